Background: an optimization exercise with open tools, aiming at small area. Do not read the settings as production practice. The RTL was checked by simulation tests, not by an equivalence proof against the original design. The runs stand in the order in which they began. Some may have run side by side, so a run need not build on the results above it, and the first need not be the original design. Some runs may be left out. An edit can pass the tests and still lose a function that they never use. Power is estimated from default activity; no workload was simulated.

`design/flow/design.v`:
```
module ALU(
    input ALU_Src,
    input [2:0]ALU_op,
    input [31:0]rs_in,rt_in,imm_in,
    output overflow,zero,bltzal_sign,
    output reg [32:0]result
    );
    always@(*)
    begin
        result = 33'b0;
        case(ALU_Src)  
            1'b0:
            begin
                case(ALU_op)
                    3'b000: result = rs_in + rt_in;    
                    3'b001: result = rs_in - rt_in;
                    3'b010: result = rs_in | rt_in;
                    3'b011: begin
                                if(rs_in[31]==1 && rt_in[31]==0 )     result = 1;
                                else if(rs_in[31]==0 && rt_in[31]==1) result = 0;
                                else if(rs_in[31]==0 && rt_in[31]==0) result = (rs_in<rt_in)?1:0;
                                else if(rs_in[31]==1 && rt_in[31]==1) result = (rs_in[30:0]<rs_in[30:0])?1:0;
                            end
                    3'b110: begin
                                if(rs_in[31] == 1) result = 1;
                                else result = 0;
                            end          
                endcase
            end
            1'b1:
            begin
                case(ALU_op)
                    3'b000: result = rs_in + imm_in;
                    3'b001: result = rs_in - imm_in;
                    3'b010: result = rs_in | imm_in;
                    3'b100: result={rs_in[31],rs_in[31:0]}+imm_in;
                    3'b101: result = imm_in; 
                endcase
            end
        endcase
    end
    assign zero=(result==0)?1:0;
    assign overflow=(ALU_op==3'b100)?( (result[32]!=result[31])?1:0 ):0;
    assign bltzal_sign = (ALU_op==3'b110 && result==1)?1:0;
endmodule
module CP0(
    input clk,rst,
    input [31:0]din,
    input [31:0]PC,
    input [5:0]HWInt,
    input [4:0]sel,
    input EPC_wr,CP0_wr,
    input EXL_set,EXL_clr,
    output reg [31:0]EPC,
    output [31:0]dout,
    output IntReq
);
    reg [15:10]IM;
    reg EXL,IE;
    wire [31:0]SR;
    assign SR={16'b0,IM,8'b0,EXL,IE};
    reg [15:10]HWInt_pend;
    wire [31:0]Cause;
    assign Cause = {16'b0,HWInt_pend,10'b0};
    reg [31:0]PRID;
    wire [31:0]prid;
    assign prid = PRID;
    assign dout = (sel==12)?SR:(sel==13)?Cause:(sel==14)?EPC:(sel==15)?prid:32'b0;
    assign IntReq = (|HWInt[5:0] & IM[15:10]) & IE & !EXL; 
    always @(posedge clk,posedge rst)
    begin
        if(rst)
        begin
            IM<=0;EXL<=0;IE<=0;PRID<=0;EPC<=0;HWInt_pend<=0;
        end
        else
        begin
            if(EXL_set) EXL<=1;
            if(EXL_clr) begin EXL<=0; HWInt_pend<=0; end
            else HWInt_pend<=HWInt;
            if(CP0_wr)
            begin
                case(sel)
                    12:
                    begin
                        IM <=din[15:10];
                        EXL<=din[1];
                        IE <=din[0];
                    end
                    15: PRID<=din;
                endcase
            end
            if(EPC_wr) EPC<=PC;
        end
    end
endmodule
module Controller_Mul (
    input clk,reset,zero,overflow,IntReq,bltzal_sign,
    input [4:0]rs,rt,      
    input [5:0]OpCode,func,
    input [31:0]addr,
    output  ALU_Src,Reg_Write,Mem_Write,Pc_Write,IR_Write,cp0_wr,EPC_wr,EXL_set,EXL_clr,wecpu,lb_sign,sb_sign,
    output  [1:0]Ext_op,Reg_Dst,
    output  [2:0]ALU_op,nPC_op,Mem_to_Reg
);
    reg [3:0] state;
    reg [3:0] next_state;
    parameter   IF        = 4'b0000;
    parameter   ID        = 4'b0001;
    parameter   EXE_ls    = 4'b0010;
    parameter   MEM_sa    = 4'b0011;
    parameter   MEM_ld    = 4'b0100;
    parameter   WB_dm     = 4'b0101;
    parameter   EXE_com   = 4'b0110;
    parameter   EXE_cal   = 4'b0111;
    parameter   WB_cal    = 4'b1000;
    parameter   WB_jal    = 4'b1001;
    parameter   EXE_jr    = 4'b1010;
    parameter   BRANCH    = 4'b1011;
    parameter   INT       = 4'b1100;
    always@(posedge clk,posedge reset)
    begin
        if(reset) state<=IF;
        else state<=next_state;
    end
    always@(*)
    begin
            next_state = IF;
            case(state)
            IF:
            begin
                next_state = ID;
            end
            ID:
            begin
                casex({OpCode,func})
                    12'b000010_xxxxxx  :next_state=BRANCH;
                    12'b000011_xxxxxx:next_state=WB_jal;
                    12'b000000_001000 :next_state=EXE_jr;
                    12'b101011_xxxxxx:next_state=EXE_ls;
                    12'b100011_xxxxxx:next_state=EXE_ls;
                    12'b101000_xxxxxx:next_state=EXE_ls;
                    12'b100000_xxxxxx:next_state=EXE_ls;
                    12'b000100_xxxxxx:next_state=EXE_com;
                    default:
                    begin
                        if(OpCode == 6'b010000)
                        begin
                            case(rs)
                                6'b00100:next_state=MEM_sa;
                                6'b00000:next_state=MEM_ld;
                                6'b10000:next_state=BRANCH;
                                default:next_state=EXE_cal;
                            endcase
                        end
                        if(OpCode==6'b000001)
                        begin
                            case(rt)
                                6'b10000:next_state=EXE_com;
                                default:next_state=ID;
                            endcase
                        end
                        else if(OpCode!=6'b010000) next_state=EXE_cal;
                    end
                endcase
            end
            EXE_ls:
            begin
                casex ({OpCode,func})
                    12'b100011_xxxxxx:next_state=MEM_ld;
                    12'b100000_xxxxxx:next_state=MEM_ld;
                    12'b101011_xxxxxx:next_state=MEM_sa;
                    12'b101000_xxxxxx:next_state=MEM_sa;
                    default:
                    begin
                        case(rs)
                            6'b00000:next_state=MEM_ld;
                            6'b00100:next_state=MEM_sa;
                            default:next_state=IF;
                        endcase
                    end 
                endcase
            end
            MEM_ld:
            begin
                next_state=WB_dm;
            end
            MEM_sa:
            begin
                next_state=IF;
            end
            WB_dm:
            begin
                if(IntReq) next_state=INT;
                else next_state=IF;
            end
            EXE_com:
            begin
                if(OpCode==6'b000001 && rt==6'b10000) next_state=WB_jal; 
                else next_state=BRANCH;
            end
            EXE_cal:
            begin
                next_state=WB_cal;
            end
            WB_cal:
            begin
                if(IntReq) next_state=INT;
                else next_state=IF;
            end
            WB_jal:
            begin
                next_state=BRANCH;
            end
            EXE_jr:
            begin
                next_state=BRANCH;
            end
            BRANCH:
            begin
                if(IntReq) next_state=INT;
                else next_state=IF;
            end
            INT:
            begin
                next_state=IF;
            end
            default: next_state=IF;
            endcase
    end
    assign ALU_Src       = (OpCode==6'b100000 || OpCode==6'b101000 || OpCode==6'b001101 || OpCode==6'b100011 || OpCode==6'b101011 || OpCode==6'b101000 || OpCode==6'b001111 || OpCode==6'b001000 || OpCode==6'b001001);
    assign Mem_to_Reg[2] = ((OpCode==6'b010000 && rs==6'b00000) || (state==WB_dm && addr>32'h7EFF));
    assign Mem_to_Reg[1] = (OpCode==6'b000011  || overflow || (state==WB_dm && addr>32'h7EFF) || (OpCode==6'b000001 && rt==6'b10000));
    assign Mem_to_Reg[0] = ((OpCode==6'b100011 && addr<32'h0000_3000) || (OpCode==6'b100000 && addr<32'h0000_3000) || overflow || (OpCode==6'b010000 && rs==6'b00000));
    assign Reg_Dst[1]    = (OpCode==6'b000011 || overflow || (OpCode==6'b000001 && rt==6'b10000));
    assign Reg_Dst[0]    = (OpCode==6'b0 && (func==6'b100001 || func==6'b100011 || func==6'b101010) || overflow);
    assign nPC_op[2]     = (state==INT || (OpCode==6'b010000 && rs==6'b10000));
    assign nPC_op[1]     = (state!=INT && state==BRANCH && (OpCode==6'b000010 || OpCode==6'b000011 || (OpCode==6'b0 && func==6'b001000)));
    assign nPC_op[0]     = (state!=INT && ((state==BRANCH && ((OpCode==6'b000001 && rt==6'b10000) || (OpCode==6'b000100 && zero==1) || (OpCode==6'b0 && func===6'b001000))) || (OpCode==6'b010000 && rs==6'b10000)));
    assign Ext_op[1]     = (OpCode==6'b001111);
    assign Ext_op[0]     = (OpCode==6'b100011 || OpCode==6'b101011 || OpCode==6'b100000 || OpCode==6'b101000 || OpCode==6'b100011 || OpCode==6'b001000 || OpCode==6'b001001);
    assign ALU_op[2]     = (OpCode==6'b001000 || OpCode==6'b001111 || (OpCode==6'b000001 && rt==6'b10000));   
    assign ALU_op[1]     = (OpCode==6'b001101 || (OpCode==0 && func==6'b101010) || (OpCode==6'b000001 && rt==6'b10000));   
    assign ALU_op[0]     = ((OpCode==6'b0 && func==6'b100011) || (OpCode==6'b0 && func==6'b101010) || OpCode==6'b001111 || OpCode==6'b000100);
    assign lb_sign       = (OpCode==6'b100000);
    assign sb_sign       = (OpCode==6'b101000);
    assign EXL_clr       = (OpCode==6'b010000 && rs==6'b10000);
    assign Pc_Write      = (state==INT || state==IF || (state==BRANCH && OpCode!=6'b000100 && OpCode!=6'b000001) || (state==BRANCH && OpCode==6'b000100 && zero) || (state==BRANCH && OpCode==6'b000001 && rt==6'b10000 && bltzal_sign));
    assign IR_Write      = (state==IF); 
    assign Reg_Write     = (state==WB_jal || state==WB_cal || state==WB_dm);
    assign Mem_Write     = (state==MEM_sa && OpCode!=6'b010000 && addr < 32'h0000_3000);
    assign cp0_wr        = ((state==MEM_sa && OpCode==6'b010000) || state==INT);
    assign EPC_wr        = (state==INT);
    assign EXL_set       = (state==INT);
    assign wecpu         = (state==MEM_sa && addr > 32'h0000_7EFF);
endmodule
module Extender(
    input [15:0]Imm,
    input [1:0]Ext_op,
    output reg [31:0]Ext_result
    );
    always@(*)
    begin
        Ext_result = 32'b0;
        case(Ext_op)
            2'b00: Ext_result = { {16{1'b0}} , Imm };
            2'b01: Ext_result = { {16{Imm[15]}} , Imm};
            2'b10: Ext_result = { Imm , {16{1'b0}} };
        endcase
    end
endmodule
module IR(
    input clk,rst,IR_Write,
    input [31:0] ins,
    output reg[5:0]OpCode,func,
    output reg[4:0]shamt,rt,rd,rs,
    output reg[15:0]Imm,
    output reg[25:0]Imm_abs
);
    reg [31:0]ins_out;
    always@(posedge clk,posedge rst)
    begin
        if(rst)
        begin
            ins_out<=0; Imm<=0; Imm_abs<=0; func<=0; shamt<=0; rd<=0; rt<=0; rs<=0; OpCode<=0;
        end
        else if(IR_Write)
        begin
            ins_out<=ins;
            Imm<=ins[15:0];
            Imm_abs<=ins[25:0];
            func<=ins[5:0];
            shamt<=ins[10:6];
            rd<=ins[15:11];
            rt<=ins[20:16];
            rs<=ins[25:21];
            OpCode<=ins[31:26];
        end
    end
endmodule
module Pc(
    input clk,rst,Pc_Write,
    input [31:0]pc_next,
    output reg[31:0] pc
);
    always@(posedge clk,posedge rst)
    begin
        if(rst) pc<=32'h0000_3000;
        else
        begin
            if(Pc_Write) pc<=pc_next;
            else pc<=pc;
        end
    end
endmodule
module RegFile(
    input reset,clk,Reg_Write,
    input [1:0]Reg_Dst,
    input [2:0]Mem_to_Reg,
    input [31:0]data_dm,data_CP0,data_PrRD,
    input [31:0]t0,  
    input [31:0]data_alu,
    input [4:0]rs,rt,rd,
    output [31:0]rs_out,rt_out
);
    reg[31:0] regfile[31:0];
    integer i;
    always@(posedge clk,posedge reset)
    begin
        if(reset)
            for(i=0;i<32;i=i+1) regfile[i]<=32'h0000_0000;
        else
        begin   
            if(regfile[30]==1) regfile[30]<=0;
            if(Reg_Write)       
            begin
                case(Reg_Dst)
                    2'b00: 
                    begin
                        if(rt!=5'b0)
                        begin
                            case(Mem_to_Reg)
                                3'b000: regfile[rt]<=data_alu;
                                3'b001: regfile[rt]<=data_dm;
                                3'b101: regfile[rt]<=data_CP0;
                                3'b110: regfile[rt]<=data_PrRD;
                            endcase
                        end
                    end   
                    2'b01:
                    begin
                        if(rd!=5'b0)
                        begin
                            case(Mem_to_Reg)
                                3'b000: regfile[rd]<=data_alu;
                                3'b001: regfile[rd]<=data_dm;
                            endcase
                        end
                    end    
                    2'b10: regfile[31]<=t0;
                endcase
                if(Reg_Dst==2'b11)
                begin
                    case(Mem_to_Reg)
                        3'b011: regfile[30]<=1;
                    endcase
                end
            end
        end
    end
    assign rs_out = regfile[rs];   
    assign rt_out = regfile[rt];
endmodule
module Temp_Reg_A(
    input clk,
    input [31:0]data_in,
    output reg [31:0]data_out
);
    always@(posedge clk)
    begin
        data_out<=data_in;
    end
endmodule
module Temp_Reg_ALU(
    input clk,
    input [31:0]data_in,
    output reg [31:0]data_out
);
    always@(posedge clk)
    begin
        data_out<=data_in;
    end
endmodule
module Temp_Reg_B(
    input clk,
    input [31:0]data_in,
    output reg [31:0]data_out
);
    always@(posedge clk)
    begin
        data_out<=data_in;
    end
endmodule
module Temp_Reg_DM(
    input clk,
    input lb_sign,
    input [31:0]data_in,
    output reg [31:0]data_out
);
    reg lb_pos;
    always@(posedge clk)
    begin
        if(!lb_sign) data_out<=data_in;
        else data_out<={ {24{data_in[7]}}  , data_in[7:0] };
    end
endmodule
module bridge (
    input [31:0]PrAddr,
    input [31:0]PrWD,
    input [31:0]dev0_rd,dev1_rd,dev2_rd,
    input IRQ,
    input wecpu,
    output we_dev0,we_dev2,
    output [5:0]HWInt,
    output [31:0]PrRD,
    output [31:0]DEV_WD,
    output [1:0]DEV_addr
);
    assign we_dev0 = wecpu && (PrAddr[31:4] == 'h0000_7F0);
    assign we_dev2 = wecpu && (PrAddr[31:4] == 'h0000_7F2);
    assign DEV_WD = PrWD;
    wire Hit_dev0,Hit_dev1,Hit_dev2;  
    assign Hit_dev0 = (PrAddr[31:4] == 'h0000_7F0);
    assign Hit_dev1 = (PrAddr[31:4] == 'h0000_7F1);
    assign Hit_dev2 = (PrAddr[31:4] == 'h0000_7F2);
    assign PrRD = (Hit_dev0)?dev0_rd:(Hit_dev1)?dev1_rd:(Hit_dev2)?dev2_rd:32'hffff_ffff;
    assign DEV_addr = PrAddr[3:2];
    assign HWInt = {5'b0,IRQ};
endmodule
module timer (
    input clk_i,rst_i,we_i,clk,
    input [3:2]addr_i,
    input [31:0]data_in,
    output [31:0]data_out,
    output reg IRQ
);
    reg [31:0]CTRL,PRESET,COUNT;
    assign data_out = 32'b0;
    always @(posedge clk,posedge rst_i) 
    begin
        if(rst_i) begin CTRL<=0;PRESET<=0;IRQ<=0; COUNT<=0;end
        else
        begin
            if(CTRL[2:1]==2'b00)
            begin
                if(COUNT!=0 && CTRL[0]==1) COUNT<=COUNT-1;
                if(COUNT==0)
                begin
                    CTRL[0]<=0;
                    if(CTRL[3]==1)
                    begin
                        IRQ<=1;
                        CTRL[3]<=0;
                    end
                end
            end
            if(CTRL[2:1]==2'b01)
            begin
                if(COUNT!=0 && CTRL[0]==1) COUNT<=COUNT-1;
                if(COUNT==0)
                begin
                    COUNT<=PRESET;
                    if(CTRL[3]==1)  IRQ<=1;
                end
            end
            if(IRQ==1) IRQ<=0;
            if(we_i)
            begin
                case(addr_i)  
                    2'b00: CTRL<=data_in;
                    2'b01: begin PRESET<=data_in;COUNT<=data_in; end
                endcase
            end
        end
    end
endmodule
module nPc(
    input rst,
    input [2:0]nPC_op,
    input [31:0]pc_now,
    input [15:0]imm_com,
    input [25:0]imm_abs,
    input [31:0]pc_jr,
    input [31:0]EPC,
    output reg [31:0] pc_next
);
    reg [31:0]t0;
    always@(*)
    begin
        t0 = pc_now+4;
        pc_next = t0;
        if(rst) pc_next = 32'h0000_3004;
        else
        begin
            t0 = pc_now+4;
            case(nPC_op)
                3'b000 : pc_next = t0;
                3'b001 : pc_next = pc_now + { {14{imm_com[15]}} , imm_com , 2'b00 };
                3'b010 : pc_next = { pc_now[31:28] , imm_abs , 2'b00 };
                3'b011 : pc_next = pc_jr;
                3'b100 : pc_next = 32'h0000_4180;
                3'b101 : pc_next = EPC;
            endcase 
        end
    end
endmodule
module sb (
    input sb_sign,
    input [31:0]data_in,
    input [23:0]pre_dm,
    output reg[31:0]data_out
);
    always@(*)
    begin
        if(!sb_sign) data_out = data_in;
        else data_out = {pre_dm,data_in[7:0] };
    end
endmodule
module output_equip(
    input clk,rst,WR_en,
    input addr,
    input [31:0]din,
    output [31:0]dout,
    output [31:0]out0,out1
);
    reg [31:0]regfile[1:0];
    assign out0 = regfile[0];
    assign out1 = regfile[1];
    assign dout = (addr == 1'b1)?regfile[1]:32'h0;
    always@(posedge clk,posedge rst)
    begin
        if(rst) begin regfile[0]<=0;regfile[1]<=0; end
        else begin
            if(WR_en)
            begin
                case(addr)
                    1'b0: regfile[0]<=din;
                    1'b1: regfile[1]<=din;
                endcase
            end
        end
    end
endmodule
module input_equip(
    input [31:0] din,
    output [31:0] dout
);
    reg [31:0] data_in;
    always@(*)
    begin
        data_in = din;
    end
    assign dout = data_in;
endmodule
module mips(clk,rst,PrAddr,PrRD,PrWD,wecpu,HWInt,imem_addr,imem_rdata,dmem_addr,dmem_wdata,dmem_we,dmem_rdata);
    input clk;
    input rst;
    input [5:0] HWInt;
    input [31:0] PrRD;
    output wecpu;
    output [31:0]PrAddr,PrWD;
    output [12:0] imem_addr;
    input  [31:0] imem_rdata;
    output [13:0] dmem_addr;
    output [31:0] dmem_wdata;
    output dmem_we;
    input  [31:0] dmem_rdata;
wire        EXL_clr,zero,overflow,ALU_Src,Reg_Write,Mem_Write,Pc_Write,IR_Write,condition,lb_sign,sb_sign,IntReq,CP0_wr,EPC_wr,EXL_set,bltzal_sign;
wire [1:0]  Reg_Dst,Ext_op;
wire [2:0]  ALU_op,Mem_to_Reg,nPC_op;
wire [4:0]  shamt,rs,rt,rd;
wire [5:0]  OpCode,func;
wire [15:0] Imm;
wire [23:0] pre_dm;
wire [25:0] Imm_abs;
wire [31:0] t0,pc_now,pc_next,rs_out,rt_out,Ext_out,dout_ins,dout_dm,data_dm,data_alu,rs_into_A,rt_into_B,rt_out_pro,data_CP0,EPC;
wire [32:0] result_alu;
assign PrWD = rt_out;
assign PrAddr = data_alu; 
Controller_Mul #(
    .IF      ( 4'b0000 ),
    .ID      ( 4'b0001 ),
    .EXE_ls  ( 4'b0010 ),
    .MEM_sa  ( 4'b0011 ),
    .MEM_ld  ( 4'b0100 ),
    .WB_dm   ( 4'b0101 ),
    .EXE_com ( 4'b0110 ),
    .EXE_cal ( 4'b0111 ),
    .WB_cal  ( 4'b1000 ),
    .WB_jal  ( 4'b1001 ),
    .EXE_jr  ( 4'b1010 ),
    .BRANCH  ( 4'b1011 ),
    .INT     ( 4'b1100 ))
 u_Controller_Mul (
    .clk                     ( clk                ),
    .reset                   ( rst                ),
    .zero                    ( zero               ),
    .overflow                ( overflow           ),
    .OpCode                  ( OpCode             ),
    .func                    ( func               ),
    .rs                      ( rs                 ),
    .rt                      ( rt                 ),
    .IntReq                  ( IntReq             ),
    .addr                    ( data_alu           ),
    .bltzal_sign             ( bltzal_sign        ),
    .ALU_Src                 ( ALU_Src      ),
    .Reg_Write               ( Reg_Write    ),
    .Mem_Write               ( Mem_Write    ),
    .Pc_Write                ( Pc_Write     ),
    .IR_Write                ( IR_Write     ),
    .Ext_op                  ( Ext_op       ),
    .Reg_Dst                 ( Reg_Dst      ),
    .nPC_op                  ( nPC_op       ),
    .Mem_to_Reg              ( Mem_to_Reg   ),
    .ALU_op                  ( ALU_op       ),
    .lb_sign                 ( lb_sign      ),
    .sb_sign                 ( sb_sign      ),
    .wecpu                   ( wecpu        ), 
    .cp0_wr                  ( CP0_wr       ),
    .EPC_wr                  ( EPC_wr       ),
    .EXL_set                 ( EXL_set      ),
    .EXL_clr                 ( EXL_clr      )
);
CP0  u_CP0 (
    .clk                     ( clk       ),
    .rst                     ( rst       ),
    .din                     ( rt_out    ),
    .PC                      ( pc_now    ),
    .HWInt                   ( HWInt     ),
    .sel                     ( rd        ),
    .EPC_wr                  ( EPC_wr    ),
    .CP0_wr                  ( CP0_wr    ),
    .EXL_set                 ( EXL_set   ),
    .EXL_clr                 ( EXL_clr   ),
    .EPC                     ( EPC       ),
    .dout                    ( data_CP0  ),
    .IntReq                  ( IntReq    )
);
nPc  u_nPc (
    .rst                     ( rst       ),
    .nPC_op                  ( nPC_op    ),
    .pc_now                  ( pc_now    ),
    .pc_jr                   ( rs_out    ),
    .imm_com                 ( Imm       ),
    .imm_abs                 ( Imm_abs   ),
    .EPC                     ( EPC       ),
    .pc_next                 ( pc_next   )
);
Pc  u_Pc (
    .clk                     ( clk           ),
    .rst                     ( rst           ),
    .Pc_Write                ( Pc_Write      ),
    .pc_next                 ( pc_next       ),
    .pc                      ( pc_now        )
);
assign imem_addr = pc_now[12:0];
assign dout_ins  = imem_rdata;
IR  u_IR (
    .clk                     ( clk              ),
    .rst                     ( rst              ),
    .IR_Write                ( IR_Write         ),
    .ins                     ( dout_ins         ),
    .OpCode                  ( OpCode           ),
    .func                    ( func             ),
    .shamt                   ( shamt            ),
    .rt                      ( rt               ),
    .rd                      ( rd               ),
    .rs                      ( rs               ),
    .Imm                     ( Imm              ),
    .Imm_abs                 ( Imm_abs          )
);
RegFile  u_RegFile (
    .reset                   ( rst            ),
    .clk                     ( clk            ),
    .Reg_Write               ( Reg_Write      ),
    .Mem_to_Reg              ( Mem_to_Reg     ),
    .Reg_Dst                 ( Reg_Dst        ),
    .data_dm                 ( data_dm        ),
    .t0                      ( pc_now         ),
    .data_alu                ( data_alu       ),
    .rs                      ( rs             ),
    .rt                      ( rt             ),
    .rd                      ( rd             ),
    .data_CP0                ( data_CP0       ),
    .data_PrRD               ( PrRD           ),
    .rs_out                  ( rs_into_A      ),
    .rt_out                  ( rt_into_B      )
);
Temp_Reg_A  u_Temp_Reg_A (
    .clk                     ( clk          ),
    .data_in                 ( rs_into_A    ),
    .data_out                ( rs_out       ) 
);
Temp_Reg_B  u_Temp_Reg_B (
    .clk                     ( clk          ),
    .data_in                 ( rt_into_B    ),
    .data_out                ( rt_out       ) 
);
Extender  u_Extender (
    .Imm                     ( Imm          ),
    .Ext_op                  ( Ext_op       ),
    .Ext_result              ( Ext_out      )
);
ALU  u_ALU (
    .ALU_Src                 ( ALU_Src      ),
    .ALU_op                  ( ALU_op       ),
    .rs_in                   ( rs_out       ),
    .rt_in                   ( rt_out       ),
    .imm_in                  ( Ext_out      ),
    .overflow                ( overflow     ),
    .zero                    ( zero         ),
    .result                  ( result_alu   ),
    .bltzal_sign             ( bltzal_sign  )
);
Temp_Reg_ALU  u_Temp_Reg_ALU (
    .clk                     ( clk                ),
    .data_in                 ( result_alu[31:0]   ),
    .data_out                ( data_alu           )
);
sb  u_sb (
    .sb_sign                 ( sb_sign             ),
    .data_in                 ( rt_out              ),
    .pre_dm                  ( dout_dm[31:8]       ),
    .data_out                ( rt_out_pro          )
);
assign dmem_addr  = data_alu[13:0];
assign dmem_wdata = rt_out_pro;
assign dmem_we    = Mem_Write;
assign dout_dm    = dmem_rdata;
Temp_Reg_DM  u_Temp_Reg_DM (  
    .clk                     ( clk             ),
    .data_in                 ( dout_dm         ),
    .lb_sign                 ( lb_sign         ),
    .data_out                ( data_dm         )
);
endmodule
module mach(
    input clk,rst,
    input [31:0] in,
    output [12:0] imem_addr,
    input  [31:0] imem_rdata,
    output [13:0] dmem_addr,
    output [31:0] dmem_wdata,
    output dmem_we,
    input  [31:0] dmem_rdata,
    output [31:0] out0,
    output [31:0] out1
);
wire wecpu,we_output_equip,we_timer;
wire [1:0]DEV_addr;
wire [5:0]HWInt;
wire [31:0] PrRD,PrAddr,PrWD,data_timer,data_input_equip,data_output_equip,DEV_WD;
wire IRQ;
mips  u_mips (
    .clk                     ( clk      ),
    .rst                     ( rst      ),
    .HWInt                   ( HWInt    ),
    .PrRD                    ( PrRD     ),
    .wecpu                   ( wecpu    ),
    .PrAddr                  ( PrAddr   ),
    .PrWD                    ( PrWD     ),
    .imem_addr               ( imem_addr  ),
    .imem_rdata              ( imem_rdata ),
    .dmem_addr               ( dmem_addr  ),
    .dmem_wdata              ( dmem_wdata ),
    .dmem_we                 ( dmem_we    ),
    .dmem_rdata              ( dmem_rdata )
);
bridge  u_bridge (
    .PrAddr                  ( PrAddr               ),
    .PrWD                    ( PrWD                 ),
    .dev0_rd                 ( data_timer           ),
    .dev1_rd                 ( data_input_equip     ),
    .dev2_rd                 ( data_output_equip    ),
    .IRQ                     ( IRQ                  ),
    .wecpu                   ( wecpu                ),
    .we_dev0                 ( we_timer           ),
    .we_dev2                 ( we_output_equip    ),
    .HWInt                   ( HWInt              ),
    .PrRD                    ( PrRD               ),
    .DEV_WD                  ( DEV_WD             ),
    .DEV_addr                ( DEV_addr           )
);
timer  u_timer (
    .clk                     ( clk             ),
    .clk_i                   ( 1'b0            ),
    .rst_i                   ( rst             ),
    .we_i                    ( we_timer        ),
    .addr_i                  ( DEV_addr        ),
    .data_in                 ( DEV_WD          ),
    .data_out                ( data_timer      ),
    .IRQ                     ( IRQ             )
);
input_equip  u_input_equip (
    .din                     ( in                    ),
    .dout                    ( data_input_equip      )
);
output_equip  u_output_equip (
    .clk                     ( clk                 ),
    .rst                     ( rst                 ),
    .WR_en                   ( we_output_equip     ),
    .addr                    ( DEV_addr[0]         ),
    .din                     ( DEV_WD              ),
    .dout                    ( data_output_equip   ),
    .out0                    ( out0                ),
    .out1                    ( out1                )
);
endmodule
```
`design/flow/run.sh`:
```
#!/bin/bash
# synth_recipe.tcl (not shown) runs the flow's synth.tcl, then flattens the netlist and writes it again
# the make line also repeats each setting of config.mk as NAME=value (left out here)
make -C /OpenROAD-flow-scripts/flow DESIGN_CONFIG=/design/flow/config.mk WORK_HOME=/design/flow/orfs CLKGATE_MAP_FILE= SYNTH_SCRIPT=/design/flow/synth_recipe.tcl finish
```
`design/flow/config.mk`:
```
export PLATFORM = sky130hd
export DESIGN_NAME = mach
export DESIGN_NICKNAME = mach
export VERILOG_FILES = /design/flow/design.v
export SDC_FILE = /design/flow/constraint.sdc
export NUM_CORES = 4
export LEC_CHECK = 0
export CAP_MARGIN = 20
export CORE_MARGIN = 2
export CORE_UTILIZATION = 40
export SLEW_MARGIN = 20
```
`design/flow/constraint.sdc`:
```
create_clock -name core_clock -period 12.0 [get_ports {clk}]
set_input_delay 2.4000 -clock core_clock [delete_from_list [all_inputs] [get_ports {clk}]]
set_output_delay 2.4000 -clock core_clock [all_outputs]
set_load 0.01 [all_outputs]
```
==> results.ini, run 1 <==
[run_status]
outcome = finished clean

[timing]
fin_skew_ns = 0.06198
finalHoldViolations = 0
fmax_mhz = 95.07
drv_slew = 0
tightest_slew_ns = 1.338
rsz0062_at_grt = no
setup_viol_count_final = 0
relSlewSlack_pct = 10.05
fin_crit_ns = 10.52
tns_ns = 0
whs_ns = 0.4596
fin_crit_sh_pct = 87.66

[floorplan]
core_mm2 = 0.2023
pin_count = 222
rows = 165
die_w_um = 455.2
start_util_pct = 40.25
die_area_mm2 = 0.2072
fp.dieH_um = 455.2

[final_layout]
top_regs = u_mips.u_RegFile.regfile (1024), u_output_equip.regfile (64)
largest_reg_flops = 1024
fillers = 18920
syn_to_final_growth_pct = 14.54
nets = 8162
final-seq-area_mm2 = 0.03505
drive_gt1_share_pct = 15.89
multi_input_area_mm2 = 0.04378
regMostFlops = u_mips.u_RegFile.regfile

[global_route]
grt_use_total_pct = 41.44
antenna_found_initial = 47
grt_max_degree = 187
grt_pass1_wl_um = 601900
grt-ovfl-total = 0
grt_pass1_vias = 74090

[placed_design]
port_buffers = 221
dp_hpwl_um = 281400
routabilityCongestion = 1.039

[synth]
syn_inst = 7894
synth.distinct_cells = 96
synth_top_cell_by_area = dfrtp_1
synth_top_flop_cell = dfrtp_1
ys_seq_area_share_pct = 43.03
yosys-top-cells-area = dfrtp_1 (40%), mux2_1 (8.9%), mux2_2 (7.1%)
syn_area_mm2 = 0.08144
synth_enable_flop_cells = 0
async_reset_ff_share_pct = 91.02
synth_warnings = 18
ys_ff_latch = 1426
yosys-top-cells-count = dfrtp_1 (1296), mux2_1 (647), clkbuf_1 (555)
syn_nets = 8219
avgSynthCellArea_um2 = 10.32
synth_top_area_share_pct = 39.82
yosysMostFrequentCell = dfrtp_1

[min_path]
hold_class = flip-flop to flip-flop

[power_and_ir_drop]
power.density_mw_per_mm2 = 317.3
peakVddDrop_mv = 0.2266
p_leak_nw = 36.84

[route]
ant_nets = 0
top_layer = met5
drt-pass1-iter-count = 8
vias = 78340
wl_met3_um = 61690
via_per_inst = 7.325
met1_length_um = 154900
dr_wl_met2_um = 179300
wl_per_cell_um = 41.35
drt-initial-drc-count = 14060
drc = 0
drt-total-wl_um = 442200

[critical_path]
worst_path_most_repeated_cell = nand3_1
timing.rr.end = u_mips.u_Pc.pc[28]
r2r_setup_slack_ns = 1.48
arrival_ns = 11.24
required_ns = 12.72
cp_slowest_cell = a2111oi_1
endpoint_kind = flip-flop
critPathCapture = u_mips.u_Pc.pc[28]
critPathMaxStageDelay_ns = 1.04
rr_worst_depth = 37
crit_fanout = 29
path_class = flip-flop to flip-flop
cp-startpoint = u_mips.u_IR.OpCode[0]
reg2reg_from = u_mips.u_IR.OpCode[0]
start_kind = flip-flop

[clock_tree]
clk_latency_ns = 0.88
cts_setup_buffers = 0
cts_resized = 0
htreeDepth = 4
path_clk_slew_ns = 0.06
cts-root-buf = clkbuf_16
cts_tree = yes
cts.sinks = 1426
clock_path_buffers = 3
cts_inserted_buffers = 163
post_cts_hold_buffer_count = 0

[job]
maxCapViolations = 0

-- routing by layer --
layer / vias to the layer above / global-route usage, %
li1: 30100 / -
met1: 38790 / 48.72
met2: 7098 / 58.75
met3: 2325 / 17.44
met4: 34 / 33.62
met5: - / 1.585
-- cells by family (layout without fill, tap and decap cells) --
kind of cell / count (synthesis) / in the layout / synth area share (%)
adders and majority gates: 227 / 227 / 3.533
AOI/OAI and AO/OA: 2501 / 2501 / 22.53
and+or+nand+nor: 1588 / 1588 / 9.384
DFF: 1426 / 1426 / 43.03
buffers and inverters: 904 / 990 / 4.489
muxes: 1183 / 1183 / 16.33
xor gates and xnor gates: 65 / 65 / 0.6990
other: 0 / 44 / 0
-- worst min-delay path by stage --
stage,cells after the start,slack (ns),to,from
after global placement,2,0.44,u_timer.PRESET[6],u_timer.PRESET[6]
after global routing,2,0.49,u_timer.PRESET[6],u_timer.PRESET[6]
after detailed placement,2,0.45,u_timer.PRESET[6],u_timer.PRESET[6]
final,2,0.46,u_timer.PRESET[6],u_timer.PRESET[6]
after floorplan,1,0.42,u_timer.IRQ,u_timer.IRQ
after CTS,2,0.46,u_timer.PRESET[6],u_timer.PRESET[6]
-- cell type report --
type / instances / area share, %
antenna: 44 / 0.1180
clock buffer: 229 / 5.014
clock inverter: 79 / 1.198
inverter: 180 / 0.7283
multi-input combinational: 5564 / 46.93
sequential: 1426 / 37.57
tap: 2672 / 3.584
timing repair buffer: 502 / 4.862
-- where the power goes --
| part | leakage, nW | switching [W] | internal, W | total [W] |
|---|---|---|---|---|
| combinational | 18.0 | 0.0100 | 0.00505 | 0.0150 |
| sequential | 16.0 | 0.00246 | 0.00666 | 0.00911 |
| clock | 2.84 | 0.00229 | 0.00314 | 0.00544 |
-- cell usage in the layout (no fill, tap or decap), types with 85 or more instances in the layout --
cell / instances
a21oi_1: 365
a221oi_1: 359
a22o_1: 336
a22oi_1: 345
a31oi_1: 86
buf_4: 265
clkbuf_16: 163
clkdlybuf4s50_1: 221
dfrtp_1: 1296
dfxtp_1: 128
ha_1: 221
inv_1: 177
mux2_1: 647
mux2_2: 511
nand2_1: 439
nand3_1: 161
nand4_1: 153
nor2_1: 339
nor3_1: 85
o21ai_0: 418
-- critical path: cells and delay by family (launching register included) --
family / cells / cell delay [ns]
buf+inv: 3 / 0.54
simple gates: 15 / 3.38
xor+xnor: 1 / 0.19
mux: 1 / 0.32
fa+ha+maj: 3 / 0.84
compound gates: 14 / 4.54
flops: 1 / 0.53
-- per-stage QoR --
stage	setup slack [ns]	std cells	cell area [um^2]	total power (W)	utilization, %
3_5_place_dp	1.659	10340	87280	0.02310	43.14
6_report	1.481	10700	93290	0.02960	46.11
4_1_cts	1.598	10650	93070	0.02857	46.00
5_1_grt	0.8904	10660	93200	0.03020	46.06
3_3_place_gp	1.291	10340	87260	0.02302	43.13
2_1_floorplan	-11.11	7894	81450	0.01640	-
==> run 2: changes to the inputs <==
==> design/flow/design.v (replaced) <==
module mach(
    input clk,rst,
    input [31:0] in,
    output [12:0] imem_addr,
    input  [31:0] imem_rdata,
    output [13:0] dmem_addr,
    output [31:0] dmem_wdata,
    output dmem_we,
    input  [31:0] dmem_rdata,
    output [31:0] out0,
    output [31:0] out1
);
localparam IF      = 4'd0;
localparam ID      = 4'd1;
localparam EXE_ls  = 4'd2;
localparam MEM_sa  = 4'd3;
localparam MEM_ld  = 4'd4;
localparam WB_dm   = 4'd5;
localparam EXE_com = 4'd6;
localparam EXE_cal = 4'd7;
localparam WB_cal  = 4'd8;
localparam WB_jal  = 4'd9;
localparam EXE_jr  = 4'd10;
localparam BRANCH  = 4'd11;
localparam INT     = 4'd12;
reg [3:0]  state;
reg [31:0] IR, PC, A;
reg [4:0]  Prt;           
reg [3:0]  dq;            
reg        f30;           
reg [15:10] IM;
reg EXL, IE, pend;
reg [31:0] PRID, EPC;
reg [3:0]  CTRL;
reg [31:0] PRESET, COUNT;
reg IRQ;
reg [31:0] o0, o1;
assign out0 = o0;
assign out1 = o1;
wire [5:0]  op = IR[31:26];
wire [4:0]  rs = IR[25:21];
wire [4:0]  rt = IR[20:16];
wire [4:0]  rd = IR[15:11];
wire [5:0]  fn = IR[5:0];
wire [15:0] imm = IR[15:0];
wire d_rtype  = (op == 6'h00);
wire d_jr     = d_rtype & (fn == 6'h08);
wire d_subu   = d_rtype & (fn == 6'h23);
wire d_slt    = d_rtype & (fn == 6'h2a);
wire d_r3     = d_rtype & ((fn == 6'h21) | (fn == 6'h23) | (fn == 6'h2a));
wire d_bltzal = (op == 6'h01) & (rt == 5'd16);
wire d_op1    = (op == 6'h01);
wire d_j      = (op == 6'h02);
wire d_jal    = (op == 6'h03);
wire d_beq    = (op == 6'h04);
wire d_addi   = (op == 6'h08);
wire d_addiu  = (op == 6'h09);
wire d_ori    = (op == 6'h0d);
wire d_lui    = (op == 6'h0f);
wire d_cp0    = (op == 6'h10);
wire d_mtc0   = d_cp0 & (rs == 5'd4);
wire d_eret   = d_cp0 & (rs == 5'd16);
wire d_mfc0   = d_cp0 & (rs == 5'd0);
wire d_lw     = (op == 6'h23);
wire d_sw     = (op == 6'h2b);
wire d_lb     = (op == 6'h20);
wire d_sb     = (op == 6'h28);
wire d_mem    = d_lw | d_sw | d_lb | d_sb;
wire d_store  = op[3];           
wire nxt_mtc0 = (imem_rdata[31:26] == 6'h10) & (imem_rdata[25:21] == 5'd4);
reg [31:0] R [1:31];
reg [31:1] V;
wire [4:0] ridx = (state == IF) ? (nxt_mtc0 ? rs : imem_rdata[25:21]) :
                  (state == ID) ? Prt : rt;
reg [31:0] rport;
integer i;
always @(*) begin
    rport = 32'b0;
    for (i = 1; i < 32; i = i + 1)
        rport = rport | ({32{(ridx == i) & V[i]}} & R[i]);
end
wire c30 = V[30] & (R[30] == 32'd1);
wire [31:0] Bv = {rport[31:1], rport[0] | ((state == ID) & (Prt == 5'd30) & f30)};
wire use_imm = d_addi | d_addiu | d_mem;
wire [31:0] sext = {{16{imm[15]}}, imm};
wire [31:0] opb  = use_imm ? sext : Bv;
wire        sub  = d_subu | d_slt | d_beq;
wire [31:0] sum;
wire        cout;
assign {cout, sum} = {1'b0, A} + {1'b0, sub ? ~opb : opb} + {32'b0, sub};
wire        slt_r = ~Bv[31] & (A[31] | sum[31]);
wire [31:0] alu  = d_lui ? {imm, 16'b0} :
                   d_ori ? (A | {16'b0, imm}) :
                   d_slt ? {31'b0, slt_r} : sum;
wire ovf  = d_addi & (A[31] ^ cout ^ sum[31]);
wire zero = (sum == 32'b0);
wire lt3000 = (alu[31:14] == 18'b0) & ~(alu[13] & alu[12]);
wire gt7eff = (alu[31:15] != 17'b0) | (alu[14:8] == 7'h7f);
wire hit0   = (alu[31:4] == 28'h00007f0);
wire hit1   = (alu[31:4] == 28'h00007f1);
wire hit2   = (alu[31:4] == 28'h00007f2);
wire IntReq = IRQ & IM[10] & IE & ~EXL;
wire sel12 = (rd == 5'd12);
wire sel15 = (rd == 5'd15);
wire [31:0] cp0_rd = sel12 ? {16'b0, IM, 8'b0, EXL, IE} :
                     (rd == 5'd13) ? {21'b0, pend, 10'b0} :
                     (rd == 5'd14) ? EPC :
                     sel15 ? PRID : 32'b0;
wire wb_state = (state == WB_cal) | (state == WB_dm) | (state == BRANCH);
wire cp0w = (wb_state & IntReq) | ((state == MEM_sa) & d_cp0);
always @(posedge clk, posedge rst) begin
    if (rst) begin
        IM <= 0; EXL <= 0; IE <= 0; pend <= 0; PRID <= 0; EPC <= 0;
    end else begin
        pend <= d_eret ? 1'b0 : IRQ;
        if (state == INT) begin
            if (!sel12) EXL <= ~d_eret;
            EPC <= PC;
        end else begin
            if (cp0w & sel12) EXL <= Bv[1];
            else if (d_eret) EXL <= 1'b0;
        end
        if (cp0w & sel12) begin IM <= Bv[15:10]; IE <= Bv[0]; end
        if (cp0w & sel15) PRID <= Bv;
    end
end
wire [31:0] PrRD = hit0 ? 32'b0 : hit1 ? in : hit2 ? (alu[2] ? o1 : 32'b0) : 32'hffffffff;
wire we_t = (state == MEM_sa) & dq[3];
wire we_o = (state == MEM_sa) & dq[2];
always @(posedge clk, posedge rst) begin
    if (rst) begin
        CTRL <= 0; PRESET <= 0; IRQ <= 0; COUNT <= 0;
    end else begin
        if (CTRL[2:1] == 2'b00) begin
            if (COUNT != 0 && CTRL[0]) COUNT <= COUNT - 1;
            if (COUNT == 0) begin
                CTRL[0] <= 1'b0;
                if (CTRL[3]) begin IRQ <= 1'b1; CTRL[3] <= 1'b0; end
            end
        end
        if (CTRL[2:1] == 2'b01) begin
            if (COUNT != 0 && CTRL[0]) COUNT <= COUNT - 1;
            if (COUNT == 0) begin
                COUNT <= PRESET;
                if (CTRL[3]) IRQ <= 1'b1;
            end
        end
        if (IRQ) IRQ <= 1'b0;
        if (we_t) begin
            case (dq[1:0])
                2'b00: CTRL <= Bv[3:0];
                2'b01: begin PRESET <= Bv; COUNT <= Bv; end
                default: ;
            endcase
        end
    end
end
always @(posedge clk, posedge rst) begin
    if (rst) begin o0 <= 0; o1 <= 0; end
    else if (we_o) begin
        if (dq[0]) o1 <= Bv; else o0 <= Bv;
    end
end
assign dmem_addr  = alu[13:0];
assign dmem_wdata = d_sb ? {dmem_rdata[31:8], Bv[7:0]} : Bv;
assign dmem_we    = (state == MEM_sa) & ~d_cp0 & lt3000;
wire [31:0] data_dm = d_lb ? {{24{dmem_rdata[7]}}, dmem_rdata[7:0]} : dmem_rdata;
reg        wen;
reg [4:0]  wdst;
reg [31:0] wdat;
always @(*) begin
    wen = 1'b0; wdst = rt; wdat = alu;
    case (state)
        WB_jal: begin wen = 1'b1; wdst = 5'd31; wdat = PC; end
        WB_cal: begin
            wen = 1'b1;
            if (d_r3) wdst = rd;
            else if (ovf) begin wdst = 5'd30; wdat = 32'd1; end
        end
        WB_dm: begin
            if (d_mfc0) begin wen = ~gt7eff; wdat = cp0_rd; end
            else begin
                wen = 1'b1;
                if (lt3000) wdat = data_dm;
                else if (gt7eff) wdat = PrRD;
            end
        end
        default: ;
    endcase
end
always @(posedge clk) begin
    for (i = 1; i < 32; i = i + 1)
        if (wen && wdst == i) R[i] <= wdat;
end
always @(posedge clk, posedge rst) begin
    if (rst) V <= 0;
    else begin
        if (c30) V[30] <= 1'b0;
        if (wen && wdst != 5'd0) V[wdst] <= 1'b1;
    end
end
reg [3:0] ns;
always @(*) begin
    ns = IF;
    case (state)
        IF: ns = ID;
        ID: begin
            if (d_j | d_eret) ns = BRANCH;
            else if (d_jal) ns = WB_jal;
            else if (d_jr) ns = EXE_jr;
            else if (d_mem) ns = EXE_ls;
            else if (d_beq | d_bltzal) ns = EXE_com;
            else if (d_mtc0) ns = MEM_sa;
            else if (d_mfc0) ns = MEM_ld;
            else if (d_op1) ns = ID;
            else ns = EXE_cal;
        end
        EXE_ls:  ns = d_store ? MEM_sa : MEM_ld;
        MEM_ld:  ns = WB_dm;
        MEM_sa:  ns = IF;
        EXE_com: ns = d_bltzal ? WB_jal : BRANCH;
        EXE_cal: ns = WB_cal;
        WB_jal:  ns = BRANCH;
        EXE_jr:  ns = BRANCH;
        WB_dm, WB_cal, BRANCH: ns = IntReq ? INT : IF;
        default: ns = IF;
    endcase
end
always @(posedge clk, posedge rst) begin
    if (rst) state <= IF;
    else state <= ns;
end
always @(posedge clk, posedge rst) begin
    if (rst) IR <= 32'b0;
    else if (state == IF) IR <= imem_rdata;
end
always @(posedge clk) begin
    if (state == IF) begin
        A   <= {rport[31:1], rport[0] & ~(~nxt_mtc0 & (imem_rdata[25:21] == 5'd30) & c30)};
        Prt <= rt;
    end
    dq  <= {hit0, hit2, alu[3], alu[2]};
    f30 <= c30;
end
wire [31:0] pc4  = PC + 32'd4;
wire [31:0] pcbr = PC + {{14{imm[15]}}, imm, 2'b00};
always @(posedge clk, posedge rst) begin
    if (rst) PC <= 32'h00003000;
    else begin
        case (state)
            IF:  PC <= d_eret ? EPC : pc4;
            INT: PC <= 32'h00004180;
            BRANCH: begin
                if (d_j | d_jal) PC <= {PC[31:28], IR[25:0], 2'b00};
                else if (d_jr) PC <= A;
                else if (d_eret) PC <= EPC;
                else if (d_beq ? zero : A[31]) PC <= pcbr;
            end
            default: ;
        endcase
    end
end
assign imem_addr = PC[12:0];
endmodule
--- a/design/flow/config.mk
+++ b/design/flow/config.mk
@@ -7,2 +7,3 @@
 export LEC_CHECK = 0
+export ABC_AREA = 1
 export CAP_MARGIN = 20
==> results.ini, run 2 <==
[synth]
avgSynthCellArea_um2 = 10.52  ; was 10.32 um^2
yosys-top-cells-area = edfxtp_1 (50%), dfrtp_1 (12%), nand2_1 (8.2%)  ; was dfrtp_1 (40%), mux2_1 (8.9%), mux2_2 (7.1%)
async_reset_ff_share_pct = 22.78  ; was 91.02%
synth_warnings = 2  ; was 18
synth_enable_flop_cells = 1029  ; was 0
synth.distinct_cells = 71  ; was 96
ys_seq_area_share_pct = 62.22  ; was 43.03%
syn_nets = 6076  ; was 8219
yosys-top-cells-count = nand2_1 (1349), edfxtp_1 (1029), nor2_1 (469)  ; was dfrtp_1 (1296), mux2_1 (647), clkbuf_1 (555)
syn_inst = 5900  ; was 7894
ys_ff_latch = 1339  ; was 1426
synth_top_flop_cell = edfxtp_1  ; was dfrtp_1
synth_top_area_share_pct = 49.76  ; was 39.82%
synth_top_cell_by_area = edfxtp_1  ; was dfrtp_1
yosysMostFrequentCell = nand2_1  ; was dfrtp_1
syn_area_mm2 = 0.06209  ; was 0.08144 mm^2

[clock_tree]
post_cts_hold_buffer_count = 0  ; unchanged
cts.sinks = 1339  ; was 1426
clk_latency_ns = 0.82  ; was 0.88 ns
clock_path_buffers = 3  ; unchanged
htreeDepth = 4  ; unchanged
path_clk_slew_ns = 0.06  ; about the same
cts-root-buf = clkbuf_16  ; unchanged
cts_tree = yes  ; unchanged
cts_inserted_buffers = 149  ; was 163

[job]
maxCapViolations = 0  ; unchanged

[final_layout]
final_common_cell = nand2_1  ; was dfrtp_1
largest_reg_flops = 992  ; was 1024
final_cell_mix = nand2_1 (1342), edfxtp_1 (1029), buf_4 (564)  ; was dfrtp_1 (1296), mux2_1 (647), mux2_2 (511)
nets = 6846  ; was 8162
fillers = 13830  ; was 18920
syn_to_final_growth_pct = 25.74  ; was 14.54%
drive_gt1_share_pct = 18.19  ; was 15.89%
regMostFlops = R  ; was u_mips.u_RegFile.regfile
instances_no_fill = 8845  ; was 10700

[critical_path]
critPathMaxStageDelay_ns = 0.46  ; was 1.04 ns
reg2reg_from = state[1]  ; was u_mips.u_IR.OpCode[0]
crit_fanout = 14  ; was 29
cp_slowest_cell = clkdlybuf4s50_1  ; was a2111oi_1
rr_worst_depth = 70  ; was 37
arrival_ns = 9.23  ; was 11.24 ns
path_class = input pin to primary output  ; was flip-flop to flip-flop
endpoint_kind = primary output  ; was flip-flop
timing.rr.end = V[19]  ; was u_mips.u_Pc.pc[28]
r2r_setup_slack_ns = 2.09  ; was 1.48 ns
required_ns = 9.60  ; was 12.72 ns
worst_path_most_repeated_cell = nand2_1  ; was nand3_1
start_kind = input pin  ; was flip-flop

[route]
drt-initial-drc-count = 6536  ; was 14060
drt-total-wl_um = 267900  ; was 442200 um
drt-pass1-iter-count = 5  ; was 8
vias = 52080  ; was 78340
via_per_inst = 5.888  ; was 7.325
ant_nets = 0  ; unchanged
drc = 0  ; unchanged
wl_per_cell_um = 30.29  ; was 41.35 um

[min_path]
min_path_cells = 2  ; unchanged
hp-start = V[27]  ; was u_timer.PRESET[6]
hold_class = flip-flop to flip-flop  ; unchanged
min_to = V[27]  ; was u_timer.PRESET[6]

[placed_design]
routabilityCongestion = 1.006  ; was 1.039
dp.cells = 8556  ; was 10340
dp_hpwl_um = 191300  ; was 281400 um
port_buffers = 221  ; unchanged

[global_route]
grt_pass1_vias = 49110  ; was 74090
grt-ovfl-total = 0  ; unchanged
antenna_found_initial = 11  ; was 47
grt_max_degree = 143  ; was 187
grt_pass1_wl_um = 374300  ; was 601900 um
grt_use_total_pct = 33.36  ; was 41.44%

[timing]
fin_crit_ns = 11.63  ; was 10.52 ns
fin_crit_sh_pct = 96.88  ; was 87.66%
fin_skew_ns = 0.06183  ; was 0.06198 ns
fmax_mhz = 86.01  ; was 95.07 MHz
setup_viol_count_final = 0  ; unchanged
tightest_slew_ns = 1.014  ; was 1.338 ns
relSlewSlack_pct = 31.97  ; was 10.05%
rsz0062_at_grt = yes  ; was no
finalHoldViolations = 0  ; unchanged
drv_slew = 0  ; unchanged

[run_status]
outcome = finished clean  ; unchanged

[floorplan]
rows = 144  ; was 165
fp.dieH_um = 398  ; was 455.2 um
core_mm2 = 0.1540  ; was 0.2023 mm^2
die_w_um = 398  ; was 455.2 um
start_util_pct = 40.31  ; was 40.25%
die_area_mm2 = 0.1584  ; was 0.2072 mm^2
pin_count = 222  ; unchanged

run 2: cell count changes after synthesis, sizes merged, moves of 183 or more:
cell,before,now
dfrtp,1296,303
mux2,1158,45
a221oi,359,176
inv,179,448
a22o,336,125
nand2,444,1386
clkbuf,556,208
edfxtp,0,1029
a22oi,345,10
run 2: cell families after synthesis:
family / count (synthesis) / share of synthesized area, %
muxes: 45 / 0.8161
buffers and inverters: 734 / 4.703
adders and majority gates: 78 / 1.596
DFF: 1339 / 62.22
xor gates and xnor gates: 99 / 1.396
AOI/OAI and AO/OA: 1115 / 11.86
and+or+nand+nor: 2490 / 17.41
run 2: cell type report:
class	count	area [um^2]	share of cell area, %
Timing Repair Buffer	893	8562	10.97
Clock inverter	82	996.0	1.276
Clock buffer	189	3970	5.085
Sequential cell	1339	38630	49.48
Tap cell	2044	2557	3.276
Inverter	460	1748	2.239
Multi-Input combinational cell	3827	21580	27.64
Antenna cell	11	27.53	0.03526
run 2: how the worst max path moves through the flow:
stage                   start           end  slack (ns)  cells after the start
2_1_floorplan  imem_rdata[22]       dmem_we        0.98                     46
3_5_place_dp   imem_rdata[30]       dmem_we       -0.72                     44
4_1_cts        imem_rdata[30]  dmem_addr[0]        0.04                     42
5_1_grt        imem_rdata[30]       dmem_we       -0.14                     51
3_3_place_gp   imem_rdata[30]       dmem_we       -0.75                     44
6_report       imem_rdata[30]       dmem_we        0.37                     47
run 2: through the flow:
stage / TNS [ns] / hold slack [ns] / instance area (um^2) / utilization, % / worst slack (ns)
after floorplan: 0 / 0.4214 / 62090 / - / 0.9797
after global placement: -10.82 / 0.4453 / 72460 / 47.04 / -0.7513
after detailed placement: -11.52 / 0.4519 / 72470 / 47.04 / -0.7153
after CTS: 0 / 0.4662 / 77840 / 50.53 / 0.04241
after global routing: -0.1368 / 0.4891 / 78050 / 50.67 / -0.1368
final: 0 / 0.4667 / 78080 / 50.68 / 0.3739
run 2: metal layers:
metal / wire length [um] / GRT usage, % / up-vias
met1: 107500 / 45.69 / 26000
met5: 0 / 0 / -
met4: 15000 / 16.99 / 0
met3: 26920 / 7.012 / 522
met2: 118500 / 50.07 / 3007
li1: - / - / 22550
run 2: timing repair:
item,in CTS,in global routing
endpoints found under the hold margin,0,0
buffers inserted,5,2
endpoints found under the setup margin,2,34
pin swaps,18,20
resized for setup,92,46
run 2: critical path, delay by kind of cell:
family          cells  cell delay (ns)
buf+inv            16             2.47
fa+ha+maj           1             0.42
xor+xnor            1             0.14
compound gates      5             1.17
simple gates       24             2.58
Power of run 2 is left out: the tool's default activity adds up to more than one toggle a clock period on the data nets, which glitch-free logic cannot reach.
==> run 3: changes to the inputs <==
--- a/design/flow/design.v
+++ b/design/flow/design.v
@@ -28,3 +28,4 @@
 reg [4:0]  Prt;           
-reg [3:0]  dq;            
+reg [13:0] aq;            
+reg        ltq, gtq, h0q, h1q, h2q;   
 reg        f30;           
@@ -33,2 +34,5 @@
 reg [31:0] PRID, EPC;
+reg PRIDv, EPCv, PRESETv;
+wire [31:0] PRIDe = PRIDv ? PRID : 32'b0;
+wire [31:0] EPCe  = EPCv ? EPC : 32'b0;
 reg [3:0]  CTRL;
@@ -69,7 +73,6 @@
 wire d_store  = op[3];           
-wire nxt_mtc0 = (imem_rdata[31:26] == 6'h10) & (imem_rdata[25:21] == 5'd4);
 reg [31:0] R [1:31];
 reg [31:1] V;
-wire [4:0] ridx = (state == IF) ? (nxt_mtc0 ? rs : imem_rdata[25:21]) :
-                  (state == ID) ? Prt : rt;
+wire ld_A = (state == IF) | ((state == ID) & ~d_mtc0);
+wire [4:0] ridx = ld_A ? rs : (state == ID) ? Prt : rt;
 reg [31:0] rport;
@@ -106,4 +109,4 @@
                      (rd == 5'd13) ? {21'b0, pend, 10'b0} :
-                     (rd == 5'd14) ? EPC :
-                     sel15 ? PRID : 32'b0;
+                     (rd == 5'd14) ? EPCe :
+                     sel15 ? PRIDe : 32'b0;
 wire wb_state = (state == WB_cal) | (state == WB_dm) | (state == BRANCH);
@@ -112,3 +115,3 @@
     if (rst) begin
-        IM <= 0; EXL <= 0; IE <= 0; pend <= 0; PRID <= 0; EPC <= 0;
+        IM <= 0; EXL <= 0; IE <= 0; pend <= 0; PRIDv <= 0; EPCv <= 0;
     end else begin
@@ -117,3 +120,3 @@
             if (!sel12) EXL <= ~d_eret;
-            EPC <= PC;
+            EPCv <= 1'b1;
         end else begin
@@ -123,11 +126,16 @@
         if (cp0w & sel12) begin IM <= Bv[15:10]; IE <= Bv[0]; end
-        if (cp0w & sel15) PRID <= Bv;
-    end
-end
-wire [31:0] PrRD = hit0 ? 32'b0 : hit1 ? in : hit2 ? (alu[2] ? o1 : 32'b0) : 32'hffffffff;
-wire we_t = (state == MEM_sa) & dq[3];
-wire we_o = (state == MEM_sa) & dq[2];
+        if (cp0w & sel15) PRIDv <= 1'b1;
+    end
+end
+always @(posedge clk) begin
+    if (state == INT) EPC <= PC;
+    if (cp0w & sel15) PRID <= Bv;
+end
+wire [31:0] PrRD = h0q ? 32'b0 : h1q ? in : h2q ? (aq[2] ? o1 : 32'b0) : 32'hffffffff;
+wire [1:0] dsel = aq[3:2];
+wire we_t = (state == MEM_sa) & h0q;
+wire we_o = (state == MEM_sa) & h2q;
 always @(posedge clk, posedge rst) begin
     if (rst) begin
-        CTRL <= 0; PRESET <= 0; IRQ <= 0; COUNT <= 0;
+        CTRL <= 0; PRESETv <= 0; IRQ <= 0; COUNT <= 0;
     end else begin
@@ -143,3 +151,3 @@
             if (COUNT == 0) begin
-                COUNT <= PRESET;
+                COUNT <= PRESETv ? PRESET : 32'b0;
                 if (CTRL[3]) IRQ <= 1'b1;
@@ -149,5 +157,5 @@
         if (we_t) begin
-            case (dq[1:0])
+            case (dsel)
                 2'b00: CTRL <= Bv[3:0];
-                2'b01: begin PRESET <= Bv; COUNT <= Bv; end
+                2'b01: begin PRESETv <= 1'b1; COUNT <= Bv; end
                 default: ;
@@ -157,2 +165,5 @@
 end
+always @(posedge clk) begin
+    if (we_t && dsel == 2'b01) PRESET <= Bv;
+end
 always @(posedge clk, posedge rst) begin
@@ -160,8 +171,8 @@
     else if (we_o) begin
-        if (dq[0]) o1 <= Bv; else o0 <= Bv;
-    end
-end
-assign dmem_addr  = alu[13:0];
+        if (dsel[0]) o1 <= Bv; else o0 <= Bv;
+    end
+end
+assign dmem_addr  = aq;
 assign dmem_wdata = d_sb ? {dmem_rdata[31:8], Bv[7:0]} : Bv;
-assign dmem_we    = (state == MEM_sa) & ~d_cp0 & lt3000;
+assign dmem_we    = (state == MEM_sa) & ~d_cp0 & ltq;
 wire [31:0] data_dm = d_lb ? {{24{dmem_rdata[7]}}, dmem_rdata[7:0]} : dmem_rdata;
@@ -180,7 +191,7 @@
         WB_dm: begin
-            if (d_mfc0) begin wen = ~gt7eff; wdat = cp0_rd; end
+            if (d_mfc0) begin wen = ~gtq; wdat = cp0_rd; end
             else begin
                 wen = 1'b1;
-                if (lt3000) wdat = data_dm;
-                else if (gt7eff) wdat = PrRD;
+                if (ltq) wdat = data_dm;
+                else if (gtq) wdat = PrRD;
             end
@@ -238,6 +249,11 @@
     if (state == IF) begin
-        A   <= {rport[31:1], rport[0] & ~(~nxt_mtc0 & (imem_rdata[25:21] == 5'd30) & c30)};
         Prt <= rt;
     end
-    dq  <= {hit0, hit2, alu[3], alu[2]};
+    if (ld_A) A <= rport;
+    aq  <= alu[13:0];
+    ltq <= lt3000;
+    gtq <= gt7eff;
+    h0q <= hit0;
+    h1q <= hit1;
+    h2q <= hit2;
     f30 <= c30;
@@ -250,3 +266,3 @@
         case (state)
-            IF:  PC <= d_eret ? EPC : pc4;
+            IF:  PC <= d_eret ? EPCe : pc4;
             INT: PC <= 32'h00004180;
@@ -255,3 +271,3 @@
                 else if (d_jr) PC <= A;
-                else if (d_eret) PC <= EPC;
+                else if (d_eret) PC <= EPCe;
                 else if (d_beq ? zero : A[31]) PC <= pcbr;
--- a/design/flow/config.mk
+++ b/design/flow/config.mk
@@ -7,6 +7,9 @@
 export LEC_CHECK = 0
-export ABC_AREA = 1
+export ABC_AREA = 0
 export CAP_MARGIN = 20
 export CORE_MARGIN = 2
-export CORE_UTILIZATION = 40
+export CORE_UTILIZATION = 55
+export CTS_BUF_LIST = sky130_fd_sc_hd__clkbuf_8 sky130_fd_sc_hd__clkbuf_16
+export CTS_CLUSTER_DIAMETER = 60
+export CTS_CLUSTER_SIZE = 30
 export SLEW_MARGIN = 20
==> results.ini, run 3 <==
[clock_tree]
cts_setup_buffers = 0  ; was 5
cts-root-buf = clkbuf_16  ; unchanged
cts_tree = yes  ; unchanged
clock_path_buffers = 3  ; unchanged
post_cts_hold_buffer_count = 0  ; unchanged
clk_latency_ns = 0.78  ; was 0.82 ns
cts_resized = 0  ; was 92
htreeDepth = 3  ; was 4
cts_inserted_buffers = 108  ; was 149
path_clk_slew_ns = 0.08  ; was 0.06 ns
cts.sinks = 1357  ; was 1339

[power_and_ir_drop]
peakVddDrop_mv = 0.3368
p_leak_nw = 24.56
power.density_mw_per_mm2 = 293.5
total_power_w = 0.02032

[critical_path]
crit_family = simple AND/OR/NAND/NOR gates  ; unchanged
crit_fanout = 30  ; was 14
path_depth = 42  ; was 47
path_class = flip-flop to flip-flop  ; was input pin to primary output
cp_num_buf_inv = 3  ; was 16
critPathMaxStageDelay_ns = 0.67  ; was 0.46 ns
cp_slowest_cell = nor3_1  ; was clkdlybuf4s50_1
required_ns = 12.70  ; was 9.60 ns
rr_worst_depth = 42  ; was 70
arrival_ns = 11.90  ; was 9.23 ns
endpoint_kind = flip-flop  ; was primary output
start_kind = flip-flop  ; was input pin

[synth]
syn_area_mm2 = 0.06003  ; was 0.06209 mm^2
ys_ff_latch = 1357  ; was 1339
yosysMostFrequentCell = edfxtp_1  ; was nand2_1
synth_enable_flop_cells = 1125  ; was 1029
async_reset_ff_share_pct = 15.62  ; was 22.78%
synth_top_area_share_pct = 56.27  ; was 49.76%
yosys-top-cells-count = edfxtp_1 (1125), a22oi_1 (298), nor2_1 (270)  ; was nand2_1 (1349), edfxtp_1 (1029), nor2_1 (469)
synth_warnings = 2  ; unchanged
syn_inst = 4547  ; was 5900
synth_top_flop_cell = edfxtp_1  ; unchanged
synth_top_cell_by_area = edfxtp_1  ; unchanged
syn_nets = 4722  ; was 6076
yosys-top-cells-area = edfxtp_1 (56%), dfrtp_1 (8.8%), a22oi_1 (3.7%)  ; was edfxtp_1 (50%), dfrtp_1 (12%), nand2_1 (8.2%)
avgSynthCellArea_um2 = 13.20  ; was 10.52 um^2
synth.distinct_cells = 101  ; was 71
ys_seq_area_share_pct = 65.78  ; was 62.22%

[route]
drt-pass1-iter-count = 8  ; was 5
vias = 44540  ; was 52080
drt-total-wl_um = 228900  ; was 267900 um
wl_per_cell_um = 36.23  ; was 30.29 um
drc = 0  ; unchanged
dr_wl_met2_um = 104400  ; was 118500 um
drt-initial-drc-count = 6742  ; was 6536
via_per_inst = 7.049  ; was 5.888
wl_met3_um = 25290  ; was 26920 um
top_layer = met5  ; was met4
met1_length_um = 84630  ; was 107500 um
ant_nets = 0  ; unchanged

[final_layout]
final_common_cell = edfxtp_1  ; was nand2_1
post-route-util_pct = 63.78  ; was 50.68%
final_cell_mix = edfxtp_1 (1125), a22oi_1 (298), a21oi_1 (236)  ; was nand2_1 (1342), edfxtp_1 (1029), buf_4 (564)
largest_reg_flops = 992  ; unchanged
drive_gt1_share_pct = 14.18  ; was 18.19%
syn_to_final_growth_pct = 15.33  ; was 25.74%
fillers = 8113  ; was 13830
nets = 4982  ; was 6846
regMostFlops = R  ; unchanged

[floorplan]
die_w_um = 334.4  ; was 398 um
start_util_pct = 55.31  ; was 40.31%
pin_count = 222  ; unchanged
rows = 121  ; was 144
die_area_mm2 = 0.1118  ; was 0.1584 mm^2
fp.dieH_um = 334.4  ; was 398 um
core_mm2 = 0.1086  ; was 0.1540 mm^2

[timing]
finalHoldViolations = 0  ; unchanged
setup_viol_count_final = 0  ; unchanged
relSlewSlack_pct = 12.46  ; was 31.97%
fin_skew_ns = 0.09186  ; was 0.06183 ns
drv_slew = 0  ; unchanged
fmax_mhz = 89.29  ; was 86.01 MHz
rsz0062_at_grt = no  ; was yes
fin_crit_ns = 11.20  ; was 11.63 ns
tns_ns = 0  ; unchanged
fin_crit_sh_pct = 93.33  ; was 96.88%
tightest_slew_ns = 1.301  ; was 1.014 ns

[placed_design]
port_buffers = 221  ; unchanged
routabilityCongestion = 1.032  ; was 1.006
dp_hpwl_um = 152400  ; was 191300 um

[min_path]
hold_class = flip-flop to flip-flop  ; unchanged
min_path_cells = 2  ; unchanged

[job]
maxCapViolations = 0  ; unchanged

[run_status]
outcome = finished clean  ; unchanged

[global_route]
grt_pass1_wl_um = 318800  ; was 374300 um
antenna_found_initial = 5  ; was 11
grt-ovfl-total = 0  ; unchanged
grt_pass1_vias = 41710  ; was 49110
grt_use_total_pct = 40.43  ; was 33.36%
grt_max_degree = 97  ; was 143

-- run 3: final cells by class --
class                      instances  area [um^2]  share of cell area, %
sequential                      1357        39490                  57.04
multi-input combinational       2841        19700                  28.45
timing repair buffer             440         4035                  5.828
clock buffer                     109         2728                  3.940
tap                             1414         1769                  2.555
clock inverter                    94         1276                  1.843
inverter                          59        229.0                 0.3307
antenna                            4        10.01                0.01446
-- run 3: routing by layer --
metal | GRT usage (%) | up-vias
li1 | - | 18510
met1 | 53.74 | 22240
met2 | 63.21 | 3154
met3 | 8.211 | 624
met4 | 21.29 | 4
met5 | 0 | -
-- run 3: power by group --
group / leakage, nW / internal (W) / total [W] / switching [W]
clock: 1.93 / 0.00195 / 0.00395 / 0.00200
combinational: 9.36 / 0.00224 / 0.00819 / 0.00594
sequential: 13.3 / 0.00761 / 0.00818 / 0.000574
-- run 3: final timing paths --
kind	slack, ns	startpoint	to
max	0.80	IR[27]	V[11]
min	0.49	o0[0]	o0[0]
max reg2reg	0.80	IR[27]	V[11]
min reg2reg	0.49	o0[0]	o0[0]
max in group asynchronous	7.50	rst	o0[26]
min in group asynchronous	2.18	rst	IR[8]
-- run 3: kinds of logic after synthesis --
kind of cell / count (synthesis) / share of synthesized area, %
compound gates: 1335 / 15.74
xor+xnor: 114 / 1.686
fa+ha+maj: 77 / 1.630
mux: 184 / 3.383
flops: 1357 / 65.78
buf+inv: 349 / 2.393
simple gates: 1131 / 9.393
-- run 3: worst min-delay path, delay by kind of cell (launching register included) --
kind | cells | cell delay, ns
DFF | 1 | 0.35
AOI/OAI and AO/OA | 1 | 0.06
and+or+nand+nor | 1 | 0.05
-- run 3: stage by stage --
step / cell area [um^2] / hold slack [ns] / instances / setup WS [ns]
after detailed placement: 65190 / 0.4761 / 6111 / 0.7191
after CTS: 69200 / 0.4937 / 6314 / 0.7476
after global routing: 69230 / 0.5129 / 6315 / 0.06540
after global placement: 65190 / 0.4619 / 6111 / 0.8737
after floorplan: 60030 / 0.4151 / 4547 / 2.353
final: 69240 / 0.4929 / 6318 / 0.8006
==> run 4: changes to the inputs <==
--- a/design/flow/design.v
+++ b/design/flow/design.v
@@ -86,9 +86,12 @@
 wire [31:0] Bv = {rport[31:1], rport[0] | ((state == ID) & (Prt == 5'd30) & f30)};
+wire pc_mode = (state == IF) | (state == BRANCH);
 wire use_imm = d_addi | d_addiu | d_mem;
 wire [31:0] sext = {{16{imm[15]}}, imm};
-wire [31:0] opb  = use_imm ? sext : Bv;
-wire        sub  = d_subu | d_slt | d_beq;
+wire [31:0] opb  = pc_mode ? ((state == IF) ? 32'd4 : {sext[29:0], 2'b00}) :
+                   use_imm ? sext : Bv;
+wire [31:0] opa  = pc_mode ? PC : A;
+wire        sub  = ~pc_mode & (d_subu | d_slt | d_beq);
 wire [31:0] sum;
 wire        cout;
-assign {cout, sum} = {1'b0, A} + {1'b0, sub ? ~opb : opb} + {32'b0, sub};
+assign {cout, sum} = {1'b0, opa} + {1'b0, sub ? ~opb : opb} + {32'b0, sub};
 wire        slt_r = ~Bv[31] & (A[31] | sum[31]);
@@ -99,2 +102,3 @@
 wire zero = (sum == 32'b0);
+reg  zq, ovfq;
 wire lt3000 = (alu[31:14] == 18'b0) & ~(alu[13] & alu[12]);
@@ -188,3 +192,3 @@
             if (d_r3) wdst = rd;
-            else if (ovf) begin wdst = 5'd30; wdat = 32'd1; end
+            else if (ovfq) begin wdst = 5'd30; wdat = 32'd1; end
         end
@@ -253,2 +257,4 @@
     aq  <= alu[13:0];
+    zq  <= zero;
+    ovfq <= ovf;
     ltq <= lt3000;
@@ -260,4 +266,2 @@
 end
-wire [31:0] pc4  = PC + 32'd4;
-wire [31:0] pcbr = PC + {{14{imm[15]}}, imm, 2'b00};
 always @(posedge clk, posedge rst) begin
@@ -266,3 +270,3 @@
         case (state)
-            IF:  PC <= d_eret ? EPCe : pc4;
+            IF:  PC <= d_eret ? EPCe : sum;
             INT: PC <= 32'h00004180;
@@ -272,3 +276,3 @@
                 else if (d_eret) PC <= EPCe;
-                else if (d_beq ? zero : A[31]) PC <= pcbr;
+                else if (d_beq ? zq : A[31]) PC <= sum;
             end
==> results.ini, run 4 <==
[run_status]
outcome = finished clean  ; unchanged

[final_layout]
post-route-util_pct = 63.76  ; was 63.78%
final_common_cell = edfxtp_1  ; unchanged
nets = 4855  ; was 4982
largest_reg_flops = 992  ; unchanged
syn_to_final_growth_pct = 14.70  ; was 15.33%
final_cell_mix = edfxtp_1 (1125), nand2_1 (446), nor2_1 (265)  ; was edfxtp_1 (1125), a22oi_1 (298), a21oi_1 (236)
insertedDiodeCount = 0  ; was 4
regMostFlops = R  ; unchanged
fin_area_mm2 = 0.06731  ; was 0.06924 mm^2
drive_gt1_share_pct = 12.66  ; was 14.18%

[synth]
synthAdderAreaFrac_pct = 1.015  ; was 1.630%
synth_xor_area_share_pct = 1.207  ; was 1.686%
syn_inst = 4503  ; was 4547
syn_area_mm2 = 0.05868  ; was 0.06003 mm^2
yosysMostFrequentCell = edfxtp_1  ; unchanged
synth.distinct_cells = 107  ; was 101
async_reset_ff_share_pct = 15.60  ; was 15.62%
yosys-top-cells-area = edfxtp_1 (58%), dfrtp_1 (9.0%), nand2_1 (2.9%)  ; was edfxtp_1 (56%), dfrtp_1 (8.8%), a22oi_1 (3.7%)
synth_top_family_by_area = compound AO/OA/AOI/OAI gates  ; unchanged
synth_top_flop_cell = edfxtp_1  ; unchanged
synth-compound-area-share_pct = 15.46  ; was 15.74%
syn_nets = 4648  ; was 4722
ys_seq_area_share_pct = 67.36  ; was 65.78%
synth_top_area_share_pct = 57.57  ; was 56.27%
synth_enable_flop_cells = 1125  ; unchanged
synth_mux_area_share_pct = 2.345  ; was 3.383%
synth_top_cell_by_area = edfxtp_1  ; unchanged
avgSynthCellArea_um2 = 13.03  ; was 13.20 um^2
yosys-top-cells-count = edfxtp_1 (1125), nand2_1 (447), nor2_1 (307)  ; was edfxtp_1 (1125), a22oi_1 (298), nor2_1 (270)
yosys.area_share.simple_pct = 10.10  ; was 9.393%
ys_ff_latch = 1359  ; was 1357
synth_warnings = 2  ; unchanged

[critical_path]
start_kind = flip-flop  ; unchanged
critPathMaxStageDelay_ns = 0.95  ; was 0.67 ns
endpoint_kind = flip-flop  ; unchanged
cp_slowest_cell = a221o_1  ; was nor3_1
reg2reg_from = IR[26]  ; was IR[27]
cp-startpoint = IR[26]  ; was IR[27]
path_class = flip-flop to flip-flop  ; unchanged
crit_fanout = 31  ; was 30
required_ns = 12.34  ; was 12.70 ns
arrival_ns = 10.90  ; was 11.90 ns

[global_route]
grt_pass1_vias = 40810  ; was 41710
grt-ovfl-total = 0  ; unchanged
grt_pass1_wl_um = 313100  ; was 318800 um
grt_use_total_pct = 41.03  ; was 40.43%
grt_max_degree = 112  ; was 97
antenna_found_initial = 4  ; was 5

[route]
via_per_inst = 7.042  ; was 7.049
ant_nets = 0  ; unchanged
vias = 43610  ; was 44540
drt-initial-drc-count = 6752  ; was 6742
wl_per_cell_um = 36.39  ; was 36.23 um
drt-total-wl_um = 225300  ; was 228900 um
drc = 0  ; unchanged
drt-pass1-iter-count = 7  ; was 8

[timing]
fmax_mhz = 94.75  ; was 89.29 MHz
rsz0062_at_grt = no  ; unchanged
drv_slew = 0  ; unchanged
fin_crit_sh_pct = 87.95  ; was 93.33%
fin_skew_ns = 0.06875  ; was 0.09186 ns
tightest_slew_ns = 1.266  ; was 1.301 ns
setup_viol_count_final = 0  ; unchanged
finalHoldViolations = 0  ; unchanged
relSlewSlack_pct = 14.84  ; was 12.46%
setup_ws_ns = 1.446  ; was 0.8006 ns
fin_crit_ns = 10.55  ; was 11.20 ns
tns_ns = 0  ; unchanged

[clock_tree]
cts_resized = 0  ; unchanged
cts_tree = yes  ; unchanged
post_cts_hold_buffer_count = 0  ; unchanged
clk_latency_ns = 0.76  ; was 0.78 ns
cts_inserted_buffers = 105  ; was 108
htreeDepth = 3  ; unchanged
cts-root-buf = clkbuf_16  ; unchanged
cts.sinks = 1359  ; was 1357
path_clk_slew_ns = 0.08  ; about the same
cts_setup_buffers = 0  ; unchanged
clock_path_buffers = 3  ; unchanged

[placed_design]
dpl_cell_area_mm2 = 0.06333  ; was 0.06519 mm^2
dp_hpwl_um = 144400  ; was 152400 um
preCtsSetupSlack_ns = 1.843  ; was 0.7191 ns
port_buffers = 221  ; unchanged
routabilityCongestion = 1.024  ; was 1.032

[min_path]
hp-start = V[11]  ; was o0[0]
hold_class = flip-flop to flip-flop  ; unchanged

[floorplan]
pin_count = 222  ; unchanged
start_util_pct = 55.59  ; was 55.31%
die_area_mm2 = 0.1093  ; was 0.1118 mm^2
core_mm2 = 0.1056  ; was 0.1086 mm^2
die_w_um = 330.6  ; was 334.4 um
rows = 119  ; was 121
fp.dieH_um = 330.6  ; was 334.4 um

[job]
maxCapViolations = 0  ; unchanged

## run 4: routing by layer
metal	track usage [%]	routed length, um	vias up
li1	-	-	18090
met1	54.99	81770	21710
met2	62.34	101000	3164
met3	8.474	26000	647
met4	24.32	16580	2
met5	0	13	-
## run 4: final timing paths
kind | end | slack, ns | depth (start not counted)
hold reg to reg | V[11] | 0.49 | 1
min in group asynchronous | o0[2] | 2.23 | 2
max in group asynchronous | state[0] | 7.60 | 4
setup / recovery | R[18][0] | 1.45 | 29
setup reg to reg | R[18][0] | 1.45 | 29
hold / removal | V[11] | 0.49 | 1
## run 4: worst max-delay path, delay by kind of cell (launching register included)
kind	cells	cell delay [ns]
compound gates	15	4.44
xor+xnor	2	0.35
fa+ha+maj	1	0.45
buf+inv	2	0.40
flops	1	0.50
mux	1	0.32
simple gates	8	3.65
## run 4: cells by family after synthesis
group,after synthesis
muxes,127
DFF,1359
xor gates and xnor gates,80
and+or+nand+nor,1251
buffers and inverters,364
adders and majority gates,47
AOI/OAI and AO/OA,1275
## run 4: final cells by class
cell class | instances | area, um^2
clock buffer | 109 | 2716
fill | 7988 | 38260
tap | 1391 | 1740
clock inverter | 90 | 1204
inverter | 52 | 202.7
timing repair buffer | 412 | 3691
sequential | 1359 | 39530
multi-input combinational | 2780 | 18220
## run 4: metrics by stage
stage | std cells | hold slack (ns)
2_1_floorplan | 4503 | 0.4193
3_3_place_gp | 5991 | 0.4719
3_5_place_dp | 5992 | 0.4787
4_1_cts | 6191 | 0.4935
5_1_grt | 6193 | 0.5055
6_report | 6193 | 0.4901
Power of run 4 is not shown: the default activity estimate is doubtful for this run.
==> run 5: changes to the inputs <==
--- a/design/flow/design.v
+++ b/design/flow/design.v
@@ -35,4 +35,2 @@
 reg PRIDv, EPCv, PRESETv;
-wire [31:0] PRIDe = PRIDv ? PRID : 32'b0;
-wire [31:0] EPCe  = EPCv ? EPC : 32'b0;
 reg [3:0]  CTRL;
@@ -97,5 +95,2 @@
 wire        slt_r = ~Bv[31] & (A[31] | sum[31]);
-wire [31:0] alu  = d_lui ? {imm, 16'b0} :
-                   d_ori ? (A | {16'b0, imm}) :
-                   d_slt ? {31'b0, slt_r} : sum;
 wire ovf  = d_addi & (A[31] ^ cout ^ sum[31]);
@@ -103,7 +98,7 @@
 reg  zq, ovfq;
-wire lt3000 = (alu[31:14] == 18'b0) & ~(alu[13] & alu[12]);
-wire gt7eff = (alu[31:15] != 17'b0) | (alu[14:8] == 7'h7f);
-wire hit0   = (alu[31:4] == 28'h00007f0);
-wire hit1   = (alu[31:4] == 28'h00007f1);
-wire hit2   = (alu[31:4] == 28'h00007f2);
+wire lt3000 = (sum[31:14] == 18'b0) & ~(sum[13] & sum[12]);
+wire gt7eff = (sum[31:15] != 17'b0) | (sum[14:8] == 7'h7f);
+wire hit0   = (sum[31:4] == 28'h00007f0);
+wire hit1   = (sum[31:4] == 28'h00007f1);
+wire hit2   = (sum[31:4] == 28'h00007f2);
 wire IntReq = IRQ & IM[10] & IE & ~EXL;
@@ -111,6 +106,2 @@
 wire sel15 = (rd == 5'd15);
-wire [31:0] cp0_rd = sel12 ? {16'b0, IM, 8'b0, EXL, IE} :
-                     (rd == 5'd13) ? {21'b0, pend, 10'b0} :
-                     (rd == 5'd14) ? EPCe :
-                     sel15 ? PRIDe : 32'b0;
 wire wb_state = (state == WB_cal) | (state == WB_dm) | (state == BRANCH);
@@ -137,3 +128,2 @@
 end
-wire [31:0] PrRD = h0q ? 32'b0 : h1q ? in : h2q ? (aq[2] ? o1 : 32'b0) : 32'hffffffff;
 wire [1:0] dsel = aq[3:2];
@@ -181,26 +171,37 @@
 assign dmem_we    = (state == MEM_sa) & ~d_cp0 & ltq;
-wire [31:0] data_dm = d_lb ? {{24{dmem_rdata[7]}}, dmem_rdata[7:0]} : dmem_rdata;
-reg        wen;
-reg [4:0]  wdst;
-reg [31:0] wdat;
-always @(*) begin
-    wen = 1'b0; wdst = rt; wdat = alu;
-    case (state)
-        WB_jal: begin wen = 1'b1; wdst = 5'd31; wdat = PC; end
-        WB_cal: begin
-            wen = 1'b1;
-            if (d_r3) wdst = rd;
-            else if (ovfq) begin wdst = 5'd30; wdat = 32'd1; end
-        end
-        WB_dm: begin
-            if (d_mfc0) begin wen = ~gtq; wdat = cp0_rd; end
-            else begin
-                wen = 1'b1;
-                if (ltq) wdat = data_dm;
-                else if (gtq) wdat = PrRD;
-            end
-        end
-        default: ;
-    endcase
-end
+wire wb_ld  = (state == WB_dm) & ~d_mfc0;      
+wire wb_mf  = (state == WB_dm) & d_mfc0;
+wire wb_cal = (state == WB_cal);
+wire s_sum  = (wb_cal & ~ovfq & ~d_ori & ~d_lui & ~d_slt) | (wb_ld & ~ltq & ~gtq);
+wire s_ori  = wb_cal & ~ovfq & d_ori;
+wire s_lui  = wb_cal & ~ovfq & d_lui;
+wire s_slt  = wb_cal & ~ovfq & d_slt;
+wire s_one  = wb_cal & ovfq;
+wire s_dmw  = wb_ld & ltq & ~d_lb;
+wire s_dmb  = wb_ld & ltq & d_lb;
+wire s_in   = wb_ld & gtq & h1q;
+wire s_o1   = wb_ld & gtq & h2q & aq[2];
+wire s_ff   = wb_ld & gtq & ~h0q & ~h1q & ~h2q;
+wire s_sr   = wb_mf & sel12;
+wire s_ca   = wb_mf & (rd == 5'd13);
+wire s_epc  = wb_mf & (rd == 5'd14) & EPCv;
+wire s_prid = wb_mf & sel15 & PRIDv;
+wire s_pc   = (state == WB_jal);
+wire [31:0] wdat =
+      ({32{s_sum}}  & sum)
+    | ({32{s_ori}}  & (A | {16'b0, imm}))
+    | ({32{s_lui}}  & {imm, 16'b0})
+    | {31'b0, (s_slt & slt_r) | s_one}
+    | ({32{s_dmw}}  & dmem_rdata)
+    | ({32{s_dmb}}  & {{24{dmem_rdata[7]}}, dmem_rdata[7:0]})
+    | ({32{s_in}}   & in)
+    | ({32{s_o1}}   & o1)
+    | {32{s_ff}}
+    | ({32{s_sr}}   & {16'b0, IM, 8'b0, EXL, IE})
+    | {21'b0, s_ca & pend, 10'b0}
+    | ({32{s_epc}}  & EPC)
+    | ({32{s_prid}} & PRID)
+    | ({32{s_pc}}   & PC);
+wire wen = s_pc | wb_cal | wb_ld | (wb_mf & ~gtq);
+wire [4:0] wdst = s_pc ? 5'd31 : (wb_cal & ovfq) ? 5'd30 : (wb_cal & d_r3) ? rd : rt;
 always @(posedge clk) begin
@@ -256,3 +257,3 @@
     if (ld_A) A <= rport;
-    aq  <= alu[13:0];
+    aq  <= sum[13:0];
     zq  <= zero;
@@ -266,17 +267,21 @@
 end
+wire st_br  = (state == BRANCH);
+wire p_sum  = ((state == IF) & ~d_eret) |
+              (st_br & ((d_beq & zq) | (d_bltzal & A[31])));
+wire p_epc  = ((state == IF) | st_br) & d_eret & EPCv;
+wire p_jt   = st_br & (d_j | d_jal);
+wire p_jr   = st_br & d_jr;
+wire p_vec  = (state == INT);
+wire p_hold = ~((state == IF) | st_br | p_vec) |
+              (st_br & ((d_beq & ~zq) | (d_bltzal & ~A[31])));
+wire [31:0] pc_next =
+      ({32{p_sum}}  & sum)
+    | ({32{p_epc}}  & EPC)
+    | ({32{p_jt}}   & {PC[31:28], IR[25:0], 2'b00})
+    | ({32{p_jr}}   & A)
+    | ({32{p_vec}}  & 32'h00004180)
+    | ({32{p_hold}} & PC);
 always @(posedge clk, posedge rst) begin
     if (rst) PC <= 32'h00003000;
-    else begin
-        case (state)
-            IF:  PC <= d_eret ? EPCe : sum;
-            INT: PC <= 32'h00004180;
-            BRANCH: begin
-                if (d_j | d_jal) PC <= {PC[31:28], IR[25:0], 2'b00};
-                else if (d_jr) PC <= A;
-                else if (d_eret) PC <= EPCe;
-                else if (d_beq ? zq : A[31]) PC <= sum;
-            end
-            default: ;
-        endcase
-    end
+    else PC <= pc_next;
 end
==> results.ini, run 5 <==
[run_status]
outcome = finished clean  ; unchanged

[global_route]
grt_pass1_wl_um = 299300  ; was 313100 um
grt_pass1_vias = 39420  ; was 40810
grt_max_degree = 88  ; was 112
antenna_found_initial = 13  ; was 4
grt_use_total_pct = 39.69  ; was 41.03%
grt-ovfl-total = 0  ; unchanged

[final_layout]
final_cell_mix = edfxtp_1 (1125), nand2_1 (262), clkdlybuf4s50_1 (221)  ; was edfxtp_1 (1125), nand2_1 (446), nor2_1 (265)
syn_to_final_growth_pct = 14.93  ; was 14.70%
regMostFlops = R  ; unchanged
final_common_cell = edfxtp_1  ; unchanged
fin_area_mm2 = 0.06612  ; was 0.06731 mm^2
nets = 4381  ; was 4855
drive_gt1_share_pct = 15.25  ; was 12.66%
largest_reg_flops = 992  ; unchanged
fillers = 7648  ; was 7988

[floorplan]
rows = 118  ; was 119
start_util_pct = 55.51  ; was 55.59%
die_w_um = 327.4  ; was 330.6 um
fp.dieH_um = 327.4  ; was 330.6 um
core_mm2 = 0.1036  ; was 0.1056 mm^2
pin_count = 222  ; unchanged
die_area_mm2 = 0.1072  ; was 0.1093 mm^2

[clock_tree]
clock_path_buffers = 3  ; unchanged
cts.sinks = 1359  ; unchanged
cts_tree = yes  ; unchanged
cts_resized = 0  ; unchanged
path_clk_slew_ns = 0.08  ; about the same
cts-root-buf = clkbuf_16  ; unchanged
post_cts_hold_buffer_count = 0  ; unchanged
clk_latency_ns = 0.78  ; was 0.76 ns
htreeDepth = 3  ; unchanged
cts_inserted_buffers = 106  ; was 105
cts_setup_buffers = 0  ; unchanged

[critical_path]
endpoint_kind = flip-flop  ; unchanged
critPathMaxStageDelay_ns = 0.68  ; was 0.95 ns
crit_family = simple AND/OR/NAND/NOR gates  ; was compound AO/OA/AOI/OAI gates
path_class = flip-flop to flip-flop  ; unchanged
arrival_ns = 10.44  ; was 10.90 ns
cp_num_buf_inv = 3  ; was 2
cp_slowest_cell = or4_4  ; was a221o_1
start_kind = flip-flop  ; unchanged
crit_fanout = 40  ; was 31
required_ns = 12.63  ; was 12.34 ns

[min_path]
hold_class = flip-flop to flip-flop  ; unchanged

[route]
drt-pass1-iter-count = 7  ; unchanged
via_per_inst = 7.243  ; was 7.042
wl_per_cell_um = 37.60  ; was 36.39 um
drt-total-wl_um = 214600  ; was 225300 um
drc = 0  ; unchanged
vias = 41350  ; was 43610
drt-initial-drc-count = 6778  ; was 6752
ant_nets = 0  ; unchanged

[placed_design]
preCtsSetupSlack_ns = 2.244  ; was 1.843 ns
routabilityCongestion = 0.9730  ; was 1.024
dp_hpwl_um = 129700  ; was 144400 um
port_buffers = 221  ; unchanged
dpl_cell_area_mm2 = 0.06218  ; was 0.06333 mm^2

[synth]
avgSynthCellArea_um2 = 14.22  ; was 13.03 um^2
synth_top_cell_by_area = edfxtp_1  ; unchanged
ys_seq_area_share_pct = 68.71  ; was 67.36%
syn_inst = 4046  ; was 4503
syn_area_mm2 = 0.05753  ; was 0.05868 mm^2
async_reset_ff_share_pct = 15.60  ; unchanged
synth_enable_flop_cells = 1125  ; unchanged
synth_top_area_share_pct = 58.72  ; was 57.57%
synth_top_flop_cell = edfxtp_1  ; unchanged
yosysMostFrequentCell = edfxtp_1  ; unchanged
synth.distinct_cells = 90  ; was 107
syn_nets = 4192  ; was 4648
yosys-top-cells-area = edfxtp_1 (59%), dfrtp_1 (9.1%), mux2_2 (3.2%)  ; was edfxtp_1 (58%), dfrtp_1 (9.0%), nand2_1 (2.9%)
yosys-top-cells-count = edfxtp_1 (1125), nand2_1 (262), clkbuf_1 (250)  ; was edfxtp_1 (1125), nand2_1 (447), nor2_1 (307)
synth_warnings = 2  ; unchanged
ys_ff_latch = 1359  ; unchanged

[timing]
setup_ws_ns = 2.191  ; was 1.446 ns
relSlewSlack_pct = 23.11  ; was 14.84%
tns_ns = 0  ; unchanged
fin_crit_sh_pct = 81.74  ; was 87.95%
drv_slew = 0  ; unchanged
rsz0062_at_grt = no  ; unchanged
fmax_mhz = 102.0  ; was 94.75 MHz
whs_ns = 0.4718  ; was 0.4901 ns
fin_crit_ns = 9.809  ; was 10.55 ns
finalHoldViolations = 0  ; unchanged
tightest_slew_ns = 1.153  ; was 1.266 ns
fin_skew_ns = 0.08666  ; was 0.06875 ns
setup_viol_count_final = 0  ; unchanged

[power_and_ir_drop]
sw_frac_of_total_pct = 38.72
p_leak_nw = 23.22
seqPwrFrac_pct = 41.5
peakVddDrop_mv = 0.1697
clockPowerShare_pct = 24.8
p_switching_w = 0.006025
power.density_mw_per_mm2 = 235.4
pwr-share-comb_pct = 33.7
internal_power_w = 0.009537

[job]
maxCapViolations = 0  ; unchanged

-- run 5: cell count changes after synthesis, sizes merged, moves of 90 or more --
cell    previous run  this run
nand2            447       263
a21oi            248       101
nor2             307       169
a22o              69       176
a221oi            86       178
a22oi            212       122
-- run 5: final cells by class --
cell class | count | area (um^2) | share of cell area, %
antenna | 2 | 5.005 | 0.007569
clock buffer | 106 | 2653 | 4.011
clock inverter | 94 | 1214 | 1.835
inverter | 47 | 183.9 | 0.2782
multi-input combinational | 2341 | 17400 | 26.31
sequential | 1359 | 39530 | 59.78
tap | 1380 | 1727 | 2.611
timing repair buffer | 380 | 3415 | 5.164
-- run 5: worst reg2reg max path, delay by kind of cell (launching register included) --
kind                       cells  cell delay (ns)
AOI/OAI and AO/OA              9             2.26
xor gates and xnor gates       2             0.60
adders and majority gates      1             0.32
buffers and inverters          3             1.07
DFF                            1             0.36
muxes                          2             0.89
and+or+nand+nor               13             4.24
-- run 5: path summary, 6_finish.rpt --
check | start | end | slack, ns | cells after the start
worst max-delay path | IR[27] | zq | 2.19 | 30
worst min-delay path | PRIDv | PRIDv | 0.47 | 2
worst max register to register | IR[27] | zq | 2.19 | 30
worst min register to register | PRIDv | PRIDv | 0.47 | 2
max in group asynchronous | rst | CTRL[2] | 8.27 | 3
min in group asynchronous | rst | IR[10] | 2.17 | 2
-- run 5: metal layers --
| metal | part of all wire (%) | vias to the layer above | track usage (%) |
|---|---|---|---|
| met5 | 0 | - | 0 |
| met4 | 6.3 | 0 | 20.74 |
| met3 | 12 | 684 | 7.805 |
| met2 | 46 | 3264 | 62.65 |
| met1 | 35 | 20760 | 52.52 |
| li1 | - | 16640 | - |
-- run 5: logic make-up after synthesis --
| group | count (synthesis) | share of synthesized area, % |
|---|---|---|
| buffers and inverters | 346 | 2.429 |
| adders and majority gates | 48 | 1.057 |
| DFF | 1359 | 68.71 |
| muxes | 226 | 4.291 |
| AOI/OAI and AO/OA | 1063 | 14.17 |
| xor gates and xnor gates | 74 | 1.153 |
| and+or+nand+nor | 930 | 8.197 |
-- run 5: through the flow --
stage / power [W] / std cells / utilization (%)
finish: 0.01556 / 5709 / 63.80
global route: 0.01602 / 5707 / 63.79
CTS: 0.01540 / 5705 / 63.73
detailed placement: 0.01160 / 5505 / 60.00
global placement: 0.01151 / 5504 / 59.99
floorplan: 0.009296 / 4046 / -
-- run 5: power groups by stage --
stage          Combinational, W  Sequential, W  Clock, W
6_report                0.00525        0.00646   0.00386
5_1_grt                 0.00549        0.00649   0.00404
4_1_cts                 0.00508        0.00645   0.00387
3_5_place_dp            0.00505        0.00655         0
3_3_place_gp            0.00498        0.00653         0
2_1_floorplan           0.00300        0.00630         0
==> run 6: changes to the inputs <==
==> design/flow/flow/run.sh (new file) <==
#!/bin/bash
# The standard layout (standard.sh, unchanged synthesis, floorplan,
# power grid, placement, routing), with two changes passed to ORFS through
# its own variables:
#  - the port buffers are buf_1 cells instead of the default clkdlybuf4s50_1;
#  - clock tree synthesis inserts no dummy loads (the clustering settings are
#    the same as config.mk's CTS_* settings).
# Each tool's output stays in ORFS's own log files (orfs/logs/...); the
# output of standard.sh itself goes to standard.log.
set -o pipefail
export BUFFER_PORTS_ARGS="-buffer_cell sky130_fd_sc_hd__buf_1"
export CTS_ARGS="-sink_clustering_enable -repair_clock_nets -sink_clustering_size 30 -sink_clustering_max_diameter 60 -buf_list {sky130_fd_sc_hd__clkbuf_8 sky130_fd_sc_hd__clkbuf_16} -dont_use_dummy_load"
cp standard.sh standard_sh.log 2>/dev/null
bash standard.sh > standard.log 2>&1
==> design/flow/standard.sh (new file) <==
#!/bin/bash
# synth_recipe.tcl (not shown) runs the flow's synth.tcl, then flattens the netlist and writes it again
# the make line also repeats each setting of config.mk as NAME=value (left out here)
make -C /OpenROAD-flow-scripts/flow DESIGN_CONFIG=/design/flow/config.mk WORK_HOME=/design/flow/orfs CLKGATE_MAP_FILE= SYNTH_SCRIPT=/design/flow/synth_recipe.tcl "${@:-finish}"
removed: design/flow/run.sh
==> results.ini, run 6 <==
[run_status]
outcome = finished clean  ; unchanged

[final_layout]
final_cell_mix = edfxtp_1 (1125), nand2_1 (262), buf_1 (221)  ; was edfxtp_1 (1125), nand2_1 (262), clkdlybuf4s50_1 (221)
nets = 4382  ; was 4381
final-seq-area_mm2 = 0.03953  ; about the same
largest_reg_flops = 992  ; unchanged
drive_gt1_share_pct = 13.39  ; was 15.25%
fin_area_mm2 = 0.06336  ; was 0.06612 mm^2
syn_to_final_growth_pct = 10.12  ; was 14.93%
multi_input_area_mm2 = 0.01738  ; was 0.01740 mm^2
fillers = 8063  ; was 7648
regMostFlops = R  ; unchanged
final_common_cell = edfxtp_1  ; unchanged

[route]
drt-pass1-iter-count = 8  ; was 7
drt-initial-drc-count = 5886  ; was 6778
via_per_inst = 7.238  ; was 7.243
ant_nets = 0  ; unchanged
wl_per_cell_um = 37.89  ; was 37.60 um
drt-total-wl_um = 212800  ; was 214600 um
drc = 0  ; unchanged
vias = 40660  ; was 41350

[floorplan]
core_mm2 = 0.1036  ; unchanged
rows = 118  ; unchanged
fp.dieH_um = 327.4  ; unchanged
pin_count = 222  ; unchanged
start_util_pct = 55.51  ; unchanged
die_w_um = 327.4  ; unchanged
die_area_mm2 = 0.1072  ; unchanged

[placed_design]
port_buffers = 221  ; unchanged
dpl_cell_area_mm2 = 0.06092  ; was 0.06218 mm^2
dp_hpwl_um = 129800  ; was 129700 um
routabilityCongestion = 0.9651  ; was 0.9730

[job]
maxCapViolations = 0  ; unchanged

[critical_path]
cp_num_buf_inv = 2  ; was 3
arrival_ns = 9.97  ; was 10.44 ns
start_kind = flip-flop  ; unchanged
critPathMaxStageDelay_ns = 0.79  ; was 0.68 ns
crit_family = simple AND/OR/NAND/NOR gates  ; unchanged
path_class = flip-flop to flip-flop  ; unchanged
reg2reg_from = IR[27]  ; unchanged
cp_slowest_cell = o311a_4  ; was or4_4
rr_worst_depth = 29  ; was 30
required_ns = 12.53  ; was 12.63 ns
crit_fanout = 40  ; unchanged
endpoint_kind = flip-flop  ; unchanged
r2r_setup_slack_ns = 2.57  ; was 2.19 ns
timing.rr.end = gtq  ; was zq

[timing]
fmax_mhz = 106.0  ; was 102.0 MHz
relSlewSlack_pct = 16.67  ; was 23.11%
rsz0062_at_grt = no  ; unchanged
fin_crit_sh_pct = 78.60  ; was 81.74%
fin_crit_ns = 9.432  ; was 9.809 ns
setup_viol_count_final = 0  ; unchanged
finalHoldViolations = 0  ; unchanged
tns_ns = 0  ; unchanged
tightest_slew_ns = 1.250  ; was 1.153 ns
fin_skew_ns = 0.1363  ; was 0.08666 ns
drv_slew = 0  ; unchanged

[synth]
yosys-top-cells-area = edfxtp_1 (59%), dfrtp_1 (9.1%), mux2_2 (3.2%)  ; unchanged
yosys-top-cells-count = edfxtp_1 (1125), nand2_1 (262), clkbuf_1 (250)  ; unchanged
synth.distinct_cells = 90  ; unchanged
syn_nets = 4192  ; unchanged
synth_top_area_share_pct = 58.72  ; unchanged
syn_area_mm2 = 0.05753  ; unchanged
synth_top_cell_by_area = edfxtp_1  ; unchanged
synth_top_flop_cell = edfxtp_1  ; unchanged
synth_enable_flop_cells = 1125  ; unchanged
ys_seq_area_share_pct = 68.71  ; unchanged
yosysMostFrequentCell = edfxtp_1  ; unchanged
syn_inst = 4046  ; unchanged
avgSynthCellArea_um2 = 14.22  ; unchanged
ys_ff_latch = 1359  ; unchanged
synth_warnings = 2  ; unchanged
async_reset_ff_share_pct = 15.60  ; unchanged

[clock_tree]
clock_path_buffers = 3  ; unchanged
cts-root-buf = clkbuf_16  ; unchanged
clk_latency_ns = 0.75  ; was 0.78 ns
cts.sinks = 1359  ; unchanged
cts_tree = yes  ; unchanged
cts_resized = 0  ; unchanged
htreeDepth = 3  ; unchanged
path_clk_slew_ns = 0.08  ; about the same
cts_inserted_buffers = 96  ; was 106
post_cts_hold_buffer_count = 0  ; unchanged
cts_setup_buffers = 0  ; unchanged

[min_path]
min_to = PRIDv  ; unchanged
hp-start = PRIDv  ; unchanged
min_path_cells = 2  ; unchanged
hold_class = flip-flop to flip-flop  ; unchanged

[power_and_ir_drop]
power.density_mw_per_mm2 = 228.2  ; was 235.4 mW/mm^2
p_leak_nw = 22.03  ; was 23.22 nW
peakVddDrop_mv = 0.2176  ; was 0.1697 mV

[global_route]
grt-ovfl-total = 0  ; unchanged
antenna_found_initial = 4  ; was 13
grt_pass1_vias = 38090  ; was 39420
grt_pass1_wl_um = 294900  ; was 299300 um
grt_max_degree = 132  ; was 88
grt_use_total_pct = 39.28  ; was 39.69%

-- run 6: worst min-delay path, cell delays in order, from the launching register on --
cell and delay (ns):
dfrtp_1 0.32, inv_1 0.06, o21ai_0 0.07
-- run 6: final cells by class --
class                   instances  area share, %
diodes                          3        0.01185
well taps                    1380          2.725
repair buffers                391          3.349
multi-input cells            2341          27.44
inverters                      47         0.2923
flip-flops and latches       1359          62.39
clock buffers                  96          3.792
-- run 6: how the worst max path moves through the flow --
stage            from   endpoint  slack, ns  depth (start not counted)
2_1_floorplan     rst   COUNT[0]       3.81                          1
3_5_place_dp   IR[27]  R[29][28]       2.51                         28
4_1_cts        IR[27]  R[10][28]       2.45                         28
5_1_grt        IR[27]        gtq       2.01                         29
3_3_place_gp   IR[27]   R[9][30]       2.42                         28
6_report       IR[27]        gtq       2.57                         29
-- run 6: logic make-up (layout without fill, tap and decap cells) --
| logic type | Yosys count | after routing | share of synthesized area, % |
|---|---|---|---|
| AND/OR/NAND/NOR | 930 | 930 | 8.197 |
| adder cells (fa/ha/maj) | 48 | 48 | 1.057 |
| flip-flops | 1359 | 1359 | 68.71 |
| buffers and inverters | 346 | 534 | 2.429 |
| AO/OA/AOI/OAI | 1063 | 1063 | 14.17 |
| other | 0 | 3 | 0 |
| multiplexers | 226 | 226 | 4.291 |
| XOR/XNOR | 74 | 74 | 1.153 |
-- run 6: metal layers --
metal	share of wire [%]	vias to the layer above	track usage [%]
li1	-	16550	-
met1	38	20780	54.02
met2	46	2783	61.34
met3	11	539	6.764
met4	5.8	4	18.66
met5	0.013	-	0
-- run 6: per-stage QoR --
| stage | utilization (%) | hold WS, ns | setup slack (ns) | power, W | cells |
|---|---|---|---|---|---|
| floorplan | - | 0.4215 | 3.809 | 0.009296 | 4046 |
| global placement | 58.77 | 0.4561 | 2.418 | 0.01144 | 5517 |
| detailed placement | 58.78 | 0.4661 | 2.514 | 0.01145 | 5517 |
| CTS | 61.09 | 0.4764 | 2.452 | 0.01430 | 5613 |
| global route | 61.12 | 0.4977 | 2.007 | 0.01490 | 5614 |
| finish | 61.13 | 0.4779 | 2.568 | 0.01446 | 5617 |
-- run 6: power by group --
group	leakage (nW)	internal, W	switching (W)
clock	1.18	0.00141	0.00151
combinational	7.44	0.00148	0.00365
sequential	13.4	0.00601	0.000403
==> run 7: changes to the inputs <==
--- a/design/flow/config.mk
+++ b/design/flow/config.mk
@@ -10,3 +10,3 @@
 export CORE_MARGIN = 2
-export CORE_UTILIZATION = 55
+export CORE_UTILIZATION = 65
 export CTS_BUF_LIST = sky130_fd_sc_hd__clkbuf_8 sky130_fd_sc_hd__clkbuf_16
==> results.ini, run 7 <==
[synth]
syn_nets = 4192  ; unchanged
yosys-top-cells-count = edfxtp_1 (1125), nand2_1 (262), clkbuf_1 (250)  ; unchanged
synth_top_flop_cell = edfxtp_1  ; unchanged
synth_top_cell_by_area = edfxtp_1  ; unchanged
syn_inst = 4046  ; unchanged
ys_seq_area_share_pct = 68.71  ; unchanged
avgSynthCellArea_um2 = 14.22  ; unchanged
synth.distinct_cells = 90  ; unchanged
syn_area_mm2 = 0.05753  ; unchanged
ys_ff_latch = 1359  ; unchanged
async_reset_ff_share_pct = 15.60  ; unchanged
yosys-top-cells-area = edfxtp_1 (59%), dfrtp_1 (9.1%), mux2_2 (3.2%)  ; unchanged
synth_top_area_share_pct = 58.72  ; unchanged
synth_warnings = 2  ; unchanged
yosysMostFrequentCell = edfxtp_1  ; unchanged
synth_enable_flop_cells = 1125  ; unchanged

[min_path]
min_path_cells = 2  ; unchanged
min_to = PC[14]  ; was PRIDv
hp-start = EPC[14]  ; was PRIDv
hold_class = flip-flop to flip-flop  ; unchanged

[clock_tree]
cts_setup_buffers = 0  ; unchanged
cts_resized = 0  ; unchanged
cts.sinks = 1359  ; unchanged
htreeDepth = 3  ; unchanged
clk_latency_ns = 0.72  ; was 0.75 ns
clock_path_buffers = 3  ; unchanged
cts-root-buf = clkbuf_16  ; unchanged
path_clk_slew_ns = 0.10  ; was 0.08 ns
cts_inserted_buffers = 89  ; was 96
post_cts_hold_buffer_count = 0  ; unchanged
cts_tree = yes  ; unchanged

[power_and_ir_drop]
power.density_mw_per_mm2 = 228.7  ; was 228.2 mW/mm^2
sw_frac_of_total_pct = 38.79  ; was 38.46%
seqPwrFrac_pct = 44.9  ; was 44.4%
peakVddDrop_mv = 0.2184  ; was 0.2176 mV
internal_power_w = 0.008811  ; was 0.008898 W
total_power_w = 0.01440  ; was 0.01446 W
pwr-share-comb_pct = 35.8  ; was 35.5%
p_switching_w = 0.005584  ; was 0.005560 W
clockPowerShare_pct = 19.3  ; was 20.2%
p_leak_nw = 21.89  ; was 22.03 nW

[final_layout]
drive_gt1_share_pct = 13.07  ; was 13.39%
fillers = 5667  ; was 8063
final-seq-area_mm2 = 0.03953  ; unchanged
instances_no_fill = 5386  ; was 5617
multi_input_area_mm2 = 0.01746  ; was 0.01738 mm^2
post-route-util_pct = 71.44  ; was 61.13%
largest_reg_flops = 992  ; unchanged
syn_to_final_growth_pct = 9.390  ; was 10.12%
final_cell_mix = edfxtp_1 (1125), nand2_1 (262), buf_1 (221)  ; unchanged
final_common_cell = edfxtp_1  ; unchanged
nets = 4365  ; was 4382
regMostFlops = R  ; unchanged

[run_status]
outcome = finished clean  ; unchanged

[critical_path]
start_kind = flip-flop  ; unchanged
r2r_setup_slack_ns = 2.27  ; was 2.57 ns
critPathMaxStageDelay_ns = 0.74  ; was 0.79 ns
timing.rr.end = h1q  ; was gtq
required_ns = 12.57  ; was 12.53 ns
crit_fanout = 40  ; unchanged
rr_worst_depth = 27  ; was 29
cp_slowest_cell = nand4_1  ; was o311a_4
arrival_ns = 10.30  ; was 9.97 ns
reg2reg_from = IR[27]  ; unchanged
endpoint_kind = flip-flop  ; unchanged
path_class = flip-flop to flip-flop  ; unchanged

[floorplan]
rows = 109  ; was 118
fp.dieH_um = 301.5  ; was 327.4 um
die_area_mm2 = 0.09091  ; was 0.1072 mm^2
core_mm2 = 0.08810  ; was 0.1036 mm^2
start_util_pct = 65.30  ; was 55.51%
die_w_um = 301.5  ; was 327.4 um
pin_count = 222  ; unchanged

[global_route]
grtUsageMet3_pct = 12.33  ; was 6.764%
global_route.usage.met2_pct = 68.29  ; was 61.34%
grt_use_total_pct = 45.29  ; was 39.28%
grt-ovfl-total = 0  ; unchanged
grt_pass1_vias = 39560  ; was 38090
top_usage_layer = met2  ; unchanged
antenna_found_initial = 4  ; unchanged
grt_pass1_wl_um = 288600  ; was 294900 um
grt.met1_usage_pct = 58.58  ; was 54.02%
grt_max_degree = 100  ; was 132

[route]
drt-pass1-iter-count = 9  ; was 8
via_per_inst = 7.770  ; was 7.238
drt-total-wl_um = 208300  ; was 212800 um
vias = 41850  ; was 40660
drc = 0  ; unchanged
drt-initial-drc-count = 7935  ; was 5886
ant_nets = 0  ; unchanged
wl_per_cell_um = 38.67  ; was 37.89 um

[timing]
fmax_mhz = 102.8  ; was 106.0 MHz
rsz0062_at_grt = no  ; unchanged
tns_ns = 0  ; unchanged
fin_crit_sh_pct = 81.08  ; was 78.60%
tightest_slew_ns = 1.351  ; was 1.250 ns
fin_skew_ns = 0.09836  ; was 0.1363 ns
fin_crit_ns = 9.730  ; was 9.432 ns
setup_viol_count_final = 0  ; unchanged
relSlewSlack_pct = 8.953  ; was 16.67%
drv_slew = 0  ; unchanged
finalHoldViolations = 0  ; unchanged

[job]
maxCapViolations = 0  ; unchanged

[placed_design]
dp_hpwl_um = 123700  ; was 129800 um
routabilityCongestion = 1.033  ; was 0.9651
port_buffers = 221  ; unchanged
dp.cells = 5288  ; was 5517

==> run 7: cell families (layout without fill, tap and decap cells) <==
kind of cell             Yosys count  after routing  share of synthesized area (%)
XOR/XNOR                          74             74                          1.153
AND/OR/NAND/NOR                  930            930                          8.197
flip-flops                      1359           1359                          68.71
AO/OA/AOI/OAI                   1063           1063                          14.17
multiplexers                     226            226                          4.291
adder cells (fa/ha/maj)           48             48                          1.057
buffers and inverters            346            517                          2.429
other                              0              4                              0
==> run 7: power by group through the flow <==
stage               Sequential (W)  Clock [W]  Combinational [W]
finish                     0.00646    0.00278            0.00515
global route               0.00649    0.00292            0.00533
detailed placement         0.00654          0            0.00485
global placement           0.00652          0            0.00476
CTS                        0.00644    0.00276            0.00487
floorplan                  0.00630          0            0.00300
==> run 7: metrics by stage <==
step,setup slack (ns),hold WS [ns],instance area (um^2)
6_report,2.270,0.4711,62940
5_1_grt,1.841,0.4868,62930
4_1_cts,2.371,0.4598,62770
3_5_place_dp,2.444,0.4648,60540
3_3_place_gp,2.590,0.4551,60480
2_1_floorplan,3.809,0.4215,57530
==> run 7: critical path: cells and delay by family (launching register included) <==
family	cells	cell delay (ns)
buffers and inverters	3	1.06
adders and majority gates	1	0.22
AOI/OAI and AO/OA	7	2.07
xor gates and xnor gates	2	0.53
DFF	1	0.36
muxes	2	0.96
and+or+nand+nor	12	4.38
==> run 7: how the worst max path moves through the flow <==
stage / depth (start not counted) / startpoint / end / slack, ns
after global placement: 29 / IR[27] / R[7][30] / 2.59
after floorplan: 1 / rst / COUNT[0] / 3.81
after detailed placement: 25 / IR[27] / R[26][0] / 2.44
final: 27 / IR[27] / h1q / 2.27
after CTS: 25 / IR[27] / R[5][0] / 2.37
after global routing: 28 / IR[27] / h0q / 1.84
==> run 7: area by class of cell <==
class,count,share of cell area [%]
antenna,4,0.01590
inverter,47,0.2922
multi-input combinational,2341,27.74
sequential,1359,62.81
timing repair buffer,381,3.286
tap,1165,2.316
clock buffer,89,3.539
==> run 7: layer usage <==
metal,vias up,part of all wire [%]
met5,-,0.012
met4,4,7.8
met3,910,15
met2,3937,44
met1,20510,33
li1,16490,-
==> run 8: changes to the inputs <==
--- a/design/flow/config.mk
+++ b/design/flow/config.mk
@@ -14,2 +14,3 @@
 export CTS_CLUSTER_SIZE = 30
+export PLACE_DENSITY = 0.8
 export SLEW_MARGIN = 20
==> results.ini, run 8 <==
[critical_path]
crit_fanout = 40  ; unchanged
endpoint_kind = flip-flop  ; unchanged
cp_slowest_cell = or4_1  ; was nand4_1
path_class = flip-flop to flip-flop  ; unchanged
critPathMaxStageDelay_ns = 0.84  ; was 0.74 ns
arrival_ns = 10.31  ; was 10.30 ns
required_ns = 12.53  ; was 12.57 ns
start_kind = flip-flop  ; unchanged

[placed_design]
port_buffers = 221  ; unchanged
dp_hpwl_um = 121700  ; was 123700 um
dpl_cell_area_mm2 = 0.06058  ; was 0.06054 mm^2
routabilityCongestion = 1.019  ; was 1.033

[power_and_ir_drop]
seqPwrFrac_pct = 44.7  ; was 44.9%
p_leak_nw = 21.92  ; was 21.89 nW
peakVddDrop_mv = 0.1823  ; was 0.2184 mV
internal_power_w = 0.008830  ; was 0.008811 W
power.density_mw_per_mm2 = 229.4  ; was 228.7 mW/mm^2
sw_frac_of_total_pct = 38.80  ; was 38.79%
clockPowerShare_pct = 19.5  ; was 19.3%
p_switching_w = 0.005598  ; was 0.005584 W
pwr-share-comb_pct = 35.8  ; about the same

[timing]
tightest_slew_ns = 1.158  ; was 1.351 ns
fmax_mhz = 102.2  ; was 102.8 MHz
setup_viol_count_final = 0  ; unchanged
fin_skew_ns = 0.1149  ; was 0.09836 ns
fin_crit_ns = 9.783  ; was 9.730 ns
finalHoldViolations = 0  ; unchanged
fin_crit_sh_pct = 81.53  ; was 81.08%
relSlewSlack_pct = 22.82  ; was 8.953%
rsz0062_at_grt = no  ; unchanged
drv_slew = 0  ; unchanged
tns_ns = 0  ; unchanged

[route]
ant_nets = 0  ; unchanged
wl_per_cell_um = 37.83  ; was 38.67 um
dr_wl_met2_um = 88610  ; was 91940 um
via_per_inst = 7.751  ; was 7.770
drt-initial-drc-count = 7753  ; was 7935
vias = 41740  ; was 41850
drt-pass1-iter-count = 13  ; was 9
drt-total-wl_um = 203700  ; was 208300 um
drc = 0  ; unchanged
top_layer = met5  ; unchanged
met1_length_um = 64440  ; was 68370 um
wl_met3_um = 32150  ; was 31680 um

[floorplan]
rows = 109  ; unchanged
die_area_mm2 = 0.09091  ; unchanged
fp.dieH_um = 301.5  ; unchanged
die_w_um = 301.5  ; unchanged
core_mm2 = 0.08810  ; unchanged
pin_count = 222  ; unchanged
start_util_pct = 65.30  ; unchanged

[clock_tree]
cts_setup_buffers = 0  ; unchanged
cts_inserted_buffers = 90  ; was 89
htreeDepth = 3  ; unchanged
cts_tree = yes  ; unchanged
path_clk_slew_ns = 0.11  ; was 0.10 ns
cts.sinks = 1359  ; unchanged
clock_path_buffers = 3  ; unchanged
cts_resized = 0  ; unchanged
cts-root-buf = clkbuf_16  ; unchanged
clk_latency_ns = 0.73  ; was 0.72 ns
post_cts_hold_buffer_count = 0  ; unchanged

[synth]
avgSynthCellArea_um2 = 14.22  ; unchanged
synth_top_area_share_pct = 58.72  ; unchanged
ys_ff_latch = 1359  ; unchanged
synth_enable_flop_cells = 1125  ; unchanged
synth.distinct_cells = 90  ; unchanged
synth_top_cell_by_area = edfxtp_1  ; unchanged
async_reset_ff_share_pct = 15.60  ; unchanged
synth_top_flop_cell = edfxtp_1  ; unchanged
synth_warnings = 2  ; unchanged
yosysMostFrequentCell = edfxtp_1  ; unchanged
yosys-top-cells-count = edfxtp_1 (1125), nand2_1 (262), clkbuf_1 (250)  ; unchanged
ys_seq_area_share_pct = 68.71  ; unchanged
yosys-top-cells-area = edfxtp_1 (59%), dfrtp_1 (9.1%), mux2_2 (3.2%)  ; unchanged
syn_inst = 4046  ; unchanged
syn_area_mm2 = 0.05753  ; unchanged
syn_nets = 4192  ; unchanged

[job]
maxCapViolations = 0  ; unchanged

[min_path]
hold_class = flip-flop to flip-flop  ; unchanged

[global_route]
grt_pass1_vias = 39990  ; was 39560
grt_pass1_wl_um = 284800  ; was 288600 um
grt_max_degree = 93  ; was 100
antenna_found_initial = 6  ; was 4
grt-ovfl-total = 0  ; unchanged
grt_use_total_pct = 44.59  ; was 45.29%

[final_layout]
final_cell_mix = edfxtp_1 (1125), nand2_1 (262), buf_1 (221)  ; unchanged
nets = 4368  ; was 4365
syn_to_final_growth_pct = 9.336  ; was 9.390%
final_common_cell = edfxtp_1  ; unchanged
regMostFlops = R  ; unchanged
drive_gt1_share_pct = 13.18  ; was 13.07%
largest_reg_flops = 992  ; unchanged
insertedDiodeCount = 0  ; was 4
fillers = 5643  ; was 5667
fin_area_mm2 = 0.06291  ; was 0.06294 mm^2
post-route-util_pct = 71.40  ; was 71.44%

[run_status]
outcome = finished clean  ; unchanged

-- run 8: cell counts after synthesis --
No cell type changed its count.
-- run 8: through the flow --
step                      power (W)  instances  hold slack, ns  setup WS (ns)
after floorplan            0.009296       4046          0.4215          3.809
after global placement      0.01134       5290          0.4535          2.290
after detailed placement    0.01141       5292          0.4667          2.266
after CTS                   0.01412       5382          0.4737          2.221
after global routing        0.01477       5385          0.5015          1.949
final                       0.01443       5385          0.4760          2.217
-- run 8: kinds of logic after synthesis --
group / Yosys count / synth area share, %
AOI/OAI and AO/OA: 1063 / 14.17
buffers and inverters: 346 / 2.429
xor gates and xnor gates: 74 / 1.153
adders and majority gates: 48 / 1.057
and+or+nand+nor: 930 / 8.197
DFF: 1359 / 68.71
muxes: 226 / 4.291
-- run 8: metal layers --
layer,global-route usage [%],vias up
met5,0,-
met4,31.98,6
met3,12.61,1025
met2,66.62,4038
met1,56.42,20170
li1,-,16500
-- run 8: power groups by stage --
stage / clock, W / combinational (W) / sequential [W]
CTS: 0.00279 / 0.00491 / 0.00643
detailed placement: 0 / 0.00488 / 0.00653
finish: 0.00282 / 0.00517 / 0.00645
floorplan: 0 / 0.00300 / 0.00630
global route: 0.00294 / 0.00535 / 0.00647
global placement: 0 / 0.00483 / 0.00651
-- run 8: layout make-up --
cell class / instances / area, um^2 / share of cell area, %
flip-flops and latches: 1359 / 39530 / 62.84
multi-input cells: 2341 / 17410 / 27.68
clock buffers: 90 / 2252 / 3.580
repair buffers: 383 / 2068 / 3.288
well taps: 1165 / 1458 / 2.317
inverters: 47 / 183.9 / 0.2924
-- run 8: worst paths after layout --
path                       slack, ns  cells after the start    from  endpoint
min                             0.48                      0  PC[31]   EPC[31]
max reg2reg                     2.22                     30  IR[27]       gtq
min reg2reg                     0.48                      0  PC[31]   EPC[31]
max in group asynchronous       7.99                      4     rst    o0[11]
min in group asynchronous       1.87                      2     rst    IR[20]
max                             2.22                     30  IR[27]       gtq
-- run 8: worst max-delay path: cells and delay by family (launching register included) --
family	cells	cell delay, ns
flops	1	0.36
fa+ha+maj	1	0.47
compound gates	11	2.60
xor+xnor	2	0.44
buf+inv	3	1.05
simple gates	12	4.31
mux	1	0.34
==> run 9: changes to the inputs <==
--- a/design/flow/flow/run.sh
+++ b/design/flow/flow/run.sh
@@ -11,3 +11,3 @@
 export BUFFER_PORTS_ARGS="-buffer_cell sky130_fd_sc_hd__buf_1"
-export CTS_ARGS="-sink_clustering_enable -repair_clock_nets -sink_clustering_size 30 -sink_clustering_max_diameter 60 -buf_list {sky130_fd_sc_hd__clkbuf_8 sky130_fd_sc_hd__clkbuf_16} -dont_use_dummy_load"
+export CTS_ARGS="-sink_clustering_enable -repair_clock_nets -sink_clustering_size 28 -sink_clustering_max_diameter 70 -buf_list {sky130_fd_sc_hd__clkbuf_8 sky130_fd_sc_hd__clkbuf_16} -dont_use_dummy_load"
 cp standard.sh standard_sh.log 2>/dev/null
--- a/design/flow/config.mk
+++ b/design/flow/config.mk
@@ -12,4 +12,4 @@
 export CTS_BUF_LIST = sky130_fd_sc_hd__clkbuf_8 sky130_fd_sc_hd__clkbuf_16
-export CTS_CLUSTER_DIAMETER = 60
-export CTS_CLUSTER_SIZE = 30
+export CTS_CLUSTER_DIAMETER = 70
+export CTS_CLUSTER_SIZE = 28
 export PLACE_DENSITY = 0.8
==> results.ini, run 9 <==
[run_status]
outcome = finished clean  ; unchanged

[final_layout]
fillers = 5742  ; was 5643
drive_gt1_share_pct = 12.74  ; was 13.18%
regMostFlops = R  ; unchanged
syn_to_final_growth_pct = 8.401  ; was 9.336%
final_common_cell = edfxtp_1  ; unchanged
nets = 4347  ; was 4368
final_cell_mix = edfxtp_1 (1125), nand2_1 (262), buf_1 (221)  ; unchanged
largest_reg_flops = 992  ; unchanged

[clock_tree]
cts.sinks = 1359  ; unchanged
path_clk_slew_ns = 0.08  ; was 0.11 ns
cts-root-buf = clkbuf_16  ; unchanged
post_cts_hold_buffer_count = 0  ; unchanged
htreeDepth = 3  ; unchanged
cts_setup_buffers = 0  ; unchanged
clock_path_buffers = 3  ; unchanged
cts_tree = yes  ; unchanged
clk_latency_ns = 0.70  ; was 0.73 ns
cts_inserted_buffers = 68  ; was 90
cts_resized = 0  ; unchanged

[synth]
synth.distinct_cells = 90  ; unchanged
synth_enable_flop_cells = 1125  ; unchanged
async_reset_ff_share_pct = 15.60  ; unchanged
syn_inst = 4046  ; unchanged
yosys-top-cells-area = edfxtp_1 (59%), dfrtp_1 (9.1%), mux2_2 (3.2%)  ; unchanged
yosys-top-cells-count = edfxtp_1 (1125), nand2_1 (262), clkbuf_1 (250)  ; unchanged
syn_area_mm2 = 0.05753  ; unchanged
synth_top_cell_by_area = edfxtp_1  ; unchanged
synth_warnings = 2  ; unchanged
yosysMostFrequentCell = edfxtp_1  ; unchanged
synth_top_area_share_pct = 58.72  ; unchanged
ys_seq_area_share_pct = 68.71  ; unchanged
avgSynthCellArea_um2 = 14.22  ; unchanged
ys_ff_latch = 1359  ; unchanged
synth_top_flop_cell = edfxtp_1  ; unchanged
syn_nets = 4192  ; unchanged

[floorplan]
die_w_um = 301.5  ; unchanged
start_util_pct = 65.30  ; unchanged
core_mm2 = 0.08810  ; unchanged
rows = 109  ; unchanged
die_area_mm2 = 0.09091  ; unchanged
fp.dieH_um = 301.5  ; unchanged
pin_count = 222  ; unchanged

[timing]
fin_crit_sh_pct = 82.26  ; was 81.53%
fmax_mhz = 101.3  ; was 102.2 MHz
fin_skew_ns = 0.1069  ; was 0.1149 ns
tns_ns = 0  ; unchanged
drv_slew = 0  ; unchanged
relSlewSlack_pct = 21.66  ; was 22.82%
whs_ns = 0.4889  ; was 0.4760 ns
rsz0062_at_grt = no  ; unchanged
finalHoldViolations = 0  ; unchanged
tightest_slew_ns = 1.163  ; was 1.158 ns
fin_crit_ns = 9.872  ; was 9.783 ns
setup_viol_count_final = 0  ; unchanged

[power_and_ir_drop]
p_leak_nw = 21.65  ; was 21.92 nW
sw_frac_of_total_pct = 39.36  ; was 38.80%
peakVddDrop_mv = 0.1848  ; was 0.1823 mV
pwr-share-comb_pct = 36.8  ; was 35.8%
power.density_mw_per_mm2 = 225.3  ; was 229.4 mW/mm^2
clockPowerShare_pct = 17.4  ; was 19.5%
p_switching_w = 0.005532  ; was 0.005598 W
seqPwrFrac_pct = 45.8  ; was 44.7%
internal_power_w = 0.008521  ; was 0.008830 W

[route]
drt-pass1-iter-count = 9  ; was 13
drt-total-wl_um = 202700  ; was 203700 um
vias = 41500  ; was 41740
drc = 0  ; unchanged
wl_per_cell_um = 37.78  ; was 37.83 um
via_per_inst = 7.732  ; was 7.751
drt-initial-drc-count = 8075  ; was 7753
ant_nets = 0  ; unchanged

[placed_design]
port_buffers = 221  ; unchanged
dp_hpwl_um = 121700  ; unchanged
routabilityCongestion = 1.019  ; unchanged

[global_route]
grt.met1_usage_pct = 56.63  ; was 56.42%
global_route.usage.met2_pct = 66.22  ; was 66.62%
grt_max_degree = 93  ; unchanged
antenna_found_initial = 9  ; was 6
grt_pass1_vias = 39670  ; was 39990
grt_pass1_wl_um = 283300  ; was 284800 um
grt_use_total_pct = 44.40  ; was 44.59%
grt-ovfl-total = 0  ; unchanged
grtUsageMet3_pct = 12.17  ; was 12.61%
top_usage_layer = met2  ; unchanged

[critical_path]
required_ns = 12.51  ; was 12.53 ns
critPathMaxStageDelay_ns = 0.86  ; was 0.84 ns
crit_fanout = 40  ; unchanged
crit_family = simple AND/OR/NAND/NOR gates  ; unchanged
path_class = flip-flop to flip-flop  ; unchanged
endpoint_kind = flip-flop  ; unchanged
start_kind = flip-flop  ; unchanged
cp_slowest_cell = or4_1  ; unchanged
arrival_ns = 10.39  ; was 10.31 ns
cp_num_buf_inv = 3  ; unchanged

[job]
maxCapViolations = 0  ; unchanged

[min_path]
hold_class = flip-flop to flip-flop  ; unchanged

## run 9: kinds of logic (layout without fill, tap and decap cells)
family	after synthesis	in the layout	share of synthesized area, %
flip-flops	1359	1359	68.71
AO/OA/AOI/OAI	1063	1063	14.17
AND/OR/NAND/NOR	930	930	8.197
buffers and inverters	346	499	2.429
multiplexers	226	226	4.291
XOR/XNOR	74	74	1.153
adder cells (fa/ha/maj)	48	48	1.057
other	0	3	0
## run 9: power by group through the flow
stage               Sequential, W  Combinational [W]  Clock, W
floorplan                 0.00630            0.00300         0
global placement          0.00651            0.00483         0
detailed placement        0.00653            0.00488         0
CTS                       0.00643            0.00490   0.00241
global route              0.00647            0.00536   0.00256
finish                    0.00644            0.00517   0.00244
## run 9: metrics by stage
stage                     instance area (um^2)  cells  setup WS, ns  utilization (%)  total power (W)
final                                    62370   5367         2.128            70.79          0.01405
after global routing                     62360   5364         1.870            70.78          0.01439
after CTS                                62280   5360         2.214            70.69          0.01374
after detailed placement                 60580   5292         2.266            68.76          0.01141
after global placement                   60510   5290         2.290            68.68          0.01134
after floorplan                          57530   4046         3.809                -         0.009296
## run 9: layout make-up
| type | instances | area (um^2) | share of cell area [%] |
|---|---|---|---|
| flip-flops and latches | 1359 | 39530 | 63.38 |
| multi-input cells | 2341 | 17410 | 27.92 |
| repair buffers | 384 | 2073 | 3.324 |
| clock buffers | 68 | 1702 | 2.728 |
| well taps | 1165 | 1458 | 2.337 |
| inverters | 47 | 183.9 | 0.2949 |
| diodes | 3 | 7.507 | 0.01204 |
## run 9: layer usage
metal  up-vias  wire [um]
met3      1035      31700
met2      3954      88170
met4         6      18600
li1      16450          -
met5         -         66
met1     20050      64220
## run 9: final timing paths
| kind | cells after the start | slack, ns | to | start |
|---|---|---|---|---|
| max reg2reg | 30 | 2.13 | gtq | IR[27] |
| min reg2reg | 2 | 0.49 | PRIDv | PRIDv |
| max in group asynchronous | 4 | 7.89 | o0[2] | rst |
| max | 30 | 2.13 | gtq | IR[27] |
| min in group asynchronous | 2 | 1.86 | IR[13] | rst |
| min | 2 | 0.49 | PRIDv | PRIDv |
## run 9: worst min-delay path: stages (launching register included)
cell     delay (ns)
dfrtp_1        0.32
inv_1          0.06
o21ai_0        0.07

## re-timing with driven ports
Ports are ideal in the flow. The routed layouts listed here were re-timed in OpenROAD.
Step 1: set_driving_cell puts a clkbuf_16 on clk and a buf_2 on each other input, an assumption about the parent block.
Step 2 moves the port delays by t, midway between the first and last clock arrival at a register: inputs arrive t later, outputs are due t later. That takes back most of the time a late clock gives input paths.
Slacks: ideal ports / drivers / drivers and shift; pairs: ideal ports / drivers.
run | t, ns | slack for setup (ns) | clock arrival spread, ns | worst slew at a driven data input, ns
run 1 | 0.929 | 1.481 / 1.481 / 1.481 | 0.062 / 0.062 | 0.07
run 2 | 0.865 | 0.374 / 0.351 / 0.039 | 0.062 / 0.062 | 0.08
run 3 | 0.809 | 0.801 / 0.801 / 0.801 | 0.092 / 0.092 | 0.08
run 4 | 0.805 | 1.446 / 1.446 / 1.446 | 0.069 / 0.068 | 0.06
run 5 | 0.821 | 2.191 / 2.191 / 2.191 | 0.086 / 0.087 | 0.09
run 6 | 0.748 | 2.568 / 2.568 / 2.568 | 0.136 / 0.137 | 0.06
run 7 | 0.744 | 2.270 / 2.270 / 2.270 | 0.098 / 0.099 | 0.06
run 8 | 0.751 | 2.217 / 2.217 / 2.217 | 0.115 / 0.114 | 0.07
run 9 | 0.715 | 2.128 / 2.128 / 2.128 | 0.107 / 0.106 | 0.07
After both steps setup and hold are still met in every run listed. For run 2, which loses most, drivers alone change the setup slack by -0.023 ns; drivers and shift together by -0.335 ns.
